Background: an optimization exercise with open tools, aiming at small area. Do not read the settings as production practice. At most, simulation tests tie the RTL to the original design; equivalence was not proved. The runs stand in the order in which they began. Some may have run side by side, so a run need not build on the results above it, and the first need not be the original design. The series may have gaps, and a smaller design here may also do less where the tests do not look. No functional check of the RTL was part of runs 2 to 4, 6 and 7. The flow treats the clock pin as an ideal source. Dropping or thinning the clock tree relies on that and would not hold on a real chip. Power figures rest on the tool's default switching activity, not on a simulated workload.

$ cat design/flow/config.mk
export PLATFORM = sky130hd
export DESIGN_NAME = TLC
export DESIGN_NICKNAME = TLC
export VERILOG_FILES = /design/flow/design.v
export SDC_FILE = /design/flow/constraint.sdc
export NUM_CORES = 4
export LEC_CHECK = 0
export CAP_MARGIN = 20
export CORE_MARGIN = 2
export CORE_UTILIZATION = 40
export SLEW_MARGIN = 20
$ cat design/flow/design.v
module TLC(HG,HY,HR,FG,FY,FR,FL_show,HL_show,time_short,time_long,time_buf,coil,button,rst,clk);
	input coil,button,rst,clk;
	input [6:0] time_short,time_long;	 
	output HG,HY,HR,FG,FY,FR;			 
	output reg [6:0] HL_show,FL_show;	 
	input [3:0] time_buf;				 
	reg [2:0] cs,ns;					 
	reg [6:0] count0_cs,count0_ns;		 
	reg [6:0] count1_cs,count1_ns;		 
	always@(posedge clk or posedge rst) 
	begin
		if(rst) begin
			cs <= 3'd0;
			count0_cs <= 7'd0;
			count1_cs <= 7'd0;
		end
		else begin
			cs <= ns;
			count0_cs <= count0_ns;
			count1_cs <= count1_ns;
		end
	end
	always @* begin
		case(cs)
				3'd0: begin
					ns = (count0_cs < time_buf) ? 3'd0:3'd1;
					count0_ns = count0_cs + 7'd1;
					count1_ns = 7'd0;
					FL_show = 7'd99;					 
					HL_show = time_buf - count0_cs + 7'd1;		 
				end
				3'd1: begin
					ns = (button) ? 3'd3 : (coil) ? 3'd2:3'd1;
					count0_ns = 7'd0;
					count1_ns = 7'd0;
					FL_show = 7'd99;		 
					HL_show = 7'd99;		 
				end
				3'd2: begin
					ns = (coil) ? (count0_cs < time_buf) ? 3'd2:3'd3 : 3'd1;
					count0_ns = count0_cs + 7'd1;
					count1_ns = 7'd0;
					FL_show = 7'd99;		 
					HL_show = 7'd99;		 
				end
				3'd3: begin 
					ns = (count1_cs < time_short) ? 3'd3:3'd4;
					count1_ns = count1_cs + 7'd1;
					count0_ns = 7'd0;
					FL_show = time_short + time_buf*2 - count1_cs + 7'd3;	 
					HL_show = time_short - count1_cs + 7'd1;				 
				end
				3'd4: begin
					ns = (count0_cs < time_buf) ? 3'd4:3'd5;
					count0_ns = count0_cs + 7'd1;
					count1_ns = 7'd0;
					FL_show = time_buf*2 - count0_cs + 7'd2;	 
					HL_show = 7'd0;						 
				end
				3'd5: begin
					ns = (count1_cs < time_buf) ? 3'd5:3'd6;
					count1_ns = count1_cs + 7'd1;
					count0_ns = 7'd0;
					FL_show = time_buf - count1_cs + 7'd1;					 
					HL_show = time_long + time_buf*3 - count1_cs + 7'd4;	 
				end
				3'd6: begin
					ns = (count0_cs < time_long) ? 3'd6:3'd7;
					count0_ns = count0_cs + 7'd1;
					count1_ns = 7'd0;
					FL_show = time_long - count0_cs + 7'd1;				 
					HL_show = time_long + time_buf*2 - count0_cs + 7'd3;	 
				end
				3'd7: begin
					ns = (count1_cs < time_buf) ? 3'd7:3'd0;
					count1_ns = count1_cs + 7'd1;
					count0_ns = 7'd0;
					FL_show = 7'd0;						 
					HL_show = time_buf*2 - count1_cs + 7'd2;	 
				end
			endcase
	end
	assign HG = (cs == 3'd1)||(cs == 3'd2)||(cs == 3'd3);
	assign HY = (cs == 3'd4);
	assign HR = (cs == 3'd0)||(cs == 3'd5)||(cs == 3'd6)||(cs == 3'd7);
	assign FG = (cs == 3'd6);
	assign FY = (cs == 3'd7);
	assign FR = (cs != 3'd6) && (cs!= 3'd7);
endmodule
$ cat design/flow/run.sh
#!/bin/bash
# synth_recipe.tcl (not shown) runs the flow's synth.tcl, then flattens the netlist and writes it again
# the make line also repeats each setting of config.mk as NAME=value (left out here)
make -C /OpenROAD-flow-scripts/flow DESIGN_CONFIG=/design/flow/config.mk WORK_HOME=/design/flow/orfs CLKGATE_MAP_FILE= SYNTH_SCRIPT=/design/flow/synth_recipe.tcl finish
$ cat design/flow/constraint.sdc
create_clock -name core_clock -period 10.0 [get_ports {clk}]
set_input_delay 2.0000 -clock core_clock [delete_from_list [all_inputs] [get_ports {clk}]]
set_output_delay 2.0000 -clock core_clock [all_outputs]
set_load 0.01 [all_outputs]
==> results of run 1 <==
==> registers in the layout, summed over array words and instances (netlist names) <==
| name | flops |
|---|---|
| count0_cs | 7 |
| count1_cs | 7 |
| cs | 3 |
==> worst max path at each step <==
stage                      startpoint    endpoint  slack [ps]
after global routing      time_buf[1]  HL_show[6]        1710
after CTS                 time_buf[1]  HL_show[6]        1980
final                     time_buf[1]  HL_show[6]        1960
after floorplan           time_buf[0]  HL_show[6]        3340
after global placement    time_buf[1]  HL_show[5]        2030
after detailed placement  time_buf[1]  HL_show[6]        1990
==> synth_stat cells, drive strengths merged, types with 2 or more instances <==
cell	n
ha	104
inv	83
a21oi	32
xnor2	32
o21ai	28
fa	27
nor2	23
a21o	18
dfrtp	17
nand2	16
xor2	15
a211oi	11
buf	11
nor2b	8
a22oi	6
nand3	6
o211ai	5
o21bai	5
o21a	4
o22ai	4
a221o	3
a31oi	3
and3	3
mux2i	3
nor3	3
or3	3
a221oi	2
and2	2
and3b	2
clkbuf	2
nand2b	2
nor4	2
==> metrics by stage <==
stage                     util (%)  instance area (um2)
final                         46.9                 4870
after global routing          46.9                 4870
after detailed placement      46.5                 4820
after CTS                     46.9                 4870
after global placement        46.5                 4820
after floorplan                  -                 4280
==> layer usage <==
metal | track usage, % | vias up
li1 | - | 1762
met1 | 30.5 | 1654
met2 | 34.5 | 103
met3 | 0.969 | 20
met4 | 7.51 | 0
met5 | 0 | -
==> where the power goes <==
group | internal, W | total, W | switching (W) | leakage (nW)
logic | 0.000359 | 0.000779 | 0.000420 | 2.15
registers | 0.0000815 | 0.000124 | 0.0000429 | 0.228
clock network | 0.0000282 | 0.0000496 | 0.0000214 | 0.0228
==> cells by family after synthesis <==
group,Yosys count,share of synthesized area [%]
compound gates,129,19.6
simple gates,71,7.97
fa+ha+maj,131,43.0
xor+xnor,47,9.78
flops,17,9.93
buf+inv,96,8.76
mux,4,0.964
==> cell usage in the layout, fill, tap and decap left out, types with 9 or more instances in the layout <==
| cell | instances |
|---|---|
| ha_1 | 104 |
| inv_1 | 83 |
| clkdlybuf4s50_1 | 41 |
| a21oi_1 | 32 |
| xnor2_1 | 31 |
| fa_1 | 27 |
| o21ai_0 | 26 |
| nor2_1 | 23 |
| a21o_1 | 18 |
| dfrtp_1 | 17 |
| nand2_1 | 16 |
| xor2_1 | 15 |
| a211oi_1 | 9 |
==> final cells by class <==
type,count,area share [%]
sequential,17,8.74
clock buffer,4,0.925
timing repair buffer,44,8.89
tap,136,3.50
multi-input combinational,382,71.5
inverter,83,6.40
==> worst max-delay path: stages <==
cell	delay [ps]
clkdlybuf4s50_1	580
inv_1	180
ha_1	390
inv_1	70
fa_1	530
fa_1	440
ha_1	330
a211oi_2	220
o21bai_1	130
a21oi_1	210
xnor2_1	90
o22ai_1	150
o22a_1	170
clkdlybuf4s50_1	540
==> impl_metrics.py, run 1 <==
metrics = {
    "run_status": {
        "status": "timing/DRC/antenna clean",
    },
    "worst_setup_path": {
        "crit_type": "primary input to primary output",
        "reg2reg_to": "cs[0]",
        "path_max_fanout": 5,
        "worstPathRequired_ps": 8000,
        "r2r_start": "count0_cs[1]",
        "reg2regPathDepth": 7,
        "cp.arrival_ps": 6040,
        "worst-r2r-setup-slack_ps": 7620,
        "start_kind": "primary input",
        "cp-end-kind": "primary output",
    },
    "global_routing": {
        "grt_max_degree": 24,
        "first_global_vias": 3568,
        "antenna_found_initial": 0,
        "overflow": 0,
        "grt_pass1_wl_um": 18900,
        "grt_usage_pct": 21.4,
    },
    "die": {
        "core_area_um2": 10400,
        "rows": 37,
        "io_pins": 42,
        "die_w_um": 107,
        "die_area_um2": 11600,
        "start_util_pct": 41.3,
        "die_h_um": 107,
    },
    "power": {
        "p_leak_nw": 2.40,
        "power_w": 0.000953,
        "power_density_nw_per_um2": 196,
        "ir_worst_vdd_v": 0.000133,
    },
    "yosys": {
        "synth-seq-cells": 17,
        "synth-edff-count": 0,
        "yosys.area.top_type_share_pct": 30.4,
        "syn_inst": 495,
        "synth_flop_cell": "dfrtp_1",
        "synth.avg_cell_area_um2": 8.65,
        "syn-num-nets": 648,
        "yosysTopAreaCell": "ha_1",
        "yosysUniqueCellTypes": 47,
        "yosysSeqAreaShare_pct": 9.93,
        "syn_area_um2": 4280,
        "ys_warn_count": 1,
        "synth.area.top_cells": "ha_1 30%, fa_1 13%, dfrtp_1 9.9%, inv_1 7.3%, xnor2_1 6.3%",
        "async_reset_ff_share_pct": 100,
    },
    "clocking": {
        "cts_tree": "yes",
        "clock_path_buffers": 2,
        "ctsResizeCount": 0,
        "cts_buffers": 3,
        "h-tree-depth": 1,
        "hold_buffers": 0,
        "clock-sinks": 17,
        "clkLatencyLatePin_ps": 250,
        "clockRootBuffer": "clkbuf_8",
        "clk_pin_slew_ps": 70,
        "postCtsSetupBuffers": 0,
    },
    "worst_hold_path": {
        "hp-start": "count0_cs[0]",
        "worstHoldEndpoint": "count0_cs[0]",
        "hold_class": "flop to flop",
        "hold_path_depth": 1,
    },
    "timing": {
        "setup_ws_ps": 1960,
        "finalClockSkew_ps": 5.98,
        "relSlewSlack_pct": 57.3,
        "slew_viol_final": 0,
        "min_period_over_period_pct": 80.4,
        "fmax_mhz": 124,
        "rsz0062_at_grt": "false",
        "period_needed_ps": 8040,
        "hold_viol_final": 0,
        "worst_pin_slew_ps": 640,
        "whs_ps": 625,
        "setup-violations-final": 0,
        "setup_tns_ps": 0,
    },
    "cells_and_area": {
        "final_layout_size_suffix_gt1_share_pct": 1.89,
        "multi_input_area_um2": 3480,
        "final-seq-area_um2": 425,
        "synthToLayoutAreaGrowth_pct": 13.6,
        "fillCellCount": 1050,
        "diodes": 0,
        "fin_nets": 684,
        "final_cells": 666,
    },
    "route": {
        "highest_layer": "met4",
        "ant_nets": 0,
        "m1WireLength_um": 5680,
        "post_drt_wl_per_cell_um": 17.8,
        "wl_met2_um": 5400,
        "via_count": 3539,
        "firstDrtPassIters": 5,
        "drtIter0Drc": 193,
        "vias_per_cell": 5.31,
        "route.detailed.drc": 0,
        "wl_met3_um": 440,
        "routed_wl_um": 11900,
    },
    "placement": {
        "place_inst": 662,
        "place.gp.congestion": 0.982,
        "io_buffers": 41,
        "dpl_worst_slack_ps": 1990,
        "hpwl_um": 10000,
    },
    "flow_run": {
        "maxCapViolCount": 0,
    },
}
==> run 2, diff against run 1 <==
==> design/flow/design.v (replaced) <==
module TLC(HG,HY,HR,FG,FY,FR,FL_show,HL_show,time_short,time_long,time_buf,coil,button,rst,clk);
	input coil,button,rst,clk;
	input [6:0] time_short,time_long;
	output HG,HY,HR,FG,FY,FR;
	output [6:0] HL_show,FL_show;
	input [3:0] time_buf;
	reg [2:0] s, ns;
	reg [6:0] H, F, Hn, Fn;
	reg [3:0] c;
	wire H1 = (H == 7'd1);
	wire F1 = (F == 7'd1);
	wire c0 = (c == 4'd0);
	always @* begin
		case (s)
			3'd0: ns = H1 ? 3'd1 : 3'd0;
			3'd1: ns = button ? 3'd3 : coil ? 3'd2 : 3'd1;
			3'd2: ns = !coil ? 3'd1 : c0 ? 3'd3 : 3'd2;
			3'd3: ns = H1 ? 3'd4 : 3'd3;
			3'd4: ns = c0 ? 3'd5 : 3'd4;
			3'd5: ns = F1 ? 3'd6 : 3'd5;
			3'd6: ns = F1 ? 3'd7 : 3'd6;
			default: ns = c0 ? 3'd0 : 3'd7;
		endcase
	end
	wire p0 = s == 3'd0, p1 = s == 3'd1, p2 = s == 3'd2, p3 = s == 3'd3;
	wire p4 = s == 3'd4, p5 = s == 3'd5, p6 = s == 3'd6, p7 = s == 3'd7;
	always @* begin
		if (rst) Hn = time_buf + 7'd1;
		else if (p1 || p2) Hn = time_short + 7'd1;
		else if (p3 && H1) Hn = time_long + 7'd1;
		else if (p4) Hn = H + 7'd3;
		else Hn = H - 7'd1;
		if (rst || p7) Fn = time_short + 7'd1;
		else if (p0) Fn = F + 7'd2;
		else if (p1 || p2) Fn = F;
		else if (p5 && F1) Fn = time_long + 7'd1;
		else Fn = F - 7'd1;
	end
	always @(posedge clk or posedge rst)
		if (rst) s <= 3'd0;
		else s <= ns;
	always @(posedge clk) begin
		H <= Hn;
		F <= Fn;
		c <= (p2 || p4 || p7) ? c - 4'd1 : time_buf;
	end
	assign HL_show = (p1 || p2) ? 7'd99 : p4 ? 7'd0 : H;
	assign FL_show = (p0 || p1 || p2) ? 7'd99 : p7 ? 7'd0 : F;
	assign HG = p1 || p2 || p3;
	assign HY = p4;
	assign HR = p0 || p5 || p6 || p7;
	assign FG = p6;
	assign FY = p7;
	assign FR = !(p6 || p7);
endmodule
==> run 2 against run 1 <==
Effect of this change: still clean; sequential share of layout area is 11 points higher; area after synthesis is 50% lower; largest cell class unchanged; synthesized cell count is 43% lower; cell count is 42% lower; worst setup slack better by 3600 ps; combinational power is 27% lower; non-clock buffer count is 2 lower; clock-buffer cell count stayed put; via count is 39% lower.
==> impl_metrics.py, run 2 <==
metrics = {
    "clocking": {
        "clock_path_buffers": 2,
        "hold_buffers": 0,
        "ctsResizeCount": 0,
        "cts_buffers": 3,
        "cts_tree": "yes",
        "clock-sinks": 21,
        "h-tree-depth": 1,
        "clk_pin_slew_ps": 80,
        "postCtsSetupBuffers": 0,
        "clockRootBuffer": "clkbuf_8",
        "clkLatencyLatePin_ps": 270,
    },
    "yosys": {
        "synth-edff-count": 7,
        "yosys.area.top_type_share_pct": 10.3,
        "yosys-top-cells-count": "36 x nor2_1, 26 x nand2_1, 21 x a21oi_1, 17 x nand3_1, 17 x xnor2_1",
        "async_reset_ff_share_pct": 14.3,
        "synth.area.top_cells": "dfxtp_1 10%, edfxtp_1 9.8%, ha_1 7.0%, xnor2_1 6.9%, nor2_1 6.3%",
        "syn_inst": 284,
        "syn_area_um2": 2150,
        "yosysSeqAreaShare_pct": 23.6,
        "yosysUniqueCellTypes": 51,
        "ys_warn_count": 1,
        "syn-num-nets": 318,
        "synth_most_common_cell": "nor2_1",
        "synth_flop_cell": "dfxtp_1",
        "synth.avg_cell_area_um2": 7.56,
        "yosysTopAreaCell": "dfxtp_1",
        "synth-seq-cells": 21,
    },
    "placement": {
        "hpwl_um": 4800,
        "io_buffers": 41,
        "place_inst": 379,
        "dpl_worst_slack_ps": 5830,
        "place.gp.congestion": 0.917,
    },
    "cells_and_area": {
        "final-seq-area_um2": 505,
        "mostFrequentLayoutCells": "41 x clkdlybuf4s50_1, 36 x nor2_1, 26 x nand2_1, 21 x a21oi_1",
        "fillCellCount": 547,
        "fin_nets": 348,
        "multi_input_area_um2": 1500,
        "final_cells": 383,
        "diodes": 0,
        "final_layout_size_suffix_gt1_share_pct": 3.83,
        "final_common_cell": "clkdlybuf4s50_1",
        "synthToLayoutAreaGrowth_pct": 21.7,
        "reg_top3": "F: 7 flops, H: 7 flops, c: 4 flops",
    },
    "timing": {
        "setup_ws_ps": 5510,
        "min_period_over_period_pct": 44.9,
        "fmax_mhz": 223,
        "worst_pin_slew_ps": 684,
        "setup-violations-final": 0,
        "finalClockSkew_ps": 4.59,
        "setup_tns_ps": 0,
        "whs_ps": 467,
        "relSlewSlack_pct": 54.2,
        "rsz0062_at_grt": "false",
        "hold_viol_final": 0,
        "period_needed_ps": 4490,
        "slew_viol_final": 0,
    },
    "worst_setup_path": {
        "crit_type": "flop to primary output",
        "path_max_fanout": 19,
        "start_kind": "flop",
        "cp-end-kind": "primary output",
        "worstPathRequired_ps": 8000,
        "cp.arrival_ps": 2490,
    },
    "global_routing": {
        "overflow": 0,
        "grt_max_degree": 32,
        "grt_pass1_wl_um": 10200,
        "antenna_found_initial": 0,
        "grt_usage_pct": 21.2,
        "first_global_vias": 2092,
    },
    "die": {
        "rows": 26,
        "io_pins": 42,
        "die_h_um": 77.2,
        "start_util_pct": 41.7,
        "core_area_um2": 5140,
        "die_area_um2": 5970,
        "die_w_um": 77.2,
    },
    "route": {
        "route.detailed.drc": 0,
        "drtIter0Drc": 148,
        "ant_nets": 0,
        "post_drt_wl_per_cell_um": 16.1,
        "routed_wl_um": 6160,
        "via_count": 2165,
        "vias_per_cell": 5.65,
        "firstDrtPassIters": 5,
    },
    "worst_hold_path": {
        "hold_class": "flop to flop",
    },
    "flow_run": {
        "maxCapViolCount": 0,
    },
    "run_status": {
        "status": "timing/DRC/antenna clean",
    },
    "power": {
        "ir_worst_vdd_v": 0.000171,
        "p_leak_nw": 1.01,
        "power_density_nw_per_um2": 327,
    },
}
==> run 2: cell types whose count changed after synthesis, moves of 14 or more <==
cell	previous run	this run
a21o_1	18	1
dfrtp_1	17	3
fa_1	27	0
ha_1	104	12
inv_1	83	14
xnor2_1	31	17
==> run 2: kinds of logic after synthesis <==
family / count (synthesis) / synth area share (%)
AOI/OAI and AO/OA: 68 / 20.6
xor gates and xnor gates: 31 / 12.7
adders and majority gates: 12 / 7.00
buffers and inverters: 31 / 6.36
DFF: 21 / 23.6
muxes: 5 / 2.39
and+or+nand+nor: 116 / 27.4
==> run 2: layout make-up <==
cell class / instances / area share (%)
Sequential cell: 21 / 19.3
Tap cell: 70 / 3.35
Inverter: 14 / 2.01
Timing Repair Buffer: 42 / 16.0
Clock buffer: 4 / 1.72
Multi-Input combinational cell: 232 / 57.6
==> run 2: final timing paths <==
kind                       from          to  slack, ps  depth (start not counted)
max                        s[1]  HL_show[4]       5510                          4
min                        c[0]        c[0]        470                          1
max reg2reg                s[2]        H[4]       7500                          6
min reg2reg                c[0]        c[0]        470                          1
max in group asynchronous   rst        s[0]       7420                          2
min in group asynchronous   rst        s[2]       2340                          2
==> run 2: metrics by stage <==
stage	power [W]	utilization (%)	area, um2
floorplan	0.000597	-	2150
global placement	0.000792	50.0	2570
detailed placement	0.000796	50.0	2570
CTS	0.000855	50.8	2610
global route	0.000932	50.8	2610
finish	0.000855	50.8	2610
==> run 2: critical path, stage by stage, from the launching register on <==
cell and delay, ps:
dfrtp_1 720, xor2_1 620, o21ai_0 210, and2_1 200
clkdlybuf4s50_1 470
==> run 2: routing by layer <==
metal	up-vias	track usage [%]	routed length, um
li1	1074	-	-
met4	0	4.46	68
met3	8	4.12	337
met2	80	32.9	2770
met5	-	0	0
met1	1003	30.4	2990
==> run 2: power by group <==
group / internal (W) / total, W / switching [W]
clock network: 0.0000285 / 0.0000588 / 0.0000303
registers: 0.000140 / 0.000228 / 0.0000886
logic: 0.000272 / 0.000568 / 0.000296
==> run 3, diff against run 2 <==
--- a/design/flow/design.v
+++ b/design/flow/design.v
@@ -6,4 +6,17 @@
 	input [3:0] time_buf;
+	function [6:0] add7;
+		input [6:0] a, b;
+		input ci;
+		integer i;
+		reg cy;
+		begin
+			cy = ci;
+			for (i = 0; i < 7; i = i + 1) begin
+				add7[i] = a[i] ^ b[i] ^ cy;
+				cy = (a[i] & b[i]) | (cy & (a[i] ^ b[i]));
+			end
+		end
+	endfunction
 	reg [2:0] s, ns;
-	reg [6:0] H, F, Hn, Fn;
+	reg [6:0] H, F;
 	reg [3:0] c;
@@ -26,14 +39,15 @@
 	wire p4 = s == 3'd4, p5 = s == 3'd5, p6 = s == 3'd6, p7 = s == 3'd7;
-	always @* begin
-		if (rst) Hn = time_buf + 7'd1;
-		else if (p1 || p2) Hn = time_short + 7'd1;
-		else if (p3 && H1) Hn = time_long + 7'd1;
-		else if (p4) Hn = H + 7'd3;
-		else Hn = H - 7'd1;
-		if (rst || p7) Fn = time_short + 7'd1;
-		else if (p0) Fn = F + 7'd2;
-		else if (p1 || p2) Fn = F;
-		else if (p5 && F1) Fn = time_long + 7'd1;
-		else Fn = F - 7'd1;
-	end
+	wire hl_tb = rst;
+	wire hl_ts = !rst && (p1 || p2);
+	wire hl_tl = !rst && p3 && H1;
+	wire hl = hl_tb || hl_ts || hl_tl;
+	wire [6:0] ha = hl_tb ? {3'd0, time_buf} : hl_ts ? time_short : hl_tl ? time_long : H;
+	wire hm = !hl && !p4;
+	wire [6:0] Hn = add7(ha, {hm, hm, hm, hm, hm, hm || (p4 && !hl), hm}, hl || p4);
+	wire fl_ts = rst || p7;
+	wire fl_tl = !rst && p5 && F1;
+	wire fl = fl_ts || fl_tl;
+	wire [6:0] fa = fl_ts ? time_short : fl_tl ? time_long : F;
+	wire fm = !fl && !(p0 || p1 || p2);
+	wire [6:0] Fn = add7(fa, {fm, fm, fm, fm, fm, fm, fm || (p0 && !fl)}, fl || p0);
 	always @(posedge clk or posedge rst)
==> run 3 against run 2 <==
Effect of this change: non-clock buffer count rose by 1; critical path depth rose by 12; register-to-register slack got worse by 2300 ps; clock skew is 1.8 ps lower; combinational power decreased by 14%; global-route usage down 0.90 points; wire length shrank 31%; critical path type is now primary input to flop; largest power group unchanged; cell count shrank 23%; via count is 28% lower.
==> impl_metrics.py, run 3 <==
metrics = {
    "worst_setup_path": {
        "path_cells": "clkdlybuf4s50_1 -> clkinv_1 -> o21ai_0 -> buf_4 -> o21ai_0 -> fa_1 -> fa_1 -> fa_1 -> fa_1 -> fa_1 -> fa_1 -> inv_1 -> nor3_1 -> o211ai_1 -> o2111ai_1 -> xor2_1",
        "slowest_delay_ps": 790,
        "worstPathRequired_ps": 10120,
        "crit_type": "primary input to flop",
        "cp_common_cell": "fa_1",
        "cp-end-kind": "flop",
        "r2r_start": "s[1]",
        "reg2reg_to": "F[6]",
        "start_kind": "primary input",
        "worst-r2r-setup-slack_ps": 5150,
        "path_max_fanout": 15,
        "endpoint": "F[6]",
        "path_depth": 16,
        "slowest_stage": "clkdlybuf4s50_1",
        "path_buf_inv": 4,
        "reg2regPathDepth": 14,
        "cp.arrival_ps": 6840,
        "crit_path_start": "rst",
        "critPathTopFamily": "adder cells",
    },
    "timing": {
        "setup_ws_ps": 3280,
        "min_period_over_period_pct": 67.2,
        "finalClockSkew_ps": 2.75,
        "slew_viol_final": 0,
        "worst_pin_slew_ps": 947,
        "setup-violations-final": 0,
        "relSlewSlack_pct": 36.9,
        "fmax_mhz": 149,
        "setup_tns_ps": 0,
        "hold_viol_final": 0,
        "rsz0062_at_grt": "false",
        "period_needed_ps": 6720,
    },
    "die": {
        "rows": 23,
        "die_w_um": 68.7,
        "die_area_um2": 4720,
        "io_pins": 42,
        "die_h_um": 68.7,
        "core_area_um2": 4000,
        "start_util_pct": 41.8,
    },
    "clocking": {
        "cts_tree": "yes",
        "clock_path_buffers": 2,
        "hold_buffers": 0,
        "postCtsSetupBuffers": 0,
        "cts_buffers": 3,
        "clkLatencyLatePin_ps": 260,
        "h-tree-depth": 1,
        "clockRootBuffer": "clkbuf_8",
        "clk_pin_slew_ps": 80,
        "clock-sinks": 21,
        "ctsResizeCount": 0,
    },
    "yosys": {
        "syn_area_um2": 1670,
        "synth_most_common_cell": "nand2_1",
        "synth-seq-cells": 21,
        "yosys-top-cells-count": "26 x nand2_1, 24 x nor2_1, 20 x a21oi_1, 18 x dfxtp_1",
        "synth.area.top_cells": "dfxtp_1 22%, fa_1 13%, a21oi_1 6.0%, nand2_1 5.8%, nor2_1 5.4%",
        "yosys.area.top_type_share_pct": 21.5,
        "ys_warn_count": 1,
        "syn-num-nets": 246,
        "yosysUniqueCellTypes": 46,
        "synth_flop_cell": "dfxtp_1",
        "async_reset_ff_share_pct": 14.3,
        "syn_inst": 209,
        "yosysTopAreaCell": "dfxtp_1",
        "synth.avg_cell_area_um2": 8.00,
        "synth-edff-count": 0,
        "yosysSeqAreaShare_pct": 26.0,
    },
    "placement": {
        "hpwl_um": 3420,
        "io_buffers": 41,
        "place.gp.congestion": 0.834,
        "dpl_worst_slack_ps": 2990,
    },
    "route": {
        "routed_wl_um": 4270,
        "ant_nets": 0,
        "firstDrtPassIters": 4,
        "post_drt_wl_per_cell_um": 14.5,
        "vias_per_cell": 5.29,
        "via_count": 1562,
        "drtIter0Drc": 51,
        "route.detailed.drc": 0,
    },
    "power": {
        "p_leak_nw": 0.889,
        "power_density_nw_per_um2": 341,
        "sequentialPowerShare_pct": 25.6,
        "ir_worst_vdd_v": 0.000143,
        "pwr-share-comb_pct": 66.5,
        "switching_power_w": 0.000335,
        "swShare_pct": 45.5,
        "clkPwrFrac_pct": 7.9,
        "p_int_w": 0.000401,
    },
    "cells_and_area": {
        "fillCellCount": 408,
        "final-seq-area_um2": 435,
        "final_layout_size_suffix_gt1_share_pct": 7.76,
        "final_common_cell": "clkdlybuf4s50_1",
        "mostFrequentLayoutCells": "41 x clkdlybuf4s50_1, 26 x nand2_1, 24 x nor2_1, 20 x a21oi_1, 18 x dfxtp_1",
        "reg_top3": "F: 7 flops, H: 7 flops, c: 4 flops",
        "fin_nets": 283,
        "diodes": 0,
        "synthToLayoutAreaGrowth_pct": 29.1,
        "multi_input_area_um2": 1140,
    },
    "flow_run": {
        "maxCapViolCount": 0,
    },
    "global_routing": {
        "antenna_found_initial": 0,
        "first_global_vias": 1455,
        "grt_usage_pct": 20.3,
        "grt_max_degree": 24,
        "overflow": 0,
        "grt_pass1_wl_um": 7070,
    },
    "worst_hold_path": {
        "hold_class": "flop to flop",
    },
    "run_status": {
        "status": "timing/DRC/antenna clean",
    },
}
==> run 3: changes by cell type after synthesis, sizes merged, moves of 7 or more <==
cell	change
dfxtp	+7
edfxtp	-7
fa	+11
ha	-8
nand3	-16
nor2	-12
xnor2	-11
xor2	-11
==> run 3: routing by layer <==
layer	up-vias	global-route usage [%]	share of wire [%]	routed length (um)
met2	32	32.5	49	2100
met3	4	2.27	3.8	161
met1	733	28.2	46	1960
met4	0	7.25	1.0	44
met5	-	0	0	0
li1	793	-	-	-
==> run 3: worst min-delay path by stage <==
stage          start    to  slack, ps  cells after the start
4_1_cts         c[0]  c[0]        470                      1
2_1_floorplan   c[0]  c[0]        430                      1
3_5_place_dp    c[0]  c[0]        460                      1
5_1_grt         c[0]  c[0]        500                      1
3_3_place_gp    c[0]  c[0]        450                      1
6_report        c[0]  c[0]        470                      1
==> run 3: stage by stage <==
step           std cells  hold slack [ps]  instance area, um2  total power, W  utilization [%]
2_1_floorplan        209              429                1670        0.000506                -
3_3_place_gp         291              453                2110        0.000687             52.8
3_5_place_dp         291              459                2110        0.000684             52.8
4_1_cts              295              472                2160        0.000746             54.0
5_1_grt              295              503                2160        0.000818             54.0
6_report             295              465                2160        0.000737             54.0
==> run 3: worst register-to-register path, cell delays in order (launching register included) <==
cell and delay, ps:
dfrtp_1 640, xnor2_1 220, nor2_1 580, nor3_1 180
fa_1 460, fa_1 390, fa_1 380, fa_1 390
fa_1 390, fa_1 390, inv_1 130, nor3_1 60
o211ai_1 190, o2111ai_1 150, xor2_1 170
==> run 3: power by group through the flow <==
stage | Combinational [W] | Clock, W | Sequential (W)
after detailed placement | 0.000493 | 0 | 0.000191
after floorplan | 0.000345 | 0 | 0.000161
after CTS | 0.000498 | 0.0000593 | 0.000189
final | 0.000490 | 0.0000580 | 0.000189
after global routing | 0.000558 | 0.0000633 | 0.000197
after global placement | 0.000496 | 0 | 0.000191
==> run 3: logic make-up (layout without fill, tap and decap cells) <==
| kind of cell | after synthesis | after routing | share of synthesized area, % |
|---|---|---|---|
| adders and majority gates | 15 | 15 | 16.2 |
| AOI/OAI and AO/OA | 51 | 51 | 18.4 |
| and+or+nand+nor | 84 | 84 | 25.8 |
| xor gates and xnor gates | 9 | 9 | 4.71 |
| DFF | 21 | 21 | 26.0 |
| buffers and inverters | 24 | 60 | 5.76 |
| muxes | 5 | 5 | 3.14 |
==> run 3: final cells by class <==
type / count / area share [%]
Clock buffer: 3 / 1.91
Clock inverter: 1 / 0.232
Inverter: 13 / 2.26
Multi-Input combinational cell: 164 / 52.8
Sequential cell: 21 / 20.2
Tap cell: 50 / 2.90
Timing Repair Buffer: 43 / 19.7
==> run 4, diff against run 3 <==
==> design/flow/flow/run.sh (new file) <==
#!/bin/bash
# Own layout flow: the standard flow (standard.sh), with
#  - synthesis: synth_recipe.tcl's passes unchanged (synth -nofsm -noshare, flatten, rename),
#    but ABC maps the logic with an area-oriented script and no full-adder extraction;
#  - port buffers of the smallest buffer cell (buf_1).
# Each tool's output goes to ORFS's own logs under orfs/logs; make's output to flow_make.log.
set -euo pipefail
here=$(pwd)
export MY_ABC_SCRIPT=$here/flow/area.abc
bash standard.sh \
  SYNTH_SCRIPT=$here/flow/my_synth.tcl \
  ADDER_MAP_FILE= \
  "BUFFER_PORTS_ARGS=-buffer_cell sky130_fd_sc_hd__buf_1" \
  finish > $here/flow_make.log 2>&1
==> design/flow/flow/area.abc (new file) <==
strash
balance; rewrite; refactor; balance; rewrite; rewrite -z; balance; refactor -z; rewrite -z; balance
balance -l; resub -K 6 -l; rewrite -l; resub -K 6 -N 2 -l; refactor -l; resub -K 8 -l; balance -l; resub -K 8 -N 2 -l; rewrite -l; resub -K 10 -l; rewrite -z -l; resub -K 10 -N 2 -l; balance -l; resub -K 12 -l; refactor -z -l; resub -K 12 -N 2 -l; rewrite -z -l; balance -l
&get -n
&deepsyn -T 10
&put
dch -f
amap
topo
==> design/flow/flow/my_synth.tcl (new file) <==
# synth_recipe.tcl with ABC's -script argument replaced by flow/area.abc
proc synth {args} { yosys synth -nofsm -noshare {*}$args }
proc abc {args} {
  set i [lsearch -exact $args -script]
  if { $i >= 0 } { set args [lreplace $args [expr {$i+1}] [expr {$i+1}] $::env(MY_ABC_SCRIPT)] }
  yosys abc {*}$args
}
source $::env(SCRIPTS_DIR)/synth.tcl
# left out here: clear keep_hierarchy, flatten, clean up, hide names made inside functions, write 1_2_yosys.v
==> design/flow/standard.sh (new file) <==
#!/bin/bash
# synth_recipe.tcl (not shown) runs the flow's synth.tcl, then flattens the netlist and writes it again
# the make line also repeats each setting of config.mk as NAME=value (left out here)
make -C /OpenROAD-flow-scripts/flow DESIGN_CONFIG=/design/flow/config.mk WORK_HOME=/design/flow/orfs CLKGATE_MAP_FILE= SYNTH_SCRIPT=/design/flow/synth_recipe.tcl "${@:-finish}"
removed: design/flow/run.sh
==> run 4 against run 3 <==
Effect of this change: largest power group unchanged; cell count fell by 2.0%; largest cell class unchanged; die area is 20% lower; utilization decreased by 4.0 points; global-route usage is 3.3 points higher; critical endpoint is now H[6]; total power fell by 24%; highest routed layer unchanged; final area shrank 28%.
==> impl_metrics.py, run 4 <==
metrics = {
    "route": {
        "routed_wl_um": 3950,
        "post_drt_wl_per_cell_um": 13.7,
        "firstDrtPassIters": 7,
        "via_count": 1584,
        "ant_nets": 0,
        "route.detailed.drc": 0,
        "vias_per_cell": 5.48,
        "drtIter0Drc": 128,
    },
    "flow_run": {
        "maxCapViolCount": 0,
    },
    "placement": {
        "hpwl_um": 3180,
        "io_buffers": 41,
        "place_inst": 285,
        "place.gp.congestion": 0.888,
    },
    "worst_setup_path": {
        "cp.arrival_ps": 5110,
        "start_kind": "primary input",
        "path_max_fanout": 12,
        "cp-end-kind": "flop",
        "cp_common_cell": "nor2_1",
        "reg2regPathDepth": 20,
        "path_buf_inv": 2,
        "critPathTopFamily": "simple AND/OR/NAND/NOR gates",
        "slowest_stage": "buf_1",
        "worstPathRequired_ps": 10210,
        "path_depth": 16,
        "slowest_delay_ps": 420,
        "path_cells": "buf_1 -> clkinv_1 -> nand2_1 -> nor2_1 -> nor2_1 -> o221ai_1 -> nor2_1 -> nor2_1 -> nor2_1 -> a31oi_1 -> or2_0 -> o21ai_0 -> nor2_1 -> a21oi_1 -> nor2_1 -> a211oi_1",
        "crit_type": "primary input to flop",
    },
    "global_routing": {
        "grt_usage_pct": 23.5,
        "first_global_vias": 1410,
        "overflow": 0,
        "grt_max_degree": 13,
        "grt_pass1_wl_um": 6530,
        "antenna_found_initial": 0,
    },
    "yosys": {
        "synth.area.top_cells": "dfxtp_1 27%, nor2_1 15%, clkinv_1 8.0%, a21oi_1 7.2%, nand2_1 6.0%",
        "synth-edff-count": 0,
        "syn_area_um2": 1320,
        "synth_flop_cell": "dfxtp_1",
        "syn_inst": 200,
        "syn-num-nets": 222,
        "yosysUniqueCellTypes": 28,
        "yosysTopAreaCell": "dfxtp_1",
        "yosys.area.top_type_share_pct": 27.4,
        "synth_most_common_cell": "nor2_1",
        "ys_warn_count": 1,
        "yosysSeqAreaShare_pct": 33.1,
        "synth-seq-cells": 21,
        "synth.avg_cell_area_um2": 6.58,
        "async_reset_ff_share_pct": 14.3,
        "yosys-top-cells-count": "51 x nor2_1, 28 x clkinv_1, 21 x nand2_1, 19 x a21oi_1, 18 x dfxtp_1",
    },
    "timing": {
        "setup-violations-final": 0,
        "period_needed_ps": 4910,
        "fmax_mhz": 204,
        "slew_viol_final": 0,
        "worst_pin_slew_ps": 629,
        "relSlewSlack_pct": 57.8,
        "min_period_over_period_pct": 49.1,
        "setup_tns_ps": 0,
        "whs_ps": 491,
        "rsz0062_at_grt": "false",
        "hold_viol_final": 0,
        "finalClockSkew_ps": 2.68,
    },
    "clocking": {
        "clockRootBuffer": "clkbuf_4",
        "clock-sinks": 21,
        "clock_path_buffers": 2,
        "hold_buffers": 0,
        "cts_tree": "yes",
        "clk_pin_slew_ps": 120,
        "clkLatencyLatePin_ps": 310,
        "cts_buffers": 3,
        "h-tree-depth": 1,
        "ctsResizeCount": 0,
        "postCtsSetupBuffers": 0,
    },
    "cells_and_area": {
        "reg_top3": "F: 7 flops, H: 7 flops, c: 4 flops",
        "multi_input_area_um2": 776,
        "final_common_cell": "nor2_1",
        "final-seq-area_um2": 435,
        "fin_nets": 268,
        "diodes": 0,
        "fillCellCount": 356,
        "synthToLayoutAreaGrowth_pct": 17.9,
        "utilization_pct": 50.0,
        "mostFrequentLayoutCells": "51 x nor2_1, 41 x buf_1, 28 x clkinv_1, 21 x nand2_1, 19 x a21oi_1",
        "final_cells": 289,
        "final_layout_size_suffix_gt1_share_pct": 1.22,
    },
    "die": {
        "die_h_um": 61.4,
        "die_area_um2": 3770,
        "io_pins": 42,
        "core_area_um2": 3100,
        "rows": 20,
        "start_util_pct": 42.4,
        "die_w_um": 61.4,
    },
    "power": {
        "pwr-share-comb_pct": 63.3,
        "p_int_w": 0.000265,
        "switching_power_w": 0.000298,
        "swShare_pct": 52.9,
        "sequentialPowerShare_pct": 29.3,
        "p_leak_nw": 0.556,
        "clkPwrFrac_pct": 7.4,
        "power_density_nw_per_um2": 363,
        "ir_worst_vdd_v": 0.000137,
    },
    "worst_hold_path": {
        "hold_class": "flop to flop",
        "hold_path_depth": 1,
    },
    "run_status": {
        "status": "timing/DRC/antenna clean",
    },
}
## run 4: cell types whose count changed after synthesis, sizes merged, moves of 7 or more
cell / delta
clkinv: +27
fa: -11
nor3: -7
nor2: +27
inv: -12
clkbuf: -8
## run 4: through the flow
| stage | total power [W] | setup WS (ps) | cell area [um2] |
|---|---|---|---|
| detailed placement | 0.000518 | 4890 | 1530 |
| global placement | 0.000521 | 4930 | 1530 |
| CTS | 0.000561 | 5200 | 1550 |
| global route | 0.000628 | 4750 | 1550 |
| floorplan | 0.000417 | 5890 | 1320 |
| finish | 0.000563 | 5090 | 1550 |
## run 4: kinds of logic after synthesis
| kind of cell | count (synthesis) | synth area share (%) |
|---|---|---|
| DFF | 21 | 33.1 |
| AOI/OAI and AO/OA | 61 | 30.0 |
| and+or+nand+nor | 90 | 28.9 |
| buffers and inverters | 28 | 7.98 |
## run 4: per-layer routing
| layer | GRT usage (%) | up-vias | share of wire [%] |
|---|---|---|---|
| met2 | 38.3 | 73 | 45 |
| met5 | 0 | - | 0 |
| met3 | 3.57 | 6 | 8.0 |
| li1 | - | 812 | - |
| met4 | 8.81 | 0 | 1.5 |
| met1 | 31.7 | 693 | 45 |
## run 4: area by class of cell
class,count,area share [%]
Multi-Input combinational cell,151,50.0
Sequential cell,21,28.1
Timing Repair Buffer,41,9.92
Inverter,28,6.77
Tap cell,44,3.55
Clock buffer,4,1.69
## run 4: path summary, 6_finish.rpt
kind | slack, ps | start | endpoint
max in group asynchronous | 8000 | rst | s[2]
max reg2reg | 5610 | s[1] | H[6]
min reg2reg | 490 | c[0] | c[0]
min in group asynchronous | 1820 | rst | s[1]
max | 5090 | rst | H[6]
min | 490 | c[0] | c[0]
## run 4: power groups by stage
stage                     Combinational, W  Clock [W]  Sequential [W]
after floorplan                   0.000264          0        0.000153
final                             0.000356  0.0000417        0.000165
after global placement            0.000355          0        0.000167
after CTS                         0.000355  0.0000425        0.000164
after global routing              0.000412  0.0000468        0.000170
after detailed placement          0.000352          0        0.000166
==> run 5, diff against run 4 <==
--- a/design/flow/design.v
+++ b/design/flow/design.v
@@ -21,6 +21,5 @@
 	reg [6:0] H, F;
-	reg [3:0] c;
 	wire H1 = (H == 7'd1);
 	wire F1 = (F == 7'd1);
-	wire c0 = (c == 4'd0);
+	wire FE = (F == add7({3'd0, time_buf}, 7'd2, 1'b0));
 	always @* begin
@@ -29,8 +28,8 @@
 			3'd1: ns = button ? 3'd3 : coil ? 3'd2 : 3'd1;
-			3'd2: ns = !coil ? 3'd1 : c0 ? 3'd3 : 3'd2;
+			3'd2: ns = !coil ? 3'd1 : H1 ? 3'd3 : 3'd2;
 			3'd3: ns = H1 ? 3'd4 : 3'd3;
-			3'd4: ns = c0 ? 3'd5 : 3'd4;
+			3'd4: ns = FE ? 3'd5 : 3'd4;
 			3'd5: ns = F1 ? 3'd6 : 3'd5;
 			3'd6: ns = F1 ? 3'd7 : 3'd6;
-			default: ns = c0 ? 3'd0 : 3'd7;
+			default: ns = FE ? 3'd0 : 3'd7;
 		endcase
@@ -39,4 +38,4 @@
 	wire p4 = s == 3'd4, p5 = s == 3'd5, p6 = s == 3'd6, p7 = s == 3'd7;
-	wire hl_tb = rst;
-	wire hl_ts = !rst && (p1 || p2);
+	wire hl_tb = rst || (p1 && !button);
+	wire hl_ts = !rst && ((p1 && button) || (p2 && H1));
 	wire hl_tl = !rst && p3 && H1;
@@ -46,8 +45,9 @@
 	wire [6:0] Hn = add7(ha, {hm, hm, hm, hm, hm, hm || (p4 && !hl), hm}, hl || p4);
-	wire fl_ts = rst || p7;
+	wire fl_ts = rst || (p7 && FE);
 	wire fl_tl = !rst && p5 && F1;
 	wire fl = fl_ts || fl_tl;
+	wire fu = !rst && (p7 || (p6 && F1));
 	wire [6:0] fa = fl_ts ? time_short : fl_tl ? time_long : F;
-	wire fm = !fl && !(p0 || p1 || p2);
-	wire [6:0] Fn = add7(fa, {fm, fm, fm, fm, fm, fm, fm || (p0 && !fl)}, fl || p0);
+	wire fm = !fl && !fu && !(p0 || p1 || p2);
+	wire [6:0] Fn = add7(fa, {fm, fm, fm, fm, fm, fm, fm || (p0 && !fl)}, fl || fu || p0);
 	always @(posedge clk or posedge rst)
@@ -58,3 +58,2 @@
 		F <= Fn;
-		c <= (p2 || p4 || p7) ? c - 4'd1 : time_buf;
 	end
==> run 5 against run 4 <==
Effect of this change: clock skew grew 9.3 ps; global-route usage decreased by 2.0 points; via count is 1.8% lower; critical path type unchanged; fmax is 14% lower; area after synthesis decreased by 3.5%; still clean; register-to-register slack gained 120 ps; clock power decreased by 7.2%.
==> impl_metrics.py, run 5 <==
metrics = {
    "clocking": {
        "clockRootBuffer": "clkbuf_4",
        "clock_path_buffers": 2,
        "postCtsSetupBuffers": 0,
        "clock-sinks": 17,
        "ctsResizeCount": 0,
        "cts_tree": "yes",
        "clkLatencyLatePin_ps": 300,
        "h-tree-depth": 1,
        "hold_buffers": 0,
        "clk_pin_slew_ps": 110,
        "cts_buffers": 3,
    },
    "yosys": {
        "synth.avg_cell_area_um2": 6.26,
        "synth_most_common_cell": "nor2_1",
        "yosysTopAreaCell": "dfxtp_1",
        "synth-edff-count": 0,
        "yosysSeqAreaShare_pct": 28.0,
        "yosysUniqueCellTypes": 25,
        "yosys.area.top_type_share_pct": 22.1,
        "async_reset_ff_share_pct": 17.6,
        "syn_inst": 203,
        "syn-num-nets": 225,
        "synth-seq-cells": 17,
        "syn_area_um2": 1270,
        "ys_warn_count": 1,
        "synth.area.top_cells": "dfxtp_1 22%, nor2_1 12%, clkinv_1 10%, o21ai_0 8.3%, a21oi_1 6.7%",
        "synth_flop_cell": "dfxtp_1",
        "yosys-top-cells-count": "41 x nor2_1, 35 x clkinv_1, 21 x nand2_1, 21 x o21ai_0, 17 x a21oi_1",
    },
    "cells_and_area": {
        "fin_nets": 271,
        "final-seq-area_um2": 355,
        "fillCellCount": 336,
        "diodes": 0,
        "synthToLayoutAreaGrowth_pct": 18.6,
        "final_cells": 292,
        "reg_top3": "F: 7 flops, H: 7 flops, s: 3 flops",
        "mostFrequentLayoutCells": "41 x nor2_1, 41 x buf_1, 35 x clkinv_1, 21 x nand2_1, 21 x o21ai_0",
        "multi_input_area_um2": 783,
        "final_layout_size_suffix_gt1_share_pct": 1.61,
    },
    "route": {
        "post_drt_wl_per_cell_um": 12.6,
        "vias_per_cell": 5.33,
        "drtIter0Drc": 115,
        "via_count": 1555,
        "routed_wl_um": 3680,
        "firstDrtPassIters": 4,
        "route.detailed.drc": 0,
        "ant_nets": 0,
    },
    "timing": {
        "relSlewSlack_pct": 57.1,
        "setup_tns_ps": 0,
        "hold_viol_final": 0,
        "slew_viol_final": 0,
        "fmax_mhz": 176,
        "rsz0062_at_grt": "false",
        "worst_pin_slew_ps": 643,
        "finalClockSkew_ps": 11.9,
        "setup-violations-final": 0,
        "period_needed_ps": 5700,
        "min_period_over_period_pct": 57.0,
    },
    "placement": {
        "place_inst": 288,
        "place.gp.congestion": 0.968,
        "hpwl_um": 3000,
        "io_buffers": 41,
    },
    "worst_setup_path": {
        "slowest_delay_ps": 410,
        "cp-end-kind": "flop",
        "path_cells": "buf_1 -> clkinv_1 -> a21oi_1 -> nor3_1 -> a21oi_1 -> nor3_1 -> a31oi_1 -> or3_1 -> nor2_1 -> nor2_1 -> clkinv_1 -> nor2_1 -> a222oi_1 -> nand2_1 -> o21ai_0 -> nor4_1 -> clkinv_1 -> a21oi_1 -> o221ai_1 -> clkinv_1 -> o221ai_1 -> nor2_1 -> a21oi_1",
        "slowest_stage": "nor2_1",
        "start_kind": "primary input",
        "crit_type": "primary input to flop",
        "path_max_fanout": 10,
        "worstPathRequired_ps": 10170,
        "cp.arrival_ps": 5870,
    },
    "die": {
        "die_w_um": 60.3,
        "core_area_um2": 3030,
        "io_pins": 42,
        "start_util_pct": 41.9,
        "rows": 20,
        "die_area_um2": 3640,
        "die_h_um": 60.3,
    },
    "global_routing": {
        "grt_max_degree": 11,
        "antenna_found_initial": 0,
        "first_global_vias": 1339,
        "overflow": 0,
        "grt_usage_pct": 21.6,
        "grt_pass1_wl_um": 5960,
    },
    "flow_run": {
        "maxCapViolCount": 0,
    },
    "worst_hold_path": {
        "hold_class": "flop to flop",
    },
    "power": {
        "p_leak_nw": 0.518,
        "power_density_nw_per_um2": 214,
        "ir_worst_vdd_v": 0.0000961,
    },
    "run_status": {
        "status": "timing/DRC/antenna clean",
    },
}
run 5: cell count changes after synthesis, sizes merged, moves of 2 or more:
cell / change
nor2: -10
nor3: +2
dfxtp: -4
nand3: +4
a21oi: -2
o21ai: +8
clkinv: +7
o21a: +2
nor4: +2
or2: -3
and3: -3
run 5: cells by family after synthesis:
family                 share of synthesized area (%)
buffers and inverters                           10.3
and+or+nand+nor                                 28.4
DFF                                             28.0
AOI/OAI and AO/OA                               33.3
run 5: critical path, delay by kind of cell:
kind / cells / cell delay, ps
AO/OA/AOI/OAI: 9 / 1370
buffers and inverters: 5 / 820
AND/OR/NAND/NOR: 9 / 1700
run 5: cell type report:
cell class	instances	share of cell area (%)
Tap cell	44	3.65
Multi-Input combinational cell	151	52.0
Inverter	35	8.72
Timing Repair Buffer	41	10.2
Sequential cell	17	23.6
Clock buffer	3	1.50
Clock inverter	1	0.332
run 5: worst paths after layout:
path                             start  endpoint  slack (ps)  depth (start not counted)
hold / removal                    H[6]      H[6]         660                          4
setup reg to reg                  F[3]      F[6]        5730                         22
min in group asynchronous          rst      s[0]        1580                          2
max in group asynchronous          rst      s[2]        8300                          2
hold reg to reg                   H[6]      H[6]         660                          4
setup / recovery           time_buf[3]      F[6]        4300                         23
run 5: metal layers:
layer | global-route usage [%] | vias up | part of all wire [%]
met1 | 31.4 | 679 | 48
met5 | 0 | - | 0
li1 | - | 817 | -
met3 | 2.99 | 4 | 7.6
met2 | 33.2 | 55 | 43
met4 | 6.35 | 0 | 0.73
run 5: power by group:
part | switching [W] | internal (W)
logic | 0.000112 | 0.0000595
clock network | 0.0000238 | 0.0000149
registers | 0.0000222 | 0.0000902
total | 0.000158 | 0.000165
run 5: through the flow:
stage	util, %	setup slack [ps]	total power (W)	hold WS (ps)	cell area (um2)
after CTS	49.8	4370	0.000325	662	1510
after detailed placement	48.8	4080	0.000285	633	1480
after floorplan	-	4790	0.000232	560	1270
after global routing	49.8	3730	0.000356	718	1510
after global placement	48.8	4190	0.000287	647	1480
final	49.8	4300	0.000323	656	1510
==> run 6, diff against run 5 <==
--- a/design/flow/design.v
+++ b/design/flow/design.v
@@ -52,6 +52,4 @@
 	wire [6:0] Fn = add7(fa, {fm, fm, fm, fm, fm, fm, fm || (p0 && !fl)}, fl || fu || p0);
-	always @(posedge clk or posedge rst)
-		if (rst) s <= 3'd0;
-		else s <= ns;
 	always @(posedge clk) begin
+		s <= rst ? 3'd0 : ns;
 		H <= Hn;
--- a/design/flow/config.mk
+++ b/design/flow/config.mk
@@ -10,2 +10,5 @@
 export CORE_UTILIZATION = 40
+export CTS_BUF_LIST = sky130_fd_sc_hd__clkbuf_4
+export CTS_CLUSTER_DIAMETER = 200
+export CTS_CLUSTER_SIZE = 30
 export SLEW_MARGIN = 20
==> run 6 against run 5 <==
Effect of this change: sequential cell count unchanged; worst setup slack improved by 760 ps; still clean; combinational power shrank 33%; critical endpoint is now F[5].
==> impl_metrics.py, run 6 <==
metrics = {
    "cells_and_area": {
        "synthToLayoutAreaGrowth_pct": 18.8,
        "design_area_um2": 1560,
        "reg_top3": "F: 7 flops, H: 7 flops, s: 3 flops",
        "fillCellCount": 354,
        "fin_nets": 285,
        "diodes": 0,
        "final_layout_size_suffix_gt1_share_pct": 1.91,
        "mostFrequentLayoutCells": "54 x nor2_1, 41 x buf_1, 40 x clkinv_1, 26 x o21ai_0, 20 x nand2_1",
        "final_common_cell": "nor2_1",
    },
    "timing": {
        "relSlewSlack_pct": 60.2,
        "finalClockSkew_ps": 2.33,
        "fmax_mhz": 203,
        "rsz0062_at_grt": "false",
        "setup_tns_ps": 0,
        "setup-violations-final": 0,
        "period_needed_ps": 4930,
        "hold_viol_final": 0,
        "worst_pin_slew_ps": 591,
        "slew_viol_final": 0,
        "min_period_over_period_pct": 49.3,
    },
    "worst_setup_path": {
        "path_max_fanout": 11,
        "slowest_delay_ps": 540,
        "crit_type": "primary input to flop",
        "cp.arrival_ps": 5180,
        "start_kind": "primary input",
        "cp_common_cell": "o21ai_0",
        "path_buf_inv": 6,
        "worstPathRequired_ps": 10250,
        "cp-end-kind": "flop",
        "critPathTopFamily": "compound AO/OA/AOI/OAI gates",
        "slowest_stage": "o21ai_0",
        "path_cells": "buf_1 -> clkinv_1 -> o22ai_1 -> nor2_1 -> a2111o_1 -> o21ai_0 -> buf_4 -> clkinv_1 -> o21ai_0 -> o21ai_0 -> o21ai_0 -> clkinv_1 -> o221ai_1 -> clkinv_1 -> o21ai_0 -> nor2_1 -> a21oi_1",
    },
    "global_routing": {
        "first_global_vias": 1392,
        "grt_usage_pct": 22.2,
        "grt_pass1_wl_um": 6180,
        "antenna_found_initial": 0,
        "grt_max_degree": 12,
        "overflow": 0,
    },
    "placement": {
        "hpwl_um": 3230,
        "io_buffers": 41,
        "placed_area_um2": 1530,
        "place.gp.congestion": 0.924,
    },
    "clocking": {
        "clock-sinks": 17,
        "hold_buffers": 0,
        "clock_path_buffers": 2,
        "ctsResizeCount": 0,
        "cts_tree": "yes",
        "clkLatencyLatePin_ps": 310,
        "postCtsSetupBuffers": 0,
        "h-tree-depth": 1,
        "clockRootBuffer": "clkbuf_4",
        "clk_pin_slew_ps": 110,
        "cts_buffers": 3,
    },
    "die": {
        "die_w_um": 61.3,
        "rows": 20,
        "core_area_um2": 3080,
        "die_area_um2": 3750,
        "start_util_pct": 42.6,
        "io_pins": 42,
        "die_h_um": 61.3,
    },
    "power": {
        "swShare_pct": 42.3,
        "p_int_w": 0.000147,
        "power_density_nw_per_um2": 163,
        "sequentialPowerShare_pct": 37.5,
        "pwr-share-comb_pct": 45.4,
        "clkPwrFrac_pct": 17.1,
        "p_leak_nw": 0.529,
        "ir_worst_vdd_v": 0.0000880,
        "switching_power_w": 0.000108,
    },
    "yosys": {
        "yosysTopAreaCell": "dfxtp_1",
        "yosysSeqAreaShare_pct": 26.0,
        "synth-edff-count": 0,
        "syn_inst": 216,
        "synth_flop_cell": "dfxtp_1",
        "syn_area_um2": 1310,
        "synth.avg_cell_area_um2": 6.07,
        "yosys.area.top_type_share_pct": 26.0,
        "yosys-top-cells-count": "54 x nor2_1, 40 x clkinv_1, 26 x o21ai_0, 20 x nand2_1, 17 x dfxtp_1",
        "syn-num-nets": 238,
        "synth.area.top_cells": "dfxtp_1 26%, nor2_1 15%, clkinv_1 11%, o21ai_0 9.9%, nand2_1 5.7%",
        "ys_warn_count": 1,
        "synth_most_common_cell": "nor2_1",
        "yosysUniqueCellTypes": 28,
        "synth-seq-cells": 17,
        "async_reset_ff_share_pct": 0,
    },
    "route": {
        "routed_wl_um": 3930,
        "firstDrtPassIters": 5,
        "vias_per_cell": 5.39,
        "route.detailed.drc": 0,
        "post_drt_wl_per_cell_um": 12.8,
        "drtIter0Drc": 106,
        "ant_nets": 0,
        "via_count": 1650,
    },
    "flow_run": {
        "maxCapViolCount": 0,
    },
    "worst_hold_path": {
        "hold_class": "flop to flop",
    },
    "run_status": {
        "status": "timing/DRC/antenna clean",
    },
}
==> run 6: cell types whose count changed in the layout (fill, tap and decap cells not counted), moves of 3 or more <==
cell	previous run	this run
a21oi_1	17	11
clkinv_1	35	40
dfrtp_1	3	0
dfxtp_1	14	17
nand3_1	5	0
nor2_1	41	54
nor3_1	6	3
o21ai_0	21	26
o31ai_1	0	3
or2_0	0	3
==> run 6: power by group through the flow <==
stage	clock network [W]	logic, W	registers, W
floorplan	0	0.0000858	0.0000938
global placement	0	0.000115	0.0000970
detailed placement	0	0.000115	0.0000968
CTS	0.0000436	0.000116	0.0000952
global route	0.0000459	0.000133	0.0000966
finish	0.0000434	0.000116	0.0000953
==> run 6: worst reg2reg max path: cells and delay by family (launching register included) <==
family	cells	cell delay [ps]
AO/OA/AOI/OAI	7	1520
AND/OR/NAND/NOR	3	520
buffers and inverters	7	1320
flip-flops	1	400
==> run 6: layout make-up <==
| cell class | count | area, um2 | share of cell area, % |
|---|---|---|---|
| Clock buffer | 4 | 30.0 | 1.93 |
| Sequential cell | 17 | 340 | 21.8 |
| Inverter | 40 | 150 | 9.64 |
| Multi-Input combinational cell | 159 | 821 | 52.7 |
| Timing Repair Buffer | 42 | 161 | 10.4 |
| Tap cell | 44 | 55.1 | 3.53 |
==> run 6: cells by family (layout without fill, tap and decap cells) <==
kind of cell / count (synthesis) / count (layout) / share of synthesized area (%)
DFF: 17 / 17 / 26.0
AOI/OAI and AO/OA: 70 / 70 / 34.4
buffers and inverters: 40 / 86 / 11.5
and+or+nand+nor: 89 / 89 / 28.1
==> run 6: stage by stage <==
step / setup WS (ps) / std cells / hold WS [ps] / utilization, % / power (W)
floorplan: 4900 / 216 / 566 / - / 0.000180
global placement: 4850 / 302 / 623 / 49.6 / 0.000212
detailed placement: 4810 / 302 / 617 / 49.6 / 0.000212
CTS: 5120 / 306 / 635 / 50.6 / 0.000255
global route: 4600 / 306 / 651 / 50.6 / 0.000275
finish: 5070 / 306 / 627 / 50.6 / 0.000254
==> run 6: final timing paths <==
path              cells after the start         from   end  slack [ps]
setup / recovery                     17  time_buf[2]  F[5]        5070
hold / removal                        2         H[3]  H[3]         630
setup reg to reg                     17         s[0]  F[5]        6180
hold reg to reg                       2         H[3]  H[3]         630
==> run 6: routing by layer <==
layer  part of all wire (%)  global-route usage, %
met5                      0                      0
met4                   0.74                   4.04
met3                    6.9                   3.78
met2                     44                   36.5
met1                     48                   30.8
==> run 7, diff against run 6 <==
==> design/flow/flow/run.sh (replaced) <==
#!/bin/bash
# Own layout flow: the standard flow (standard.sh) with three changes:
#  - synthesis: synth_recipe.tcl's passes unchanged (synth -nofsm -noshare, flatten, rename),
#    but ABC maps the logic with area-oriented scripts (flow/area*.abc, smallest result kept)
#    and without full-adder extraction;
#  - port buffers are the smallest buffer cell (buf_1);
#  - clock tree: one clkbuf_4 from the clock port to all registers, no dummy loads.
# ORFS writes each tool's log under orfs/logs; make's own output goes to flow_make.log.
set -euo pipefail
here=$(pwd)
export MY_ABC_DIR=$here/flow
bash standard.sh \
  SYNTH_SCRIPT=$here/flow/my_synth.tcl \
  ADDER_MAP_FILE= \
  "BUFFER_PORTS_ARGS=-buffer_cell sky130_fd_sc_hd__buf_1" \
  "CTS_ARGS=-buf_list sky130_fd_sc_hd__clkbuf_4 -root_buf sky130_fd_sc_hd__clkbuf_4 -dont_use_dummy_load -repair_clock_nets" \
  finish > $here/flow_make.log 2>&1
==> design/flow/flow/area0.abc (new file) <==
strash
balance
rewrite
refactor
balance
rewrite
rewrite -z
balance
refactor -z
rewrite -z
balance
balance -l
resub -K 6 -l
rewrite -l
resub -K 6 -N 2 -l
refactor -l
resub -K 8 -l
balance -l
resub -K 8 -N 2 -l
rewrite -l
resub -K 10 -l
rewrite -z -l
resub -K 10 -N 2 -l
balance -l
resub -K 12 -l
refactor -z -l
resub -K 12 -N 2 -l
rewrite -z -l
balance -l
dch -f
amap
topo
==> design/flow/flow/area1.abc (new file) <==
strash
&get -n
&deepsyn -T 20 -S 1
&put
dch -f
amap -m -F 3
topo
==> design/flow/flow/area2.abc (new file) <==
strash
&get -n
&deepsyn -T 20 -S 2
&put
dch -f
amap
topo
==> design/flow/flow/area3.abc (new file) <==
strash
balance
rewrite
refactor
balance
rewrite
rewrite -z
balance
refactor -z
rewrite -z
balance
balance -l
resub -K 6 -l
rewrite -l
resub -K 6 -N 2 -l
refactor -l
resub -K 8 -l
balance -l
resub -K 8 -N 2 -l
rewrite -l
resub -K 10 -l
rewrite -z -l
resub -K 10 -N 2 -l
balance -l
resub -K 12 -l
refactor -z -l
resub -K 12 -N 2 -l
rewrite -z -l
balance -l
&get -n
&deepsyn -T 20 -S 3
&put
dch -f
amap -m -F 3
topo
==> design/flow/flow/my_synth.tcl (replaced) <==
# synth_recipe.tcl, except that ABC maps the logic with each of the scripts flow/area*.abc
# (area-oriented) and the smallest result is kept. Registers are mapped before ABC, so the
# register cells and names are those of the standard synthesis.
proc synth {args} { yosys synth -nofsm -noshare {*}$args }
proc abc {args} {
  set i [lsearch -exact $args -script]
  set lib [lindex $args [expr {[lsearch -exact $args -liberty] + 1}]]
  yosys design -save preabc
  set best -1
  set bestarea 1e12
  set n 0
  foreach sc [lsort [glob $::env(MY_ABC_DIR)/area*.abc]] {
    yosys design -load preabc
    set a [lreplace $args [expr {$i+1}] [expr {$i+1}] $sc]
    if { [catch { yosys abc {*}$a } err] } { puts "ABC script $sc failed: $err"; incr n; continue }
    yosys tee -q -o $::env(RESULTS_DIR)/abc_try_$n.txt stat -liberty $lib
    set fp [open $::env(RESULTS_DIR)/abc_try_$n.txt r]; set txt [read $fp]; close $fp
    regexp {Chip area for module[^:]*:\s*([0-9.]+)} $txt -> area
    puts "ABC script $sc: area $area"
    if { $area < $bestarea } { set bestarea $area; set best $n }
    yosys design -save abc_res_$n
    incr n
  }
  puts "Keeping ABC result $best (area $bestarea)"
  yosys design -load abc_res_$best
}
source $::env(SCRIPTS_DIR)/synth.tcl
# left out here: clear keep_hierarchy, flatten, clean up, hide names made inside functions, write 1_2_yosys.v
--- a/design/flow/config.mk
+++ b/design/flow/config.mk
@@ -10,5 +10,2 @@
 export CORE_UTILIZATION = 40
-export CTS_BUF_LIST = sky130_fd_sc_hd__clkbuf_4
-export CTS_CLUSTER_DIAMETER = 200
-export CTS_CLUSTER_SIZE = 30
 export SLEW_MARGIN = 20
removed: design/flow/flow/area.abc
==> run 7 against run 6 <==
Effect of this change: cell count is 11% lower; combinational power is 88% higher; clock-buffer cell count is 1 lower; area after synthesis is 5.2% lower; critical path type unchanged; clock power is 13% lower; still clean on timing, DRC and antenna; sequential cell count stayed put; global-route usage is 0.86 points higher; synthesized cell count is 9.3% lower; non-clock buffer count is 1 lower; worst hold slack better by 11 ps; die area is 4.9% lower.
==> impl_metrics.py, run 7 <==
metrics = {
    "run_status": {
        "status": "timing/DRC/antenna clean",
    },
    "yosys": {
        "synth_flop_cell": "dfxtp_1",
        "syn_inst": 196,
        "yosysSeqAreaShare_pct": 27.4,
        "synth-edff-count": 0,
        "ys_warn_count": 1,
        "synth.area.top_cells": "dfxtp_1 27%, nor2_1 12%, clkinv_1 11%, o21ai_0 8.5%, a21oi_1 8.1%",
        "synth-seq-cells": 17,
        "yosys-top-cells-count": "39 x nor2_1, 35 x clkinv_1, 21 x o21ai_0, 20 x a21oi_1, 17 x dfxtp_1",
        "yosysUniqueCellTypes": 23,
        "syn-num-nets": 218,
        "synth.avg_cell_area_um2": 6.34,
        "async_reset_ff_share_pct": 0,
        "yosys.area.top_type_share_pct": 27.4,
        "syn_area_um2": 1240,
        "yosysTopAreaCell": "dfxtp_1",
        "synth_most_common_cell": "nor2_1",
    },
    "route": {
        "vias_per_cell": 5.69,
        "wl_met2_um": 1680,
        "highest_layer": "met4",
        "post_drt_wl_per_cell_um": 13.9,
        "wl_met3_um": 247,
        "ant_nets": 0,
        "m1WireLength_um": 1810,
        "routed_wl_um": 3790,
        "firstDrtPassIters": 4,
        "route.detailed.drc": 0,
        "via_count": 1554,
        "drtIter0Drc": 138,
    },
    "timing": {
        "hold_viol_final": 0,
        "slew_viol_final": 0,
        "setup-violations-final": 0,
        "rsz0062_at_grt": "false",
        "whs_ps": 638,
        "worst_pin_slew_ps": 1070,
        "min_period_over_period_pct": 63.1,
        "setup_tns_ps": 0,
        "relSlewSlack_pct": 27.6,
        "fmax_mhz": 158,
        "period_needed_ps": 6310,
        "finalClockSkew_ps": 13.8,
    },
    "clocking": {
        "h-tree-depth": 1,
        "clock_path_buffers": 2,
        "postCtsSetupBuffers": 0,
        "cts_buffers": 3,
        "clkLatencyLatePin_ps": 300,
        "cts_tree": "yes",
        "clock-sinks": 17,
        "clk_pin_slew_ps": 120,
        "hold_buffers": 0,
        "clockRootBuffer": "clkbuf_4",
        "ctsResizeCount": 0,
    },
    "worst_setup_path": {
        "slowest_stage": "o21ai_0",
        "path_max_fanout": 10,
        "r2r_start": "s[0]",
        "reg2reg_to": "F[6]",
        "worst-r2r-setup-slack_ps": 4980,
        "crit_type": "primary input to flop",
        "path_cells": "buf_1 -> clkinv_1 -> a222oi_1 -> a31oi_1 -> nor4_1 -> clkinv_1 -> o21ai_0 -> clkinv_1 -> o22ai_1 -> o21ai_0 -> nor2_1 -> a31oi_1 -> o22ai_1 -> nor2_1 -> a21oi_1 -> nor2_1 -> nor2b_1 -> o22a_1 -> o221ai_1 -> nor2_1 -> a21oi_1",
        "slowest_delay_ps": 860,
        "cp-end-kind": "flop",
        "reg2regPathDepth": 20,
        "worstPathRequired_ps": 10180,
        "cp_common_cell": "nor2_1",
        "cp.arrival_ps": 6490,
        "start_kind": "primary input",
    },
    "cells_and_area": {
        "final_cells": 273,
        "final_layout_size_suffix_gt1_share_pct": 1.67,
        "fin_nets": 264,
        "reg_top3": "F: 7 flops, H: 7 flops, s: 3 flops",
        "synthToLayoutAreaGrowth_pct": 18.0,
        "mostFrequentLayoutCells": "41 x buf_1, 39 x nor2_1, 35 x clkinv_1, 21 x o21ai_0, 20 x a21oi_1",
        "final_common_cell": "buf_1",
        "utilization_pct": 48.8,
        "fillCellCount": 328,
        "diodes": 0,
    },
    "placement": {
        "hpwl_um": 3070,
        "place.gp.congestion": 0.932,
        "io_buffers": 41,
        "place_inst": 270,
    },
    "global_routing": {
        "grt_pass1_wl_um": 6240,
        "first_global_vias": 1314,
        "grt_usage_pct": 23.0,
        "grt_max_degree": 11,
        "overflow": 0,
        "antenna_found_initial": 0,
    },
    "worst_hold_path": {
        "hp-start": "s[1]",
        "hold_class": "flop to flop",
        "worstHoldEndpoint": "s[0]",
        "hold_path_depth": 4,
    },
    "die": {
        "start_util_pct": 41.4,
        "die_area_um2": 3570,
        "die_w_um": 59.7,
        "io_pins": 42,
        "die_h_um": 59.7,
        "rows": 20,
        "core_area_um2": 3000,
    },
    "power": {
        "p_leak_nw": 0.485,
        "power_density_nw_per_um2": 257,
        "ir_worst_vdd_v": 0.000103,
    },
    "flow_run": {
        "maxCapViolCount": 0,
    },
}
-- run 7: cell types whose count changed after synthesis, sizes merged, moves of 5 or more --
cell	delta
nor2	-15
a21oi	+9
o21ai	-5
clkinv	-5
nand2	-9
-- run 7: area by class of cell --
class / count / area, um2 / area share, %
clock buffer: 3 / 22.5 / 1.54
inverter: 35 / 131 / 8.96
multi-input combinational: 144 / 777 / 53.0
sequential: 17 / 340 / 23.2
tap: 33 / 41.3 / 2.82
timing repair buffer: 41 / 154 / 10.5
-- run 7: cell families after synthesis --
group                  synth area share (%)
AOI/OAI and AO/OA                      35.0
buffers and inverters                  10.6
DFF                                    27.4
muxes                                 0.806
and+or+nand+nor                        26.2
-- run 7: critical path, delay by kind of cell --
kind | cells | cell delay (ps)
AOI/OAI and AO/OA | 11 | 2590
buffers and inverters | 4 | 860
and+or+nand+nor | 6 | 1020
-- run 7: worst max-delay path by stage --
stage | from | cells after the start | to
floorplan | time_buf[3] | 20 | F[6]
global placement | time_buf[3] | 21 | F[6]
detailed placement | time_buf[3] | 21 | F[6]
CTS | time_buf[3] | 21 | F[6]
global route | time_buf[3] | 21 | F[6]
finish | time_buf[3] | 21 | F[6]
-- run 7: per-layer routing --
metal | GRT usage [%] | up-vias
met5 | 0 | -
met4 | 5.08 | 0
met3 | 4.76 | 6
met2 | 35.2 | 54
met1 | 33.3 | 686
li1 | - | 808
-- run 7: power by group --
part | switching (W) | leakage, nW | internal (W)
Sequential | 0.0000269 | 0.142 | 0.0000950
Combinational | 0.000139 | 0.329 | 0.0000786
Clock | 0.0000236 | 0.0138 | 0.0000140
-- run 7: metrics by stage --
| step | total power [W] | setup slack (ps) | area (um2) |
|---|---|---|---|
| 5_1_grt | 0.000417 | 3240 | 1470 |
| 6_report | 0.000377 | 3690 | 1470 |
| 3_3_place_gp | 0.000342 | 3810 | 1440 |
| 4_1_cts | 0.000376 | 3830 | 1460 |
| 3_5_place_dp | 0.000339 | 3540 | 1440 |
| 2_1_floorplan | 0.000277 | 4460 | 1240 |
==> run 8, diff against run 7 <==
--- a/design/flow/design.v
+++ b/design/flow/design.v
@@ -20,2 +20,3 @@
 	reg [2:0] s, ns;
+	localparam [2:0] E0 = 3'd0, E1 = 3'd1, E2 = 3'd3, E3 = 3'd2, E4 = 3'd5, E5 = 3'd7, E6 = 3'd6, E7 = 3'd4;
 	reg [6:0] H, F;
@@ -26,14 +27,14 @@
 		case (s)
-			3'd0: ns = H1 ? 3'd1 : 3'd0;
-			3'd1: ns = button ? 3'd3 : coil ? 3'd2 : 3'd1;
-			3'd2: ns = !coil ? 3'd1 : H1 ? 3'd3 : 3'd2;
-			3'd3: ns = H1 ? 3'd4 : 3'd3;
-			3'd4: ns = FE ? 3'd5 : 3'd4;
-			3'd5: ns = F1 ? 3'd6 : 3'd5;
-			3'd6: ns = F1 ? 3'd7 : 3'd6;
-			default: ns = FE ? 3'd0 : 3'd7;
+			E0: ns = H1 ? E1 : E0;
+			E1: ns = button ? E3 : coil ? E2 : E1;
+			E2: ns = !coil ? E1 : H1 ? E3 : E2;
+			E3: ns = H1 ? E4 : E3;
+			E4: ns = FE ? E5 : E4;
+			E5: ns = F1 ? E6 : E5;
+			E6: ns = F1 ? E7 : E6;
+			default: ns = FE ? E0 : E7;
 		endcase
 	end
-	wire p0 = s == 3'd0, p1 = s == 3'd1, p2 = s == 3'd2, p3 = s == 3'd3;
-	wire p4 = s == 3'd4, p5 = s == 3'd5, p6 = s == 3'd6, p7 = s == 3'd7;
+	wire p0 = s == E0, p1 = s == E1, p2 = s == E2, p3 = s == E3;
+	wire p4 = s == E4, p5 = s == E5, p6 = s == E6, p7 = s == E7;
 	wire hl_tb = rst || (p1 && !button);
@@ -53,3 +54,3 @@
 	always @(posedge clk) begin
-		s <= rst ? 3'd0 : ns;
+		s <= rst ? E0 : ns;
 		H <= Hn;
==> run 8 against run 7 <==
Effect of this change: still clean; die area shrank 1.6%; total power down 27%; worst hold slack lost 79 ps; synthesized cell count fell by 3.1%; critical path type unchanged; largest power group unchanged.
==> impl_metrics.py, run 8 <==
metrics = {
    "global_routing": {
        "grt_pass1_wl_um": 6070,
        "overflow": 0,
        "antenna_found_initial": 0,
        "grt_max_degree": 10,
        "first_global_vias": 1269,
        "grt_usage_pct": 22.7,
    },
    "yosys": {
        "yosysUniqueCellTypes": 24,
        "synth.avg_cell_area_um2": 6.43,
        "synth-edff-count": 0,
        "syn-num-nets": 212,
        "synth_flop_cell": "dfxtp_1",
        "yosysTopAreaCell": "dfxtp_1",
        "synth.area.top_cells": "dfxtp_1 28%, o21ai_0 9.8%, clkinv_1 9.8%, nor2_1 9.8%, a222oi_1 8.2%",
        "async_reset_ff_share_pct": 0,
        "syn_area_um2": 1220,
        "yosys-top-cells-count": "32 x clkinv_1, 32 x nor2_1, 24 x o21ai_0, 17 x a21oi_1, 17 x dfxtp_1",
        "ys_warn_count": 1,
        "yosysSeqAreaShare_pct": 27.9,
        "synth-seq-cells": 17,
        "syn_inst": 190,
        "yosys.area.top_type_share_pct": 27.9,
    },
    "run_status": {
        "status": "timing/DRC/antenna clean",
    },
    "power": {
        "p_leak_nw": 0.472,
        "power_density_nw_per_um2": 190,
        "ir_worst_vdd_v": 0.0000786,
    },
    "timing": {
        "hold_viol_final": 0,
        "rsz0062_at_grt": "false",
        "finalClockSkew_ps": 13.9,
        "relSlewSlack_pct": 57.1,
        "setup-violations-final": 0,
        "fmax_mhz": 195,
        "period_needed_ps": 5120,
        "setup_tns_ps": 0,
        "worst_pin_slew_ps": 638,
        "slew_viol_final": 0,
        "whs_ps": 559,
        "min_period_over_period_pct": 51.2,
    },
    "worst_setup_path": {
        "path_max_fanout": 9,
        "worst-r2r-setup-slack_ps": 6180,
        "crit_type": "primary input to flop",
        "cp.arrival_ps": 5280,
        "start_kind": "primary input",
        "r2r_start": "s[1]",
        "crit_path_start": "time_buf[3]",
        "reg2reg_to": "F[6]",
        "endpoint": "F[6]",
        "worstPathRequired_ps": 10170,
        "reg2regPathDepth": 18,
        "cp-end-kind": "flop",
    },
    "clocking": {
        "hold_buffers": 0,
        "clk_pin_slew_ps": 110,
        "cts_tree": "yes",
        "clkLatencyLatePin_ps": 290,
        "ctsResizeCount": 0,
        "clockRootBuffer": "clkbuf_4",
        "clock_path_buffers": 2,
        "h-tree-depth": 1,
        "cts_buffers": 3,
        "clock-sinks": 17,
        "postCtsSetupBuffers": 0,
    },
    "placement": {
        "hpwl_um": 3080,
        "place_inst": 265,
        "place.gp.congestion": 0.869,
        "io_buffers": 41,
    },
    "die": {
        "die_w_um": 59.3,
        "die_area_um2": 3510,
        "core_area_um2": 2980,
        "io_pins": 42,
        "die_h_um": 59.3,
        "start_util_pct": 41.0,
        "rows": 20,
    },
    "route": {
        "vias_per_cell": 5.74,
        "routed_wl_um": 3720,
        "ant_nets": 0,
        "firstDrtPassIters": 5,
        "via_count": 1539,
        "drtIter0Drc": 129,
        "route.detailed.drc": 0,
        "post_drt_wl_per_cell_um": 13.9,
    },
    "cells_and_area": {
        "synthToLayoutAreaGrowth_pct": 18.4,
        "final_layout_size_suffix_gt1_share_pct": 1.70,
        "mostFrequentLayoutCells": "41 x buf_1, 32 x clkinv_1, 32 x nor2_1, 24 x o21ai_0",
        "diodes": 0,
        "final_common_cell": "buf_1",
        "final_cells": 268,
        "reg_top3": "F: 7 flops, H: 7 flops, s: 3 flops",
        "fin_nets": 259,
    },
    "worst_hold_path": {
        "hold_path_depth": 1,
        "hold_class": "flop to flop",
    },
    "flow_run": {
        "maxCapViolCount": 0,
    },
}
==> run 8: cell count changes after synthesis, sizes merged, moves of 3 or more <==
| cell | delta |
|---|---|
| a21oi | -3 |
| clkinv | -3 |
| nand2 | +5 |
| nor2 | -7 |
| nor4 | -3 |
| o21ai | +3 |
| o22ai | -4 |
==> run 8: how the worst min path moves through the flow <==
stage / from / end / slack (ps)
4_1_cts: s[2] / s[1] / 550
3_3_place_gp: s[2] / s[1] / 540
3_5_place_dp: s[2] / s[1] / 520
5_1_grt: s[2] / s[1] / 580
2_1_floorplan: s[2] / s[1] / 470
6_report: s[2] / s[1] / 560
==> run 8: critical path, cell delays in order <==
cell and delay (ps):
buf_1 140, clkinv_1 120, a21oi_1 160, o2111ai_1 110, a211oi_1 220, o221ai_1 180
o31ai_1 230, buf_4 210, clkinv_1 180, o221ai_1 340, o21ai_0 140, o21a_1 140
o31ai_1 100, o21ai_0 210, nor3_1 270, nand2_1 100, nor2_1 150, o22ai_1 110
nor2_1 120, a21oi_1 40
==> run 8: per-stage QoR <==
| stage | power [W] | util, % | area, um2 | setup WS (ps) |
|---|---|---|---|---|
| final | 0.000274 | 48.6 | 1450 | 4880 |
| after global routing | 0.000297 | 48.6 | 1450 | 4440 |
| after floorplan | 0.000194 | - | 1220 | 4760 |
| after detailed placement | 0.000237 | 47.8 | 1420 | 4670 |
| after CTS | 0.000273 | 48.6 | 1450 | 4950 |
| after global placement | 0.000239 | 47.8 | 1420 | 4780 |
==> run 8: power by group <==
group          internal [W]  switching, W
Combinational     0.0000463     0.0000833
Clock             0.0000140     0.0000223
Sequential        0.0000877     0.0000207
==> run 8: layer usage <==
metal / track usage [%] / vias to the layer above / share of wire [%]
li1: - / 788 / -
met1: 34.2 / 684 / 49
met2: 32.0 / 59 / 43
met3: 2.84 / 8 / 5.9
met4: 9.42 / 0 / 1.8
met5: 0 / - / 0
==> run 8: logic make-up (layout without fill, tap and decap cells) <==
family / Yosys count / count (layout) / share of synthesized area (%)
and+or+nand+nor: 70 / 70 / 25.7
buffers and inverters: 32 / 77 / 9.84
AOI/OAI and AO/OA: 71 / 71 / 36.6
DFF: 17 / 17 / 27.9
==> run 8: cell type report <==
| cell class | count | area [um2] |
|---|---|---|
| inverters | 32 | 120 |
| clock buffers | 3 | 22.5 |
| flip-flops and latches | 17 | 340 |
| well taps | 33 | 41.3 |
| fillers | 333 | 1530 |
| multi-input cells | 141 | 761 |
| repair buffers | 42 | 161 |
==> run 9, diff against run 8 <==
==> design/flow/flow/run.sh (replaced) <==
#!/bin/bash
# Own layout flow: the standard flow (standard.sh) with these changes:
#  - synthesis: synth_recipe.tcl's passes unchanged (synth -nofsm -noshare, flatten, rename),
#    but ABC maps the logic with area-oriented scripts (flow/area*.abc, smallest result kept)
#    and without full-adder extraction;
#  - port buffers are the smallest buffer cell (buf_1);
#  - clock tree: CTS with a clkbuf_8 root and no dummy loads, then flow/post_cts.tcl drives
#    all registers from the root clock buffer alone.
# ORFS writes each tool's log under orfs/logs; make's own output goes to flow_make.log.
set -euo pipefail
here=$(pwd)
export MY_ABC_DIR=$here/flow
bash standard.sh \
  SYNTH_SCRIPT=$here/flow/my_synth.tcl \
  ADDER_MAP_FILE= \
  "BUFFER_PORTS_ARGS=-buffer_cell sky130_fd_sc_hd__buf_1" \
  "CTS_ARGS=-buf_list sky130_fd_sc_hd__clkbuf_4 -root_buf sky130_fd_sc_hd__clkbuf_8 -dont_use_dummy_load -repair_clock_nets" \
  POST_CTS_TCL=$here/flow/post_cts.tcl \
  finish > $here/flow_make.log 2>&1
==> design/flow/flow/post_cts.tcl (new file) <==
# After CTS: drive every clock sink straight from the root clock buffer, removing the
# leaf buffers that CTS placed below it (the design has few registers, all close together).
set block [ord::get_db_block]
set root [$block findInst clkbuf_0_clk]
if { $root != "NULL" } {
  set rnet ""
  foreach it [$root getITerms] { if { [$it isOutputSignal] } { set rnet [$it getNet] } }
  set leaves {}
  foreach it [$rnet getITerms] {
    set inst [$it getInst]
    if { $inst != $root && [string match "*clkbuf*" [[$inst getMaster] getName]] } { lappend leaves $inst }
  }
  foreach leaf $leaves {
    set lnet ""
    foreach it [$leaf getITerms] { if { [$it isOutputSignal] } { set lnet [$it getNet] } }
    foreach it [$lnet getITerms] {
      if { [$it getInst] != $leaf } { $it disconnect; $it connect $rnet }
    }
    puts "post_cts: removed clock buffer [$leaf getName]"
    odb::dbInst_destroy $leaf
    odb::dbNet_destroy $lnet
  }
  estimate_parasitics -placement
  report_clock_skew
  report_check_types -max_slew -max_capacitance
}
==> run 9 against run 8 <==
Effect of this change: global-route usage rose by 1.8 points; sequential power hardly changed; critical path type unchanged; first-iteration DRC count increased by 23%; clock skew shrank 13 ps; critical endpoint unchanged; final area is 0.61% lower; worst hold slack lost 16 ps.
==> impl_metrics.py, run 9 <==
metrics = {
    "worst_setup_path": {
        "cp.arrival_ps": 5260,
        "path_cells": "buf_1 -> clkinv_1 -> a21oi_1 -> o2111ai_1 -> a211oi_1 -> o221ai_1 -> o31ai_1 -> buf_4 -> clkinv_1 -> o221ai_1 -> o21ai_0 -> o21a_1 -> o31ai_1 -> o21ai_0 -> nor3_1 -> nand2_1 -> nor2_1 -> o22ai_1 -> nor2_1 -> a21oi_1",
        "start_kind": "primary input",
        "slowest_stage": "o221ai_1",
        "slowest_delay_ps": 330,
        "path_buf_inv": 4,
        "crit_type": "primary input to flop",
        "path_max_fanout": 9,
        "worstPathRequired_ps": 10060,
        "critPathTopFamily": "compound AO/OA/AOI/OAI gates",
        "cp-end-kind": "flop",
    },
    "yosys": {
        "synth_compound_area_share_pct": 36.6,
        "synth.area.top_cells": "dfxtp_1 28%, o21ai_0 9.8%, clkinv_1 9.8%, nor2_1 9.8%, a222oi_1 8.2%",
        "async_reset_ff_share_pct": 0,
        "yosys-top-cells-count": "32 x clkinv_1, 32 x nor2_1, 24 x o21ai_0, 17 x a21oi_1, 17 x dfxtp_1",
        "yosysSeqAreaShare_pct": 27.9,
        "synth-adder-area-share_pct": 0,
        "synth_flop_cell": "dfxtp_1",
        "ys_warn_count": 1,
        "synth-seq-cells": 17,
        "syn_area_um2": 1220,
        "synth_mux_area_share_pct": 0,
        "yosys.area.top_type_share_pct": 27.9,
        "synth_xor_xnor_area_share_pct": 0,
        "yosys.area_share.simple_pct": 25.7,
        "synth.avg_cell_area_um2": 6.43,
        "syn_inst": 190,
        "syn-num-nets": 212,
        "synth_top_family_by_area": "compound AO/OA/AOI/OAI gates",
        "synth-edff-count": 0,
        "yosysTopAreaCell": "dfxtp_1",
        "yosysUniqueCellTypes": 24,
    },
    "timing": {
        "rsz0062_at_grt": "false",
        "setup_tns_ps": 0,
        "hold_viol_final": 0,
        "period_needed_ps": 5190,
        "finalClockSkew_ps": 0.678,
        "setup_ws_ps": 4810,
        "slew_viol_final": 0,
        "min_period_over_period_pct": 51.9,
        "fmax_mhz": 193,
        "setup-violations-final": 0,
        "relSlewSlack_pct": 58.5,
        "worst_pin_slew_ps": 618,
    },
    "die": {
        "die_area_um2": 3510,
        "start_util_pct": 41.0,
        "die_h_um": 59.3,
        "io_pins": 42,
        "die_w_um": 59.3,
        "rows": 20,
        "core_area_um2": 2980,
    },
    "power": {
        "power_density_nw_per_um2": 186,
        "ir_worst_vdd_v": 0.0000787,
        "p_leak_nw": 0.465,
    },
    "clocking": {
        "clock-sinks": 17,
        "clkLatencyLatePin_ps": 170,
        "clk_pin_slew_ps": 120,
    },
    "cells_and_area": {
        "reg_top3": "F: 7 flops, H: 7 flops, s: 3 flops",
        "utilization_pct": 48.3,
        "fillCellCount": 335,
        "final_cells": 266,
        "final_layout_size_suffix_gt1_share_pct": 0.858,
        "multi_input_area_um2": 761,
        "fin_nets": 257,
        "diodes": 0,
        "final-seq-area_um2": 340,
        "synthToLayoutAreaGrowth_pct": 17.7,
        "mostFrequentLayoutCells": "41 x buf_1, 32 x clkinv_1, 32 x nor2_1, 24 x o21ai_0",
        "final_common_cell": "buf_1",
    },
    "global_routing": {
        "antenna_found_initial": 0,
        "grt_max_degree": 18,
        "overflow": 0,
        "grt_usage_pct": 24.5,
        "first_global_vias": 1252,
        "grt_pass1_wl_um": 6000,
    },
    "flow_run": {
        "maxCapViolCount": 0,
    },
    "route": {
        "vias_per_cell": 5.78,
        "via_count": 1537,
        "post_drt_wl_per_cell_um": 14.1,
        "firstDrtPassIters": 8,
        "routed_wl_um": 3760,
        "drtIter0Drc": 159,
        "ant_nets": 0,
        "route.detailed.drc": 0,
    },
    "run_status": {
        "status": "timing/DRC/antenna clean",
    },
    "placement": {
        "place_inst": 265,
        "dpl_worst_slack_ps": 4670,
        "io_buffers": 41,
        "place.gp.congestion": 0.869,
        "hpwl_um": 3080,
    },
    "worst_hold_path": {
        "hold_class": "flop to flop",
    },
}
==> run 9: kinds of logic (layout without fill, tap and decap cells) <==
group | after synthesis | count (layout)
compound gates | 71 | 71
buf+inv | 32 | 75
simple gates | 70 | 70
flops | 17 | 17
==> run 9: area by class of cell <==
| class | instances | area share [%] |
|---|---|---|
| Clock buffer | 1 | 0.957 |
| Multi-Input combinational cell | 141 | 52.9 |
| Sequential cell | 17 | 23.7 |
| Tap cell | 33 | 2.87 |
| Timing Repair Buffer | 42 | 11.2 |
| Inverter | 32 | 8.36 |
==> run 9: worst reg2reg max path: cells and delay by family (launching register included) <==
| family | cells | cell delay (ps) |
|---|---|---|
| buffers and inverters | 2 | 390 |
| AO/OA/AOI/OAI | 7 | 870 |
| AND/OR/NAND/NOR | 9 | 1940 |
| flip-flops | 1 | 470 |
==> run 9: report_power, final <==
| part | switching [W] | internal (W) | total, W |
|---|---|---|---|
| Combinational | 0.0000831 | 0.0000463 | 0.000129 |
| Clock | 0.0000207 | 0.00000942 | 0.0000301 |
| Sequential | 0.0000206 | 0.0000877 | 0.000108 |
| Total | 0.000124 | 0.000143 | 0.000268 |
==> run 9: metal layers <==
layer  track usage, %  wire (um)  part of all wire (%)
met3             3.49        381                    10
met4             6.49         99                   2.6
met2             36.3       1570                    42
met5                0          0                     0
met1             36.8       1710                    45
==> run 9: final timing paths <==
check / end / cells after the start / slack, ps / from
max reg2reg: F[6] / 18 / 6210 / s[1]
min reg2reg: s[1] / 1 / 540 / s[2]
min: s[1] / 1 / 540 / s[2]
max: F[6] / 20 / 4810 / time_buf[3]
==> run 9: stage by stage <==
stage	hold WS [ps]	power [W]	instance area, um2
after floorplan	468	0.000194	1220
after global placement	538	0.000239	1420
after detailed placement	518	0.000237	1420
after global routing	575	0.000289	1440
final	543	0.000268	1440
==> run 10, diff against run 9 <==
==> design/flow/flow/area_ds00.abc (new file) <==
strash
&get -n
&deepsyn -T 10 -S 0
&put
dch -f
amap -m -F 3
strash
dch -f
amap -m -F 3
topo
==> design/flow/flow/area_ds01.abc (new file) <==
strash
&get -n
&deepsyn -T 10 -S 1
&put
dch -f
amap -m -F 3
strash
dch -f
amap -m -F 3
topo
==> design/flow/flow/area_ds02.abc (new file) <==
strash
&get -n
&deepsyn -T 10 -S 2
&put
dch -f
amap -m -F 3
strash
dch -f
amap -m -F 3
topo
==> design/flow/flow/area_ds03.abc (new file) <==
strash
&get -n
&deepsyn -T 10 -S 3
&put
dch -f
amap -m -F 3
strash
dch -f
amap -m -F 3
topo
==> design/flow/flow/area_ds04.abc (new file) <==
strash
&get -n
&deepsyn -T 10 -S 4
&put
dch -f
amap -m -F 3
strash
dch -f
amap -m -F 3
topo
==> design/flow/flow/area_ds05.abc (new file) <==
strash
&get -n
&deepsyn -T 10 -S 5
&put
dch -f
amap -m -F 3
strash
dch -f
amap -m -F 3
topo
==> design/flow/flow/area_ds06.abc (new file) <==
strash
&get -n
&deepsyn -T 10 -S 6
&put
dch -f
amap -m -F 3
strash
dch -f
amap -m -F 3
topo
==> design/flow/flow/area_ds07.abc (new file) <==
strash
&get -n
&deepsyn -T 10 -S 7
&put
dch -f
amap -m -F 3
strash
dch -f
amap -m -F 3
topo
==> design/flow/flow/area_ds08.abc (new file) <==
strash
&get -n
&deepsyn -T 10 -S 8
&put
dch -f
amap -m -F 3
strash
dch -f
amap -m -F 3
topo
==> design/flow/flow/area_ds09.abc (new file) <==
strash
&get -n
&deepsyn -T 10 -S 9
&put
dch -f
amap -m -F 3
strash
dch -f
amap -m -F 3
topo
==> design/flow/flow/area_ds10.abc (new file) <==
strash
&get -n
&deepsyn -T 10 -S 10
&put
dch -f
amap -m -F 3
strash
dch -f
amap -m -F 3
topo
==> design/flow/flow/area_ds11.abc (new file) <==
strash
&get -n
&deepsyn -T 10 -S 11
&put
dch -f
amap -m -F 3
strash
dch -f
amap -m -F 3
topo
==> design/flow/flow/area_ds12.abc (new file) <==
strash
&get -n
&deepsyn -T 10 -S 12
&put
dch -f
amap -m -F 3
strash
dch -f
amap -m -F 3
topo
==> design/flow/flow/area_ds13.abc (new file) <==
strash
&get -n
&deepsyn -T 10 -S 13
&put
dch -f
amap -m -F 3
strash
dch -f
amap -m -F 3
topo
--- a/design/flow/config.mk
+++ b/design/flow/config.mk
@@ -9,3 +9,3 @@
 export CORE_MARGIN = 2
-export CORE_UTILIZATION = 40
+export CORE_UTILIZATION = 30
 export SLEW_MARGIN = 20
removed: design/flow/flow/area1.abc
removed: design/flow/flow/area2.abc
removed: design/flow/flow/area3.abc
==> run 10 against run 9 <==
Effect of this change: register-to-register slack worse by 110 ps; cell count up 6.0%; total power down 21%; highest routed layer unchanged; non-clock buffer count down 1; critical endpoint unchanged; largest power group is now registers; synthesized cell count unchanged; critical path type unchanged; clock power down 5%; final area down 0.26%; still clean; clock-buffer cell count unchanged.
==> impl_metrics.py, run 10 <==
metrics = {
    "cells_and_area": {
        "utilization_pct": 36.4,
        "final_cells": 282,
        "design_area_um2": 1430,
        "reg_top3": "F: 7 flops, H: 7 flops, s: 3 flops",
        "final_layout_size_suffix_gt1_share_pct": 0.431,
        "synthToLayoutAreaGrowth_pct": 19.1,
        "fin_nets": 256,
        "mostFrequentLayoutCells": "41 x buf_1, 36 x nor2_1, 30 x clkinv_1, 22 x o21ai_0, 18 x a21oi_1",
        "diodes": 0,
        "final_common_cell": "buf_1",
    },
    "worst_hold_path": {
        "hold_path_depth": 2,
        "hold_class": "flop to flop",
    },
    "yosys": {
        "syn_inst": 190,
        "async_reset_ff_share_pct": 0,
        "synth-edff-count": 0,
        "syn_area_um2": 1200,
        "yosysTopAreaCell": "dfxtp_1",
        "yosys-top-cells-count": "36 x nor2_1, 30 x clkinv_1, 22 x o21ai_0, 18 x a21oi_1, 17 x dfxtp_1",
        "synth_flop_cell": "dfxtp_1",
        "synth_most_common_cell": "nor2_1",
        "synth_xor_xnor_area_share_pct": 0,
        "synth-adder-area-share_pct": 0,
        "synth.avg_cell_area_um2": 6.34,
        "synth.area.top_cells": "dfxtp_1 28%, nor2_1 11%, clkinv_1 9.4%, o21ai_0 9.1%, a21oi_1 7.5%",
        "synth-seq-cells": 17,
        "synth_mux_area_share_pct": 0,
        "yosys.area_share.simple_pct": 26.5,
        "syn-num-nets": 212,
        "yosysUniqueCellTypes": 23,
        "yosysSeqAreaShare_pct": 28.3,
        "yosys.area.top_type_share_pct": 28.3,
        "synth_top_family_by_area": "compound AO/OA/AOI/OAI gates",
        "ys_warn_count": 1,
        "synth_compound_area_share_pct": 35.9,
    },
    "worst_setup_path": {
        "r2r_start": "F[3]",
        "endpoint": "F[6]",
        "slowest_stage": "a21oi_1",
        "path_cells": "buf_1 -> clkinv_1 -> nor2_1 -> or2_0 -> o22ai_1 -> a31oi_1 -> a211oi_1 -> a21oi_1 -> clkinv_1 -> nand2_1 -> o21ai_0 -> o21a_1 -> o22ai_1 -> nand3_1 -> nor2b_1 -> o22ai_1 -> nor3_1 -> o22ai_1 -> nor2_1 -> a21oi_1",
        "reg2regPathDepth": 19,
        "reg2reg_to": "F[6]",
        "cp_common_cell": "o22ai_1",
        "crit_type": "primary input to flop",
        "path_max_fanout": 9,
        "worstPathRequired_ps": 10050,
        "slowest_delay_ps": 450,
        "start_kind": "primary input",
        "cp.arrival_ps": 5410,
        "worst-r2r-setup-slack_ps": 6100,
        "crit_path_start": "time_buf[3]",
        "cp-end-kind": "flop",
    },
    "power": {
        "ir_worst_vdd_v": 0.0000427,
        "p_leak_nw": 0.467,
        "power_density_nw_per_um2": 148,
    },
    "die": {
        "die_w_um": 67.3,
        "core_area_um2": 3940,
        "io_pins": 42,
        "start_util_pct": 30.5,
        "die_area_um2": 4530,
        "die_h_um": 67.3,
        "rows": 23,
    },
    "clocking": {
        "clkLatencyLatePin_ps": 170,
        "clock-sinks": 17,
        "clk_pin_slew_ps": 110,
    },
    "placement": {
        "io_buffers": 41,
        "hpwl_um": 3260,
        "place.gp.congestion": 0.872,
        "placed_area_um2": 1420,
        "place_inst": 281,
    },
    "timing": {
        "hold_viol_final": 0,
        "setup_tns_ps": 0,
        "period_needed_ps": 5360,
        "rsz0062_at_grt": "false",
        "fmax_mhz": 187,
        "min_period_over_period_pct": 53.6,
        "relSlewSlack_pct": 48.2,
        "whs_ps": 584,
        "slew_viol_final": 0,
        "setup-violations-final": 0,
        "finalClockSkew_ps": 4.79,
        "worst_pin_slew_ps": 771,
    },
    "global_routing": {
        "grt_util_met1_pct": 26.9,
        "antenna_found_initial": 0,
        "grt_pass1_wl_um": 6200,
        "first_global_vias": 1389,
        "grt_max_degree": 18,
        "grt_usage_pct": 19.7,
        "grt_use_met3_pct": 2.33,
        "met2_usage_pct": 32.5,
        "busiest_layer": "met2",
        "overflow": 0,
    },
    "flow_run": {
        "maxCapViolCount": 0,
    },
    "route": {
        "route.detailed.drc": 0,
        "ant_nets": 0,
        "drtIter0Drc": 175,
        "routed_wl_um": 3910,
        "post_drt_wl_per_cell_um": 13.9,
        "via_count": 1544,
        "firstDrtPassIters": 5,
        "vias_per_cell": 5.48,
    },
    "run_status": {
        "status": "timing/DRC/antenna clean",
    },
}
[run 10: kinds of logic (layout without fill, tap and decap cells)]
| family | Yosys count | in the layout |
|---|---|---|
| AOI/OAI and AO/OA | 70 | 70 |
| buffers and inverters | 30 | 72 |
| and+or+nand+nor | 73 | 73 |
| DFF | 17 | 17 |
[run 10: layout make-up]
class | count | area (um2)
well taps | 50 | 62.6
inverters | 30 | 113
repair buffers | 41 | 154
fillers | 467 | 2510
clock buffers | 1 | 13.8
multi-input cells | 143 | 751
flip-flops and latches | 17 | 340
[run 10: worst min-delay path by stage]
| stage | startpoint | end | slack (ps) |
|---|---|---|---|
| finish | s[2] | s[2] | 580 |
| global placement | s[2] | s[2] | 550 |
| detailed placement | s[2] | s[2] | 560 |
| floorplan | s[2] | s[2] | 500 |
| global route | s[2] | s[2] | 620 |
[run 10: stage by stage]
stage,power (W),worst slack [ps]
6_report,0.000212,4640
5_1_grt,0.000232,4210
3_3_place_gp,0.000185,4680
2_1_floorplan,0.000156,5140
3_5_place_dp,0.000185,4490
[run 10: critical path, delay by kind of cell]
| family | cells | cell delay (ps) |
|---|---|---|
| buffers and inverters | 3 | 570 |
| AOI/OAI and AO/OA | 10 | 1630 |
| and+or+nand+nor | 7 | 1210 |
[run 10: layer usage]
layer / routed length [um] / share of wire, %
met4: 101 / 2.6
met2: 1720 / 44
met1: 1750 / 45
met3: 341 / 8.7
met5: 0 / 0
[run 10: power by group]
| group | switching (W) | internal, W | leakage, nW | total [W] |
|---|---|---|---|---|
| logic | 0.0000542 | 0.0000333 | 0.318 | 0.0000875 |
| clock network | 0.0000192 | 0.00000937 | 0.00719 | 0.0000285 |
| registers | 0.0000139 | 0.0000825 | 0.142 | 0.0000964 |
==> run 11, diff against run 10 <==
--- a/design/flow/flow/run.sh
+++ b/design/flow/flow/run.sh
@@ -3,3 +3,4 @@
 #  - synthesis: synth_recipe.tcl's passes unchanged (synth -nofsm -noshare, flatten, rename),
-#    but ABC maps the logic with area-oriented scripts (flow/area*.abc, smallest result kept)
+#    but ABC maps the logic with several area-oriented scripts (see flow/my_synth.tcl;
+#    the smallest result is kept)
 #    and without full-adder extraction;
--- a/design/flow/flow/my_synth.tcl
+++ b/design/flow/flow/my_synth.tcl
@@ -1,4 +1,5 @@
-# synth_recipe.tcl, except that ABC maps the logic with each of the scripts flow/area*.abc
-# (area-oriented) and the smallest result is kept. Registers are mapped before ABC, so the
-# register cells and names are those of the standard synthesis.
+# synth_recipe.tcl, except that ABC maps the logic with several area-oriented scripts and the
+# smallest result is kept: flow/area0.abc, and ABC's &deepsyn with seeds 0..15 followed by two
+# or three rounds of dch + amap. Registers are mapped before ABC, so the register cells and
+# names are those of the standard synthesis.
 proc synth {args} { yosys synth -nofsm -noshare {*}$args }
@@ -7,2 +8,17 @@
   set lib [lindex $args [expr {[lsearch -exact $args -liberty] + 1}]]
+  set scripts [list $::env(MY_ABC_DIR)/area0.abc]
+  foreach seed {0 1 2 3 4 5 6 7 8 9 10 11 12 13 14 15} {
+    foreach rounds {2 3} {
+      set f $::env(RESULTS_DIR)/area_s${seed}_r${rounds}.abc
+      set fp [open $f w]
+      puts $fp "strash\n&get -n\n&deepsyn -T 8 -S $seed\n&put"
+      for {set r 0} {$r < $rounds} {incr r} {
+        if { $r > 0 } { puts $fp "strash" }
+        puts $fp "dch -f\namap -m -F 3"
+      }
+      puts $fp "topo"
+      close $fp
+      lappend scripts $f
+    }
+  }
   yosys design -save preabc
@@ -11,3 +27,3 @@
   set n 0
-  foreach sc [lsort [glob $::env(MY_ABC_DIR)/area*.abc]] {
+  foreach sc $scripts {
     yosys design -load preabc
removed: design/flow/flow/area_ds00.abc
removed: design/flow/flow/area_ds01.abc
removed: design/flow/flow/area_ds02.abc
removed: design/flow/flow/area_ds03.abc
removed: design/flow/flow/area_ds04.abc
removed: design/flow/flow/area_ds05.abc
removed: design/flow/flow/area_ds06.abc
removed: design/flow/flow/area_ds07.abc
removed: design/flow/flow/area_ds08.abc
removed: design/flow/flow/area_ds09.abc
removed: design/flow/flow/area_ds10.abc
removed: design/flow/flow/area_ds11.abc
removed: design/flow/flow/area_ds12.abc
removed: design/flow/flow/area_ds13.abc
==> run 11 against run 10 <==
Effect of this change: first-iteration DRC count rose by 27%; sequential cell count did not move; register-to-register slack got worse by 380 ps; combinational power rose by 28%; critical endpoint is now H[6]; critical path type unchanged.
==> impl_metrics.py, run 11 <==
metrics = {
    "timing": {
        "setup_ws_ps": 4590,
        "hold_viol_final": 0,
        "rsz0062_at_grt": "false",
        "slew_viol_final": 0,
        "min_period_over_period_pct": 54.1,
        "relSlewSlack_pct": 49.1,
        "worst_pin_slew_ps": 758,
        "period_needed_ps": 5410,
        "fmax_mhz": 185,
        "finalClockSkew_ps": 0.923,
        "setup-violations-final": 0,
        "setup_tns_ps": 0,
    },
    "route": {
        "via_count": 1529,
        "drtIter0Drc": 223,
        "ant_nets": 0,
        "vias_per_cell": 5.60,
        "routed_wl_um": 3880,
        "firstDrtPassIters": 7,
        "route.detailed.drc": 0,
        "post_drt_wl_per_cell_um": 14.2,
    },
    "worst_setup_path": {
        "slowest_stage": "a222oi_1",
        "crit_type": "primary input to flop",
        "critPathTopFamily": "compound AO/OA/AOI/OAI gates",
        "cp.arrival_ps": 5460,
        "start_kind": "primary input",
        "slowest_delay_ps": 510,
        "cp-end-kind": "flop",
        "path_buf_inv": 3,
        "reg2regPathDepth": 16,
        "worstPathRequired_ps": 10050,
        "cp_common_cell": "a21oi_1",
        "path_depth": 15,
        "path_cells": "buf_1 -> clkinv_1 -> a21oi_1 -> clkinv_1 -> a21oi_1 -> nor3_1 -> a222oi_1 -> nor2_1 -> a21oi_1 -> o22ai_1 -> or3_1 -> nor2b_1 -> o22ai_1 -> nor2_1 -> a21oi_1",
        "path_max_fanout": 8,
    },
    "die": {
        "core_area_um2": 3740,
        "die_area_um2": 4500,
        "die_h_um": 67.1,
        "rows": 22,
        "die_w_um": 67.1,
        "start_util_pct": 31.9,
        "io_pins": 42,
    },
    "placement": {
        "hpwl_um": 3150,
        "dpl_worst_slack_ps": 4540,
        "io_buffers": 41,
        "place.gp.congestion": 0.931,
        "place_inst": 272,
        "placed_area_um2": 1410,
    },
    "power": {
        "clkPwrFrac_pct": 11.8,
        "swShare_pct": 43.7,
        "power_density_nw_per_um2": 174,
        "ir_worst_vdd_v": 0.0000555,
        "switching_power_w": 0.000108,
        "pwr-share-comb_pct": 45.2,
        "sequentialPowerShare_pct": 43.0,
        "p_int_w": 0.000139,
        "p_leak_nw": 0.464,
    },
    "yosys": {
        "synth_most_common_cell": "nor2_1",
        "syn_area_um2": 1190,
        "async_reset_ff_share_pct": 0,
        "yosysUniqueCellTypes": 26,
        "synth-seq-cells": 17,
        "yosys-top-cells-count": "38 x nor2_1, 29 x clkinv_1, 21 x o21ai_0, 17 x dfxtp_1, 16 x a21oi_1",
        "synth.avg_cell_area_um2": 6.52,
        "syn_inst": 183,
        "ys_warn_count": 1,
        "syn-num-nets": 205,
        "yosysTopAreaCell": "dfxtp_1",
        "yosysSeqAreaShare_pct": 28.5,
        "yosys.area.top_type_share_pct": 28.5,
        "synth.area.top_cells": "dfxtp_1 29%, nor2_1 12%, a222oi_1 9.2%, clkinv_1 9.1%, o21ai_0 8.8%",
        "synth_flop_cell": "dfxtp_1",
        "synth-edff-count": 0,
    },
    "cells_and_area": {
        "reg_top3": "F: 7 flops, H: 7 flops, s: 3 flops",
        "diodes": 0,
        "final_cells": 273,
        "fillCellCount": 445,
        "final_layout_size_suffix_gt1_share_pct": 0.444,
        "final_common_cell": "buf_1",
        "synthToLayoutAreaGrowth_pct": 19.1,
        "design_area_um2": 1420,
        "mostFrequentLayoutCells": "41 x buf_1, 38 x nor2_1, 29 x clkinv_1, 21 x o21ai_0, 17 x dfxtp_1",
        "utilization_pct": 38.0,
        "fin_nets": 249,
    },
    "global_routing": {
        "grt_pass1_wl_um": 6150,
        "overflow": 0,
        "grt_max_degree": 18,
        "first_global_vias": 1314,
        "antenna_found_initial": 0,
        "grt_usage_pct": 19.5,
    },
    "flow_run": {
        "maxCapViolCount": 0,
    },
    "clocking": {
        "clock-sinks": 17,
        "clkLatencyLatePin_ps": 170,
        "clk_pin_slew_ps": 110,
    },
    "run_status": {
        "status": "timing/DRC/antenna clean",
    },
    "worst_hold_path": {
        "hold_class": "flop to flop",
        "hold_path_depth": 2,
    },
}
## run 11: cell types whose count changed in the layout (fill, tap and decap cells not counted), sizes merged, moves of 3 or more
cell    change
a222oi      +3
nand2       -5
o22ai       -3
nor4        -3
or2         -4
## run 11: worst paths after layout
path	endpoint	slack, ps	from
setup reg to reg	H[6]	5720	s[0]
setup / recovery	H[6]	4590	rst
hold / removal	s[0]	630	s[0]
hold reg to reg	s[0]	630	s[0]
## run 11: area by class of cell
cell class | count | area (um2) | area share, %
multi-input cells | 137 | 744 | 52.4
repair buffers | 41 | 154 | 10.8
clock buffers | 1 | 13.8 | 0.968
well taps | 48 | 60.1 | 4.23
flip-flops and latches | 17 | 340 | 23.9
inverters | 29 | 109 | 7.66
## run 11: cells by family after synthesis
logic type	after synthesis	share of synthesized area, %
AOI/OAI and AO/OA	68	37.3
buffers and inverters	29	9.12
DFF	17	28.5
and+or+nand+nor	69	25.1
## run 11: per-stage QoR
stage | power [W] | hold slack, ps
after floorplan | 0.000181 | 526
after global placement | 0.000219 | 619
after detailed placement | 0.000219 | 610
after global routing | 0.000268 | 671
final | 0.000247 | 633
## run 11: layer usage
metal	track usage [%]	wire length (um)	share of wire (%)
met4	6.38	72	1.9
met5	0	0	0
met3	3.21	408	11
met2	28.8	1620	42
met1	28.3	1780	46
## run 11: worst min-delay path, delay by kind of cell, from the launching register on
family        cells  cell delay (ps)
simple gates      2              190
flops             1              410
## run 11: power by group through the flow
| stage | logic (W) | registers (W) | clock network (W) |
|---|---|---|---|
| after detailed placement | 0.000111 | 0.000107 | 0 |
| after floorplan | 0.0000817 | 0.0000997 | 0 |
| after global routing | 0.000127 | 0.000109 | 0.0000316 |
| after global placement | 0.000111 | 0.000108 | 0 |
| final | 0.000112 | 0.000106 | 0.0000290 |

[re-timing with driven ports]
The results above use ideal ports. As a check the final layouts listed here were re-extracted and re-timed, cells and wires unchanged. Step 1 assumes that a clkbuf_16 drives the clock port and a buf_2 every other input. Step 2 also shifts input and output timing later by t, the mid clock arrival at the registers, as if the neighbouring blocks saw the same clock. a / b / c = no drivers / after step 1 / after step 2; a / b = the first two.
run | t, ns | setup WS [ns] | worst data-port slew with drivers (ns)
run 1 | 0.266 | 1.956 / 1.934 / 1.934 | 0.04
run 2 | 0.294 | 5.510 / 5.482 / 5.776 | 0.04
run 3 | 0.289 | 3.277 / 3.280 / 2.990 | 0.04
run 4 | 0.329 | 5.095 / 5.097 / 4.768 | 0.03
run 5 | 0.317 | 4.304 / 4.303 / 3.986 | 0.03
run 6 | 0.327 | 5.069 / 5.067 / 4.741 | 0.03
run 7 | 0.314 | 3.689 / 3.689 / 3.375 | 0.03
run 8 | 0.310 | 4.883 / 4.875 / 4.565 | 0.03
run 9 | 0.196 | 4.807 / 4.801 / 4.606 | 0.03
run 10 | 0.195 | 4.640 / 4.648 / 4.453 | 0.04
run 11 | 0.193 | 4.589 / 4.590 / 4.397 | 0.03
After both steps every run listed still meets setup and hold. The setup slack of run 6, which loses most, moves by -0.002 ns with the drivers and by -0.328 ns with both steps.
